What follows belongs to an exercise in optimizing a design on an open flow for small area, a short achievable clock period and few clock cycles; a production flow would make more cautious choices.
In this exercise RTL edits were held to simulation tests only and were not proved equivalent to the original.
Runs are listed by start time; runs that overlapped did not see each other's results, and the first one shown may already differ from the original design.
The series may have gaps, and a smaller design here may also do less where the tests do not look.
Power and IR drop assume default switching activity.

===== design/flow/run.sh =====
#!/bin/bash
# synth_recipe.tcl (not shown) runs the flow's synth.tcl, then flattens the netlist and writes it again
# the make line also repeats each setting of config.mk as NAME=value (left out here)
make -C /OpenROAD-flow-scripts/flow DESIGN_CONFIG=/design/flow/config.mk WORK_HOME=/design/flow/orfs CLKGATE_MAP_FILE= SYNTH_SCRIPT=/design/flow/synth_recipe.tcl finish

===== design/flow/design.v =====
module mont_mul (
    input  logic        clk,
    input  logic [12:0] X,
    input  logic [12:0] Y,
    input  logic        sub,
    input  logic [12:0] B,
    output logic [12:0] res
);
  localparam logic [14:0] Q = 15'd7681;
  logic [13:0] a_c, a_r;
  logic [12:0] b_r;
  logic [26:0] p_r;
  assign a_c = sub ? ({1'b0, X} + 14'd7681 - {1'b0, Y}) : ({1'b0, X} + {1'b0, Y});
  always_ff @(posedge clk) begin
    a_r <= a_c;
    b_r <= B;
    p_r <= a_r * b_r;
  end
  logic [13:0] h;
  logic [12:0] l, n;
  logic [4:0]  s4;
  logic [14:0] t, t1, t2;
  assign h  = p_r[26:13];
  assign l  = p_r[12:0];
  assign s4 = {1'b0, l[12:9]} + {1'b0, l[3:0]};
  assign n  = {s4[3:0], l[8:0]};
  assign t  = {1'b0, h} + Q - {2'b0, n} + {6'b0, n[12:4]} + {14'b0, s4[4]};
  assign t1 = t - Q;
  assign t2 = t - 15'd15362;
  assign res = !t2[14] ? t2[12:0] : (!t1[14] ? t1[12:0] : t[12:0]);
endmodule
module top_top_module #(parameter W = 32, radix = 16, NUM_stages = $clog2(radix) - 1)
(
    input  logic clk,
    input  logic rst,
    input  logic start,
    input  logic [W-1:0] incoming_data,
    input  logic [NUM_stages:0] write_en_array,
    input  logic [(NUM_stages+1)*W-1:0] write_data_array,
    input  logic [(NUM_stages+1)*$clog2(radix/2)-1:0] write_addr_array,
    output logic [W-1:0] final_result,
    output logic done,
    output logic valid,
    output logic [NUM_stages:0] full_ram
);
  localparam logic [12:0] KCONST = 13'd4470;    
  logic [12:0] tw0 [0:7];
  logic [12:0] tw1 [0:3];
  logic [12:0] tw2 [0:1];
  logic [12:0] tw3;
  logic [7:0]  wf0;
  logic [3:0]  wf1;
  logic [1:0]  wf2;
  logic        wf3;
  logic [7:0]  dec0;
  logic [3:0]  dec1;
  logic [1:0]  dec2;
  always_comb begin
    for (int i = 0; i < 8; i++) dec0[i] = write_en_array[0] && write_addr_array[2:0] == i;
    for (int i = 0; i < 4; i++) dec1[i] = write_en_array[1] && write_addr_array[4:3] == i;
    for (int i = 0; i < 2; i++) dec2[i] = write_en_array[2] && write_addr_array[6] == i;
  end
  always_ff @(posedge clk) begin
    for (int i = 0; i < 8; i++) if (dec0[i]) tw0[i] <= write_data_array[12:0];
    for (int i = 0; i < 4; i++) if (dec1[i]) tw1[i] <= write_data_array[44:32];
    for (int i = 0; i < 2; i++) if (dec2[i]) tw2[i] <= write_data_array[76:64];
    if (write_en_array[3]) tw3 <= write_data_array[108:96];
  end
  always_ff @(posedge clk) begin
    if (rst) begin
      wf0 <= '0; wf1 <= '0; wf2 <= '0; wf3 <= 1'b0;
      full_ram <= '0;
    end else begin
      wf0 <= wf0 | dec0;
      wf1 <= wf1 | dec1;
      wf2 <= wf2 | dec2;
      wf3 <= wf3 | write_en_array[3];
      full_ram <= {wf3 | write_en_array[3], &(wf2 | dec2), &(wf1 | dec1), &(wf0 | dec0)};
    end
  end
  logic [5:0] cnt;
  always_ff @(posedge clk) begin
    if (rst) cnt <= '0;
    else if (start && cnt != 6'd40) cnt <= cnt + 6'd1;
  end
  always_ff @(posedge clk) begin
    if (rst) begin
      valid <= 1'b0;
      done  <= 1'b0;
    end else begin
      valid <= cnt >= 6'd19 && cnt <= 6'd34;
      done  <= cnt >= 6'd35;
    end
  end
  function automatic logic [12:0] addq(input logic [12:0] a, input logic [12:0] b);
    logic [13:0] s, s2;
    s  = {1'b0, a} + {1'b0, b};
    s2 = s - 14'd7681;
    addq = s2[13] ? s[12:0] : s2[12:0];
  endfunction
  function automatic logic [12:0] subq(input logic [12:0] a, input logic [12:0] b);
    logic [13:0] d;
    d = {1'b0, a} - {1'b0, b};
    subq = d[13] ? (d[12:0] + 13'd7681) : d[12:0];
  endfunction
  logic [12:0] xr;              
  logic [12:0] dl [0:7];        
  always_ff @(posedge clk) begin
    xr <= incoming_data[12:0];
    dl[0] <= xr;
    for (int k = 1; k < 8; k++) dl[k] <= dl[k-1];
  end
  logic        xin_en;
  logic [12:0] xin;
  logic [3:0]  nidx;
  assign xin_en = cnt >= 6'd1 && cnt <= 6'd16;
  assign xin    = xin_en ? xr : 13'd0;
  assign nidx   = 4'(cnt - 6'd1);
  logic [12:0] eo0, eo1;
  logic [12:0] uv0, uv1;
  logic [12:0] ep [0:3];
  logic first2, first4;
  assign first2 = cnt <= 6'd2;
  assign first4 = cnt <= 6'd4;
  always_ff @(posedge clk) begin
    eo0 <= addq(first2 ? 13'd0 : eo1, xin);
    eo1 <= eo0;
    uv0 <= nidx[1] ? subq(first2 ? 13'd0 : uv1, xin) : addq(first2 ? 13'd0 : uv1, xin);
    uv1 <= uv0;
    ep[0] <= nidx[2] ? subq(first4 ? 13'd0 : ep[3], xin) : addq(first4 ? 13'd0 : ep[3], xin);
    for (int k = 1; k < 4; k++) ep[k] <= ep[k-1];
  end
  logic [12:0] x1, y1, b1, x2, y2, b2;
  logic        s1, s2;
  logic [12:0] m1, m2;          
  logic [12:0] r1, r2;          
  mont_mul mm1 (.clk(clk), .X(x1), .Y(y1), .sub(s1), .B(b1), .res(m1));
  mont_mul mm2 (.clk(clk), .X(x2), .Y(y2), .sub(s2), .B(b2), .res(m2));
  logic [12:0] dd [0:6];        
  logic [12:0] ee [0:5];        
  logic [12:0] g0, g1, g2, g3;  
  logic [12:0] p0, p1, p2, p3, p4, p5, p6, p7;  
  logic [12:0] fe0, fe1, fu0, fu1;              
  always_ff @(posedge clk) begin
    r1 <= m1;
    r2 <= m2;
    dd[0] <= r1;
    for (int k = 1; k < 7; k++) dd[k] <= dd[k-1];
    ee[0] <= r2;
    for (int k = 1; k < 6; k++) ee[k] <= ee[k-1];
  end
  logic        din_en;
  logic [12:0] din;
  logic [2:0]  jidx;
  logic        firstd;
  assign din_en = cnt >= 6'd12 && cnt <= 6'd19;
  assign din    = din_en ? r1 : 13'd0;
  assign jidx   = 3'(cnt - 6'd12);
  assign firstd = cnt <= 6'd13;
  always_ff @(posedge clk) begin
    fe0 <= addq(firstd ? 13'd0 : fe1, din);
    fe1 <= fe0;
    fu0 <= jidx[1] ? subq(firstd ? 13'd0 : fu1, din) : addq(firstd ? 13'd0 : fu1, din);
    fu1 <= fu0;
  end
  always_ff @(posedge clk) begin
    case (cnt)
      6'd3:  g0 <= m1;           
      6'd6:  g2 <= m1;           
      6'd9:  g0 <= m1;           
      6'd21: g0 <= m1;           
      6'd23: g2 <= m1;           
      default: ;
    endcase
    case (cnt)
      6'd6:  g1 <= m2;           
      6'd21: g1 <= m2;           
      6'd23: g3 <= m2;           
      default: ;
    endcase
    if (cnt == 6'd7)  p6 <= m1;   
    if (cnt == 6'd10) p2 <= m1;   
    if (cnt == 6'd7)  p7 <= m2;   
    if (cnt == 6'd9)  p3 <= m2;   
    if (cnt == 6'd10) p4 <= m2;   
    if (cnt == 6'd11) p5 <= m2;   
    if (cnt == 6'd12) p0 <= m2;   
    if (cnt == 6'd13) p1 <= m2;   
  end
  always_comb begin
    x1 = '0; y1 = '0; s1 = 1'b0; b1 = '0;
    x2 = '0; y2 = '0; s2 = 1'b0; b2 = '0;
    case (cnt)
      6'd1:  begin x1 = KCONST; b1 = tw3; end
      6'd4:  begin x1 = g0; b1 = tw0[0]; end
      6'd5:  begin x1 = g0; b1 = tw2[0]; end
      6'd7:  begin x1 = g2; b1 = tw1[0]; end
      6'd8:  begin x1 = g2; b1 = tw2[0]; end
      6'd9, 6'd10, 6'd11, 6'd12, 6'd13, 6'd14, 6'd15, 6'd16:
             begin x1 = dl[7]; y1 = xr; s1 = 1'b1; b1 = tw0[3'(cnt - 6'd9)]; end
      6'd17: begin x1 = eo1; y1 = eo0; b1 = p0; end
      6'd18: begin x1 = uv0; b1 = p0; end
      6'd19: begin x1 = dd[6]; y1 = dd[2]; s1 = 1'b1; b1 = tw1[0]; end
      6'd20: begin x1 = ee[3]; y1 = ee[1]; b1 = p2; end
      6'd21: begin x1 = dd[6]; y1 = dd[2]; s1 = 1'b1; b1 = tw1[2]; end
      6'd22: begin x1 = ee[5]; y1 = ee[3]; s1 = 1'b1; b1 = p2; end
      6'd24: begin x1 = fe1; b1 = p4; end
      6'd26: begin x1 = fu1; b1 = p4; end
      6'd28: begin x1 = g0; y1 = g2; b1 = p6; end
      6'd30: begin x1 = g0; y1 = g2; s1 = 1'b1; b1 = p6; end
      default: ;
    endcase
    case (cnt)
      6'd4:  begin x2 = g0; b2 = tw1[0]; end
      6'd5:  begin x2 = g0; b2 = tw2[1]; end
      6'd7:  begin x2 = g2; b2 = tw2[1]; end
      6'd8:  begin x2 = g1; b2 = tw2[0]; end
      6'd9:  begin x2 = g1; b2 = tw2[1]; end
      6'd10: begin x2 = g0; b2 = tw2[0]; end
      6'd11: begin x2 = g0; b2 = tw2[1]; end
      6'd13, 6'd14, 6'd15, 6'd16:
             begin x2 = ep[3]; y2 = xr; s2 = 1'b1; b2 = tw1[2'(cnt - 6'd13)]; end
      6'd17: begin x2 = eo1; y2 = eo0; s2 = 1'b1; b2 = p0; end
      6'd18: begin x2 = uv1; b2 = p1; end
      6'd19: begin x2 = dd[5]; y2 = dd[1]; s2 = 1'b1; b2 = tw1[1]; end
      6'd20: begin x2 = ee[2]; y2 = ee[0]; b2 = p2; end
      6'd21: begin x2 = dd[5]; y2 = dd[1]; s2 = 1'b1; b2 = tw1[3]; end
      6'd22: begin x2 = ee[4]; y2 = ee[2]; s2 = 1'b1; b2 = p3; end
      6'd24: begin x2 = fe0; b2 = p4; end
      6'd26: begin x2 = fu0; b2 = p5; end
      6'd28: begin x2 = g1; y2 = g3; b2 = p6; end
      6'd30: begin x2 = g1; y2 = g3; s2 = 1'b1; b2 = p7; end
      default: ;
    endcase
  end
  logic [12:0] yout, hold;
  always_ff @(posedge clk) begin
    if (cnt == 6'd19)      yout <= m1;                 
    else if (cnt == 6'd20) yout <= r2;                 
    else if (cnt[0])       yout <= addq(r1, r2);       
    else                   yout <= hold;               
    hold <= subq(r1, r2);
  end
  assign final_result = {19'd0, yout};
endmodule

===== design/flow/config.mk =====
export PLATFORM = sky130hd
export DESIGN_NAME = top_top_module
export DESIGN_NICKNAME = top_top_module
export VERILOG_FILES = /design/flow/design.v
export SDC_FILE = /design/flow/constraint.sdc
export NUM_CORES = 4
export LEC_CHECK = 0
export CAP_MARGIN = 20
export CORE_MARGIN = 2
export CORE_UTILIZATION = 40
export SLEW_MARGIN = 20

===== design/flow/constraint.sdc =====
create_clock -name core_clock -period 15.0 [get_ports {clk}]
set_input_delay 3.0000 -clock core_clock [delete_from_list [all_inputs] [get_ports {clk}]]
set_output_delay 3.0000 -clock core_clock [all_outputs]
set_load 0.01 [all_outputs]

==> flow_summary.yaml, run 1 <==
placed_design:
  pre_cts_ws_ps: 8030
  gpl.final_weighted_congestion: 0.931
  placedCellCount: 7525
  dp_hpwl_mm: 130
  io_buffer_count: 96
global_routing:
  antenna_found_initial: 13
  groute.usage.overall: 0.235
  globalRoute.totalOverflow: 0
  grt_first_pass_wirelength_mm: 262
  first_global_vias: 42399
  grt_start_max_net_pins: 67
cts:
  tritoncts.num_buffers: 99
  clock_tree.buffer_depth: 3
  cts_root_buf: "sky130_fd_sc_hd__clkbuf_16"
  clock_latency_ps: 740
  post_cts_buffers: 0
  h_tree_levels: 3
  cts_resized: 0
  tritoncts_num_sinks: 979
  tritoncts: "built"
  cts_hold_repair.buffers: 0
  clock_slew_at_reported_path_ffs_ps: 60
synth:
  synth-seq-area-share: 0.403
  postSynthAreaPerCell_sq_um: 10.1
  arithmetic_cell_share_of_the_synthesized_area_counting_full_adders_half_adders_and_majority_gates: 0.202
  synthSimpleGateAreaFrac: 0.139
  synth.area.top_cells: "sky130_fd_sc_hd__dfxtp_1, sky130_fd_sc_hd__edfxtp_1, sky130_fd_sc_hd__fa_1"
  synth-seq-cells: 979
  synth_cell_type_count: 104
  syn-cell-area_sq_um: 57400
  netlist.top_cell.by_area: "sky130_fd_sc_hd__dfxtp_1"
  synth_xor_area_frac: 0.0461
  synth.area.mux_share: 0.00641
  ys.flop_type: "sky130_fd_sc_hd__dfxtp_1"
  synth_top_area_share: 0.219
  yosys_warnings: 9
  syn-instance-count: 5698
  main_combinational_cell_family_by_area_after_synthesis: "adder cells"
  synth-edff-count: 351
  async_reset_ff_frac: 0
  synth_compound_gate_area_share: 0.145
layout:
  share_of_cells_above_drive_strength_1: 0.0616
  area_growth_syn_to_layout_pct: 11.5
  layout.cells.non_filler: 7720
  design.final.nets: 6649
  n_fill_cell: 13418
setup_path:
  reg2reg_to: "mm1.a_r[13]$_DFF_P_"
  critical-path-top-delay-family: "compound AO/OA/AOI/OAI gates"
  r2r_slack_ps: 7830
  cell_chain_of_the_critical_path: "inv_1 -> ha_1 -> buf_4 -> and3_1 -> a21oi_1 -> nand3_1 -> buf_4 -> a211oi_1 -> ha_1 -> ha_1 -> inv_1 -> fa_1 -> nor2b_1 -> o21ai_0 -> a21boi_0 -> o21ai_0 -> a21boi_0 -> o21ai_0 -> a21oi_1 -> o211ai_1 -> and4b_1 -> nor3_1"
  regToRegStartpoint: "cnt[0]$_SDFFE_PP0P_"
  worst-r2r-cell-count: 22
  crit_buf_inv: 4
  cp.required_ps: 15600
  timing.critical_path.slowest_cell_delay_ps: 770
  critical_path.startpoint_type: "flop"
  cp_max_fo: 26
  crit_path_top_delay_cell: "sky130_fd_sc_hd__a211oi_1"
  worstSetupEndpointType: "flop"
  critical_path_class: "reg -> reg"
  arrival_ps: 7770
power_and_ir_drop:
  report.power.total_w: 0.00915
  switching_share: 0.375
  static-leakage-power_nw: 27.1
  net-switching-power_w: 0.00343
  pwr-share-comb: 0.315
  worst_ir_drop_vdd_mv: 0.421
  share_seq_of_total_power: 0.394
  clock_power_share: 0.290
  power_density_nw_per_um2: 143
  cellInternalPower_w: 0.00572
hold_path:
  hold_path_class: "reg -> reg"
  min_delay_path_depth: 0
  hold_path_startpoint: "dd[4][8]$_DFF_P_"
  holdPathEnd: "dd[5][8]$_DFF_P_"
route:
  route.final.wire_length_mm: 174
  wire_per_inst_microns: 22.5
  drt_iter0_markers: 4625
  first_pass_iters: 11
  postRouteAntennaNets: 0
  total_via_count_in_the_routed_design: 43158
  post_drt_via_cell_ratio: 5.59
  drc: 0
timing:
  rsz_0062_raised_after_global_routing: "false"
  final_hold_vio_count: 0
  timing_max_transition_violations_final: 0
  pin_slew_with_the_least_headroom_to_its_limit_ps: 1250
  tns_ps: 0
  min_period_over_period: 0.478
  layout_min_cycle_time_ps: 7170
  finalSetupViolCount: 0
  final_setup_skew_ps: 51.0
  fmaxAchievable_mhz: 140
  setup_slack_ps: 7830
  slew_headroom: 0.161
floorplan:
  design.portCount: 217
  placeableCoreArea_sq_um: 143000
  die-height_microns: 383
  initial_core_util: 0.401
  row_count: 139
  die_area_sq_um: 147000
  die-width_microns: 383
status:
  status: "complete, no violations"
run:
  drv_cap: 0
[cells by family after synthesis]
kind of cell	after synthesis
other	1
and+or+nand+nor	1609
buffers and inverters	868
DFF	979
adders and majority gates	747
xor gates and xnor gates	300
muxes	34
AOI/OAI and AO/OA	1160
[power groups by stage]
stage / clock, W / combinational (W) / sequential (W)
5_1_grt: 0.00280 / 0.00302 / 0.00362
4_1_cts: 0.00270 / 0.00279 / 0.00360
3_3_place_gp: 0 / 0.00273 / 0.00365
2_1_floorplan: 0 / 0.00157 / 0.00347
3_5_place_dp: 0 / 0.00276 / 0.00365
6_report: 0.00266 / 0.00289 / 0.00361
[cells in the mapped netlist (all sizes together) (170+ instances only)]
cell and number:
inv 612, o21ai 170, fa 300, xnor2 206
nor2 244, dfxtp 628, nand2 547, ha 447
clkbuf 205, a21oi 229, edfxtp 351, and2 222
[flip-flops by register name, indices dropped and copies added, names as in the netlist, 14 cells and up]
| register | cells |
|---|---|
| mm1.a_r | 14 |
| tw0 | 104 |
| mm1.p_r | 27 |
| tw1 | 52 |
| mm2.p_r | 27 |
| tw2 | 26 |
| ee | 78 |
| dd | 91 |
| ep | 52 |
| mm2.a_r | 14 |
| dl | 104 |
[how the worst max path moves through the flow]
stage,startpoint,to,slack (ps),cells after the start
final,cnt[0]$_SDFFE_PP0P_,mm1.a_r[13]$_DFF_P_,7830,22
after floorplan,mm1.b_r[1]$_DFF_P_,mm1.p_r[26]$_DFF_P_,9210,20
after global routing,mm2.p_r[0]$_DFF_P_,g1[4]$_DFFE_PP_,7530,18
after global placement,mm2.p_r[0]$_DFF_P_,g1[4]$_DFFE_PP_,8150,18
after detailed placement,cnt[0]$_SDFFE_PP0P_,mm1.a_r[13]$_DFF_P_,8030,22
after CTS,cnt[0]$_SDFFE_PP0P_,mm1.a_r[13]$_DFF_P_,7990,22
[stage by stage]
step / hold WS, ps / area, sq um / utilization
detailed placement: 312 / 60400 / 0.422
CTS: 309 / 64000 / 0.447
global placement: 309 / 60400 / 0.422
global route: 314 / 64000 / 0.447
finish: 315 / 64000 / 0.447
floorplan: 310 / 57500 / -
[layout by cell type, fill, tap and decap left out, types with 36 or more instances in the layout]
master	n
sky130_fd_sc_hd__a22oi_1	159
sky130_fd_sc_hd__nand3_1	107
sky130_fd_sc_hd__dfxtp_1	628
sky130_fd_sc_hd__edfxtp_1	351
sky130_fd_sc_hd__nand2_1	546
sky130_fd_sc_hd__nor2b_1	60
sky130_fd_sc_hd__xnor2_1	200
sky130_fd_sc_hd__a21oi_1	224
sky130_fd_sc_hd__a21o_1	61
sky130_fd_sc_hd__a211oi_1	36
sky130_fd_sc_hd__xor2_1	90
sky130_fd_sc_hd__ha_1	446
sky130_fd_sc_hd__fa_1	300
sky130_fd_sc_hd__or3_1	44
sky130_fd_sc_hd__nand4_1	47
sky130_fd_sc_hd__a221oi_1	45
sky130_fd_sc_hd__buf_4	63
sky130_fd_sc_hd__clkbuf_16	103
sky130_fd_sc_hd__clkdlybuf4s50_1	96
sky130_fd_sc_hd__inv_1	612
sky130_fd_sc_hd__and2_1	217
sky130_fd_sc_hd__nor2_1	239
sky130_fd_sc_hd__nand2b_1	47
sky130_fd_sc_hd__a222oi_1	90
sky130_fd_sc_hd__nor3_1	101
sky130_fd_sc_hd__and3_1	55
sky130_fd_sc_hd__o21ai_0	164
[per-layer routing]
metal	wire length, microns	share of wire	track usage
met2	75900	0.44	0.359
met3	14600	0.084	0.0394
met5	57	0.00033	0
met1	76500	0.44	0.331
met4	6580	0.038	0.0900
[cell type report]
cell class | instances | area (sq um) | area share
well taps | 1903 | 2380 | 0.0372
flip-flops and latches | 979 | 23100 | 0.361
diodes | 7 | 17.5 | 0.000274
clock inverters | 50 | 623 | 0.00973
clock buffers | 138 | 2930 | 0.0458
repair buffers | 159 | 1430 | 0.0224
inverters | 615 | 2310 | 0.0361
multi-input cells | 3869 | 31200 | 0.488
[worst register-to-register path: cells and delay by family (launching register included)]
| kind | cells | cell delay (ps) |
|---|---|---|
| fa+ha+maj | 4 | 1270 |
| compound gates | 9 | 2470 |
| buf+inv | 4 | 1180 |
| flops | 1 | 640 |
| simple gates | 5 | 1470 |
Testbench counts, summed over its fixed seeds: cycles 6,912.
==> run 2: changes to the inputs <==
--- a/design/flow/config.mk
+++ b/design/flow/config.mk
@@ -7,2 +7,3 @@
 export LEC_CHECK = 0
+export ABC_CLOCK_PERIOD_IN_PS = 4000
 export CAP_MARGIN = 20
==> run 2 against run 1 <==
  * Synthesized area is the same
  * Largest cell class unchanged
  * Power is the same
  * Die area is the same
  * Combinational power is essentially flat
  * Cell area is the same
  * Hold slack is the same
  * Still clean
  * Setup slack is the same
  * Critical path depth is the same
==> flow_summary.yaml, run 2 <==
status:
  status: "complete, no violations"
global_routing:
  globalRoute.totalOverflow: 0
  antenna_found_initial: 13
  grt_first_pass_wirelength_mm: 262
  groute.usage.overall: 0.235
  first_global_vias: 42399
  grt_start_max_net_pins: 67
cts:
  post_cts_buffers: 0
  tritoncts.num_buffers: 99
  h_tree_levels: 3
  clock_latency_ps: 740
  tritoncts_num_sinks: 979
  tritoncts: "built"
  cts_resized: 0
  clock_slew_at_reported_path_ffs_ps: 60
  cts_hold_repair.buffers: 0
  clock_tree.buffer_depth: 3
  cts_root_buf: "sky130_fd_sc_hd__clkbuf_16"
timing:
  final_setup_skew_ps: 51.0
  tns_ps: 0
  setup_slack_ps: 7830
  fmaxAchievable_mhz: 140
  timing_max_transition_violations_final: 0
  pin_slew_with_the_least_headroom_to_its_limit_ps: 1250
  final_hold_vio_count: 0
  layout_min_cycle_time_ps: 7170
  min_period_over_period: 0.478
  final.hold.worst_slack_ps: 315
  rsz_0062_raised_after_global_routing: "false"
  finalSetupViolCount: 0
  slew_headroom: 0.161
synth:
  synthSimpleGateAreaFrac: 0.139
  synth-edff-count: 351
  main_combinational_cell_family_by_area_after_synthesis: "adder cells"
  synth_cell_type_count: 104
  syn-instance-count: 5698
  synth-seq-cells: 979
  synth_compound_gate_area_share: 0.145
  synth_top_area_share: 0.219
  ys.flop_type: "sky130_fd_sc_hd__dfxtp_1"
  synthMostInstantiatedCell: "sky130_fd_sc_hd__dfxtp_1"
  arithmetic_cell_share_of_the_synthesized_area_counting_full_adders_half_adders_and_majority_gates: 0.202
  yosys_warnings: 9
  synth_xor_area_frac: 0.0461
  netlist.top_cell.by_area: "sky130_fd_sc_hd__dfxtp_1"
  postSynthAreaPerCell_sq_um: 10.1
  synth-seq-area-share: 0.403
  syn-cell-area_sq_um: 57400
  synth.area.top_cells: "sky130_fd_sc_hd__dfxtp_1, sky130_fd_sc_hd__edfxtp_1, sky130_fd_sc_hd__fa_1"
  synth.area.mux_share: 0.00641
  async_reset_ff_frac: 0
  synth_common_cells: "sky130_fd_sc_hd__dfxtp_1, sky130_fd_sc_hd__inv_1, sky130_fd_sc_hd__nand2_1, sky130_fd_sc_hd__ha_1, sky130_fd_sc_hd__edfxtp_1"
route:
  drt_iter0_markers: 4625
  drc: 0
  route.final.wire_length_mm: 174
  first_pass_iters: 11
  wire_per_inst_microns: 22.5
  postRouteAntennaNets: 0
  post_drt_via_cell_ratio: 5.59
  total_via_count_in_the_routed_design: 43158
layout:
  share_of_cells_above_drive_strength_1: 0.0616
  design.final.nets: 6649
  area_growth_syn_to_layout_pct: 11.5
  mostFrequentLayoutCell: "sky130_fd_sc_hd__dfxtp_1"
  finish.utilization: 0.447
  layout_common_cells: "sky130_fd_sc_hd__dfxtp_1, sky130_fd_sc_hd__inv_1, sky130_fd_sc_hd__nand2_1"
  layout.cells.non_filler: 7720
  largest_registers: "dl (104), tw0 (104), dd (91)"
power_and_ir_drop:
  worst_ir_drop_vdd_mv: 0.421
  power_density_nw_per_um2: 143
  static-leakage-power_nw: 27.1
floorplan:
  die_area_sq_um: 147000
  placeableCoreArea_sq_um: 143000
  die-height_microns: 383
  die-width_microns: 383
  design.portCount: 217
  row_count: 139
  initial_core_util: 0.401
run:
  drv_cap: 0
setup_path:
  r2r_slack_ps: 7830
  critical_path_class: "reg -> reg"
  arrival_ps: 7770
  worstSetupEndpointType: "flop"
  critical_path.startpoint_type: "flop"
  crit_path_top_delay_cell: "sky130_fd_sc_hd__a211oi_1"
  crit_buf_inv: 4
  cp_max_fo: 26
  cell_chain_of_the_critical_path: "inv_1 -> ha_1 -> buf_4 -> and3_1 -> a21oi_1 -> nand3_1 -> buf_4 -> a211oi_1 -> ha_1 -> ha_1 -> inv_1 -> fa_1 -> nor2b_1 -> o21ai_0 -> a21boi_0 -> o21ai_0 -> a21boi_0 -> o21ai_0 -> a21oi_1 -> o211ai_1 -> and4b_1 -> nor3_1"
  critical-path-top-delay-family: "compound AO/OA/AOI/OAI gates"
  cp.required_ps: 15600
  timing.critical_path.slowest_cell_delay_ps: 770
placed_design:
  dp_hpwl_mm: 130
  gpl.final_weighted_congestion: 0.931
  io_buffer_count: 96
  pre_cts_ws_ps: 8030
  placedCellCount: 7525
hold_path:
  hold_path_class: "reg -> reg"
==> run 2: cell counts after synthesis <==
No cell type changed its count.
==> run 2: layout make-up <==
cell class                 instances  area, sq um
clock inverter                    50          623
sequential                       979        23100
timing repair buffer             159         1430
multi-input combinational       3869        31200
antenna                            7         17.5
clock buffer                     138         2930
fill                           13418        79100
inverter                         615         2310
tap                             1903         2380
==> run 2: final timing paths <==
check                            from             endpoint  depth (start not counted)
hold reg to reg      dd[4][8]$_DFF_P_     dd[5][8]$_DFF_P_                          0
setup / recovery  cnt[0]$_SDFFE_PP0P_  mm1.a_r[13]$_DFF_P_                         22
hold / removal       dd[4][8]$_DFF_P_     dd[5][8]$_DFF_P_                          0
setup reg to reg  cnt[0]$_SDFFE_PP0P_  mm1.a_r[13]$_DFF_P_                         22
==> run 2: power by group <==
part,internal (W),switching (W)
clock network,0.00154,0.00112
logic,0.000873,0.00201
registers,0.00331,0.000300
total,0.00572,0.00343
==> run 2: stage by stage <==
step / power, W / cell area [sq um]
floorplan: 0.00503 / 57500
global placement: 0.00638 / 60400
detailed placement: 0.00641 / 60400
CTS: 0.00908 / 64000
global route: 0.00944 / 64000
finish: 0.00915 / 64000
==> run 2: logic make-up after synthesis <==
family                   after synthesis
buffers and inverters                868
XOR/XNOR                             300
other                                  1
adder cells (fa/ha/maj)              747
AO/OA/AOI/OAI                       1160
flip-flops                           979
multiplexers                          34
AND/OR/NAND/NOR                     1609
==> run 2: routing by layer <==
metal / track usage / routed length [microns] / vias up
met4: 0.0900 / 6580 / 8
met2: 0.359 / 75900 / 1781
li1: - / - / 19972
met5: 0 / 57 / -
met3: 0.0394 / 14600 / 337
met1: 0.331 / 76500 / 21060
==> run 3: changes to the inputs <==
==> design/flow/design.v (replaced) <==
module fadd15 (
    input  logic [14:0] a,
    input  logic [14:0] b,
    input  logic        ci,
    output logic [14:0] s
);
  logic [15:0] g, p;
  logic [15:0] gg [0:4];
  logic [15:0] pp [0:4];
  assign g = {a & b, ci};
  assign p = {a ^ b, 1'b0};
  always_comb begin
    gg[0] = g;
    pp[0] = p;
    for (int l = 0; l < 4; l++) begin
      gg[l+1] = gg[l];
      pp[l+1] = pp[l];
      for (int i = 0; i < 16; i++) begin
        if ((i >> l) & 1) begin
          gg[l+1][i] = gg[l][i] | (pp[l][i] & gg[l][((i >> l) << l) - 1]);
          pp[l+1][i] = pp[l][i] & pp[l][((i >> l) << l) - 1];
        end
      end
    end
  end
  assign s = p[15:1] ^ gg[4][14:0];
endmodule
module mont_mul (
    input  logic        clk,
    input  logic [12:0] X,
    input  logic [12:0] Y,
    input  logic        sub,
    input  logic [12:0] B,
    output logic [12:0] res
);
  logic [14:0] sum_c, dif_c, dcs, dcc;
  logic [13:0] a_r;
  logic [12:0] b_r;
  logic [26:0] ps_c, pc_c, ps_r, pc_r;
  assign dcs = {2'b0, X} ^ {2'b0, ~Y} ^ 15'd15874;
  assign dcc = {(({2'b0, X} & {2'b0, ~Y}) | ({2'b0, X} & 15'd15874) | ({2'b0, ~Y} & 15'd15874)), 1'b0};
  fadd15 u_sum (.a({2'b0, X}), .b({2'b0, Y}), .ci(1'b0), .s(sum_c));
  fadd15 u_dif (.a(dcs), .b(dcc), .ci(1'b0), .s(dif_c));
  mul_cs u_mul (.a(a_r), .b(b_r), .ps(ps_c), .pc(pc_c));
  always_ff @(posedge clk) begin
    a_r  <= sub ? dif_c[13:0] : sum_c[13:0];
    b_r  <= B;
    ps_r <= ps_c;
    pc_r <= pc_c;
  end
  logic [14:0] lo;
  logic [12:0] l, n;
  logic [4:0]  s4;
  logic        c13, cp;
  fadd15 u_lo (.a({2'b0, ps_r[12:0]}), .b({2'b0, pc_r[12:0]}), .ci(1'b0), .s(lo));
  assign l   = lo[12:0];
  assign c13 = lo[13];
  assign s4  = {1'b0, l[12:9]} + {1'b0, l[3:0]};
  assign n   = {s4[3:0], l[8:0]};
  assign cp  = s4[4];
  logic [14:0] o1, o2, o3, o4, s1, k1, s2, k2, s2_r, k2_r;
  logic        c13_r;
  assign o1 = {1'b0, ps_r[26:13]};
  assign o2 = {1'b0, pc_r[26:13]};
  assign o3 = ~{2'b0, n};
  assign o4 = {6'b0, n[12:4]};
  assign s1 = o1 ^ o2 ^ o3;
  assign k1 = {((o1 & o2) | (o1 & o3) | (o2 & o3)), 1'b0};
  assign s2 = s1 ^ k1 ^ o4;
  assign k2 = {((s1 & k1) | (s1 & o4) | (k1 & o4)), cp};
  always_ff @(posedge clk) begin
    s2_r  <= s2;
    k2_r  <= k2;
    c13_r <= c13;
  end
  logic [14:0] t0, t1, t2;
  logic [14:0] u0, v0, u1, v1, u2, v2;
  assign u0 = s2_r ^ k2_r ^ 15'd7682;
  assign v0 = {((s2_r & k2_r) | (s2_r & 15'd7682) | (k2_r & 15'd7682)), 1'b0};
  assign u1 = s2_r ^ k2_r ^ 15'd1;
  assign v1 = {((s2_r & k2_r) | (s2_r & 15'd1) | (k2_r & 15'd1)), 1'b0};
  assign u2 = s2_r ^ k2_r ^ 15'd25088;
  assign v2 = {((s2_r & k2_r) | (s2_r & 15'd25088) | (k2_r & 15'd25088)), 1'b0};
  fadd15 u_t0 (.a(u0), .b(v0), .ci(c13_r), .s(t0));
  fadd15 u_t1 (.a(u1), .b(v1), .ci(c13_r), .s(t1));
  fadd15 u_t2 (.a(u2), .b(v2), .ci(c13_r), .s(t2));
  assign res = !t2[14] ? t2[12:0] : (!t1[14] ? t1[12:0] : t0[12:0]);
endmodule
module mul_cs (input logic [13:0] a, input logic [12:0] b,
    output logic [26:0] ps, output logic [26:0] pc);
  wire w1 = (a[0] & b[9]) ^ (a[1] & b[8]);
  wire w2 = (a[0] & b[9]) & (a[1] & b[8]);
  wire w3 = (a[0] & b[10]) ^ (a[1] & b[9]) ^ (a[2] & b[8]);
  wire w4 = ((a[0] & b[10]) & (a[1] & b[9])) | ((a[0] & b[10]) & (a[2] & b[8])) | ((a[1] & b[9]) & (a[2] & b[8]));
  wire w5 = (a[3] & b[7]) ^ (a[4] & b[6]);
  wire w6 = (a[3] & b[7]) & (a[4] & b[6]);
  wire w7 = (a[0] & b[11]) ^ (a[1] & b[10]) ^ (a[2] & b[9]);
  wire w8 = ((a[0] & b[11]) & (a[1] & b[10])) | ((a[0] & b[11]) & (a[2] & b[9])) | ((a[1] & b[10]) & (a[2] & b[9]));
  wire w9 = (a[3] & b[8]) ^ (a[4] & b[7]) ^ (a[5] & b[6]);
  wire w10 = ((a[3] & b[8]) & (a[4] & b[7])) | ((a[3] & b[8]) & (a[5] & b[6])) | ((a[4] & b[7]) & (a[5] & b[6]));
  wire w11 = (a[6] & b[5]) ^ (a[7] & b[4]);
  wire w12 = (a[6] & b[5]) & (a[7] & b[4]);
  wire w13 = (a[0] & b[12]) ^ (a[1] & b[11]) ^ (a[2] & b[10]);
  wire w14 = ((a[0] & b[12]) & (a[1] & b[11])) | ((a[0] & b[12]) & (a[2] & b[10])) | ((a[1] & b[11]) & (a[2] & b[10]));
  wire w15 = (a[3] & b[9]) ^ (a[4] & b[8]) ^ (a[5] & b[7]);
  wire w16 = ((a[3] & b[9]) & (a[4] & b[8])) | ((a[3] & b[9]) & (a[5] & b[7])) | ((a[4] & b[8]) & (a[5] & b[7]));
  wire w17 = (a[6] & b[6]) ^ (a[7] & b[5]) ^ (a[8] & b[4]);
  wire w18 = ((a[6] & b[6]) & (a[7] & b[5])) | ((a[6] & b[6]) & (a[8] & b[4])) | ((a[7] & b[5]) & (a[8] & b[4]));
  wire w19 = (a[9] & b[3]) ^ (a[10] & b[2]);
  wire w20 = (a[9] & b[3]) & (a[10] & b[2]);
  wire w21 = (a[1] & b[12]) ^ (a[2] & b[11]) ^ (a[3] & b[10]);
  wire w22 = ((a[1] & b[12]) & (a[2] & b[11])) | ((a[1] & b[12]) & (a[3] & b[10])) | ((a[2] & b[11]) & (a[3] & b[10]));
  wire w23 = (a[4] & b[9]) ^ (a[5] & b[8]) ^ (a[6] & b[7]);
  wire w24 = ((a[4] & b[9]) & (a[5] & b[8])) | ((a[4] & b[9]) & (a[6] & b[7])) | ((a[5] & b[8]) & (a[6] & b[7]));
  wire w25 = (a[7] & b[6]) ^ (a[8] & b[5]) ^ (a[9] & b[4]);
  wire w26 = ((a[7] & b[6]) & (a[8] & b[5])) | ((a[7] & b[6]) & (a[9] & b[4])) | ((a[8] & b[5]) & (a[9] & b[4]));
  wire w27 = (a[10] & b[3]) ^ (a[11] & b[2]) ^ (a[12] & b[1]);
  wire w28 = ((a[10] & b[3]) & (a[11] & b[2])) | ((a[10] & b[3]) & (a[12] & b[1])) | ((a[11] & b[2]) & (a[12] & b[1]));
  wire w29 = (a[2] & b[12]) ^ (a[3] & b[11]) ^ (a[4] & b[10]);
  wire w30 = ((a[2] & b[12]) & (a[3] & b[11])) | ((a[2] & b[12]) & (a[4] & b[10])) | ((a[3] & b[11]) & (a[4] & b[10]));
  wire w31 = (a[5] & b[9]) ^ (a[6] & b[8]) ^ (a[7] & b[7]);
  wire w32 = ((a[5] & b[9]) & (a[6] & b[8])) | ((a[5] & b[9]) & (a[7] & b[7])) | ((a[6] & b[8]) & (a[7] & b[7]));
  wire w33 = (a[8] & b[6]) ^ (a[9] & b[5]) ^ (a[10] & b[4]);
  wire w34 = ((a[8] & b[6]) & (a[9] & b[5])) | ((a[8] & b[6]) & (a[10] & b[4])) | ((a[9] & b[5]) & (a[10] & b[4]));
  wire w35 = (a[11] & b[3]) ^ (a[12] & b[2]);
  wire w36 = (a[11] & b[3]) & (a[12] & b[2]);
  wire w37 = (a[3] & b[12]) ^ (a[4] & b[11]) ^ (a[5] & b[10]);
  wire w38 = ((a[3] & b[12]) & (a[4] & b[11])) | ((a[3] & b[12]) & (a[5] & b[10])) | ((a[4] & b[11]) & (a[5] & b[10]));
  wire w39 = (a[6] & b[9]) ^ (a[7] & b[8]) ^ (a[8] & b[7]);
  wire w40 = ((a[6] & b[9]) & (a[7] & b[8])) | ((a[6] & b[9]) & (a[8] & b[7])) | ((a[7] & b[8]) & (a[8] & b[7]));
  wire w41 = (a[9] & b[6]) ^ (a[10] & b[5]) ^ (a[11] & b[4]);
  wire w42 = ((a[9] & b[6]) & (a[10] & b[5])) | ((a[9] & b[6]) & (a[11] & b[4])) | ((a[10] & b[5]) & (a[11] & b[4]));
  wire w43 = (a[4] & b[12]) ^ (a[5] & b[11]) ^ (a[6] & b[10]);
  wire w44 = ((a[4] & b[12]) & (a[5] & b[11])) | ((a[4] & b[12]) & (a[6] & b[10])) | ((a[5] & b[11]) & (a[6] & b[10]));
  wire w45 = (a[7] & b[9]) ^ (a[8] & b[8]) ^ (a[9] & b[7]);
  wire w46 = ((a[7] & b[9]) & (a[8] & b[8])) | ((a[7] & b[9]) & (a[9] & b[7])) | ((a[8] & b[8]) & (a[9] & b[7]));
  wire w47 = (a[5] & b[12]) ^ (a[6] & b[11]) ^ (a[7] & b[10]);
  wire w48 = ((a[5] & b[12]) & (a[6] & b[11])) | ((a[5] & b[12]) & (a[7] & b[10])) | ((a[6] & b[11]) & (a[7] & b[10]));
  wire w49 = (a[0] & b[6]) ^ (a[1] & b[5]);
  wire w50 = (a[0] & b[6]) & (a[1] & b[5]);
  wire w51 = (a[0] & b[7]) ^ (a[1] & b[6]) ^ (a[2] & b[5]);
  wire w52 = ((a[0] & b[7]) & (a[1] & b[6])) | ((a[0] & b[7]) & (a[2] & b[5])) | ((a[1] & b[6]) & (a[2] & b[5]));
  wire w53 = (a[3] & b[4]) ^ (a[4] & b[3]);
  wire w54 = (a[3] & b[4]) & (a[4] & b[3]);
  wire w55 = (a[0] & b[8]) ^ (a[1] & b[7]) ^ (a[2] & b[6]);
  wire w56 = ((a[0] & b[8]) & (a[1] & b[7])) | ((a[0] & b[8]) & (a[2] & b[6])) | ((a[1] & b[7]) & (a[2] & b[6]));
  wire w57 = (a[3] & b[5]) ^ (a[4] & b[4]) ^ (a[5] & b[3]);
  wire w58 = ((a[3] & b[5]) & (a[4] & b[4])) | ((a[3] & b[5]) & (a[5] & b[3])) | ((a[4] & b[4]) & (a[5] & b[3]));
  wire w59 = (a[6] & b[2]) ^ (a[7] & b[1]);
  wire w60 = (a[6] & b[2]) & (a[7] & b[1]);
  wire w61 = (w1) ^ (a[2] & b[7]) ^ (a[3] & b[6]);
  wire w62 = ((w1) & (a[2] & b[7])) | ((w1) & (a[3] & b[6])) | ((a[2] & b[7]) & (a[3] & b[6]));
  wire w63 = (a[4] & b[5]) ^ (a[5] & b[4]) ^ (a[6] & b[3]);
  wire w64 = ((a[4] & b[5]) & (a[5] & b[4])) | ((a[4] & b[5]) & (a[6] & b[3])) | ((a[5] & b[4]) & (a[6] & b[3]));
  wire w65 = (a[7] & b[2]) ^ (a[8] & b[1]) ^ (a[9] & b[0]);
  wire w66 = ((a[7] & b[2]) & (a[8] & b[1])) | ((a[7] & b[2]) & (a[9] & b[0])) | ((a[8] & b[1]) & (a[9] & b[0]));
  wire w67 = (w3) ^ (w5) ^ (a[5] & b[5]);
  wire w68 = ((w3) & (w5)) | ((w3) & (a[5] & b[5])) | ((w5) & (a[5] & b[5]));
  wire w69 = (a[6] & b[4]) ^ (a[7] & b[3]) ^ (a[8] & b[2]);
  wire w70 = ((a[6] & b[4]) & (a[7] & b[3])) | ((a[6] & b[4]) & (a[8] & b[2])) | ((a[7] & b[3]) & (a[8] & b[2]));
  wire w71 = (a[9] & b[1]) ^ (a[10] & b[0]) ^ (w2);
  wire w72 = ((a[9] & b[1]) & (a[10] & b[0])) | ((a[9] & b[1]) & (w2)) | ((a[10] & b[0]) & (w2));
  wire w73 = (w7) ^ (w9) ^ (w11);
  wire w74 = ((w7) & (w9)) | ((w7) & (w11)) | ((w9) & (w11));
  wire w75 = (a[8] & b[3]) ^ (a[9] & b[2]) ^ (a[10] & b[1]);
  wire w76 = ((a[8] & b[3]) & (a[9] & b[2])) | ((a[8] & b[3]) & (a[10] & b[1])) | ((a[9] & b[2]) & (a[10] & b[1]));
  wire w77 = (a[11] & b[0]) ^ (w4) ^ (w6);
  wire w78 = ((a[11] & b[0]) & (w4)) | ((a[11] & b[0]) & (w6)) | ((w4) & (w6));
  wire w79 = (w13) ^ (w15) ^ (w17);
  wire w80 = ((w13) & (w15)) | ((w13) & (w17)) | ((w15) & (w17));
  wire w81 = (w19) ^ (a[11] & b[1]) ^ (a[12] & b[0]);
  wire w82 = ((w19) & (a[11] & b[1])) | ((w19) & (a[12] & b[0])) | ((a[11] & b[1]) & (a[12] & b[0]));
  wire w83 = (w8) ^ (w10) ^ (w12);
  wire w84 = ((w8) & (w10)) | ((w8) & (w12)) | ((w10) & (w12));
  wire w85 = (w21) ^ (w23) ^ (w25);
  wire w86 = ((w21) & (w23)) | ((w21) & (w25)) | ((w23) & (w25));
  wire w87 = (w27) ^ (a[13] & b[0]) ^ (w14);
  wire w88 = ((w27) & (a[13] & b[0])) | ((w27) & (w14)) | ((a[13] & b[0]) & (w14));
  wire w89 = (w16) ^ (w18) ^ (w20);
  wire w90 = ((w16) & (w18)) | ((w16) & (w20)) | ((w18) & (w20));
  wire w91 = (w29) ^ (w31) ^ (w33);
  wire w92 = ((w29) & (w31)) | ((w29) & (w33)) | ((w31) & (w33));
  wire w93 = (w35) ^ (a[13] & b[1]) ^ (w22);
  wire w94 = ((w35) & (a[13] & b[1])) | ((w35) & (w22)) | ((a[13] & b[1]) & (w22));
  wire w95 = (w24) ^ (w26) ^ (w28);
  wire w96 = ((w24) & (w26)) | ((w24) & (w28)) | ((w26) & (w28));
  wire w97 = (w37) ^ (w39) ^ (w41);
  wire w98 = ((w37) & (w39)) | ((w37) & (w41)) | ((w39) & (w41));
  wire w99 = (a[12] & b[3]) ^ (a[13] & b[2]) ^ (w30);
  wire w100 = ((a[12] & b[3]) & (a[13] & b[2])) | ((a[12] & b[3]) & (w30)) | ((a[13] & b[2]) & (w30));
  wire w101 = (w32) ^ (w34) ^ (w36);
  wire w102 = ((w32) & (w34)) | ((w32) & (w36)) | ((w34) & (w36));
  wire w103 = (w43) ^ (w45) ^ (a[10] & b[6]);
  wire w104 = ((w43) & (w45)) | ((w43) & (a[10] & b[6])) | ((w45) & (a[10] & b[6]));
  wire w105 = (a[11] & b[5]) ^ (a[12] & b[4]) ^ (a[13] & b[3]);
  wire w106 = ((a[11] & b[5]) & (a[12] & b[4])) | ((a[11] & b[5]) & (a[13] & b[3])) | ((a[12] & b[4]) & (a[13] & b[3]));
  wire w107 = (w38) ^ (w40) ^ (w42);
  wire w108 = ((w38) & (w40)) | ((w38) & (w42)) | ((w40) & (w42));
  wire w109 = (w47) ^ (a[8] & b[9]) ^ (a[9] & b[8]);
  wire w110 = ((w47) & (a[8] & b[9])) | ((w47) & (a[9] & b[8])) | ((a[8] & b[9]) & (a[9] & b[8]));
  wire w111 = (a[10] & b[7]) ^ (a[11] & b[6]) ^ (a[12] & b[5]);
  wire w112 = ((a[10] & b[7]) & (a[11] & b[6])) | ((a[10] & b[7]) & (a[12] & b[5])) | ((a[11] & b[6]) & (a[12] & b[5]));
  wire w113 = (a[13] & b[4]) ^ (w44) ^ (w46);
  wire w114 = ((a[13] & b[4]) & (w44)) | ((a[13] & b[4]) & (w46)) | ((w44) & (w46));
  wire w115 = (a[6] & b[12]) ^ (a[7] & b[11]) ^ (a[8] & b[10]);
  wire w116 = ((a[6] & b[12]) & (a[7] & b[11])) | ((a[6] & b[12]) & (a[8] & b[10])) | ((a[7] & b[11]) & (a[8] & b[10]));
  wire w117 = (a[9] & b[9]) ^ (a[10] & b[8]) ^ (a[11] & b[7]);
  wire w118 = ((a[9] & b[9]) & (a[10] & b[8])) | ((a[9] & b[9]) & (a[11] & b[7])) | ((a[10] & b[8]) & (a[11] & b[7]));
  wire w119 = (a[12] & b[6]) ^ (a[13] & b[5]) ^ (w48);
  wire w120 = ((a[12] & b[6]) & (a[13] & b[5])) | ((a[12] & b[6]) & (w48)) | ((a[13] & b[5]) & (w48));
  wire w121 = (a[7] & b[12]) ^ (a[8] & b[11]) ^ (a[9] & b[10]);
  wire w122 = ((a[7] & b[12]) & (a[8] & b[11])) | ((a[7] & b[12]) & (a[9] & b[10])) | ((a[8] & b[11]) & (a[9] & b[10]));
  wire w123 = (a[10] & b[9]) ^ (a[11] & b[8]) ^ (a[12] & b[7]);
  wire w124 = ((a[10] & b[9]) & (a[11] & b[8])) | ((a[10] & b[9]) & (a[12] & b[7])) | ((a[11] & b[8]) & (a[12] & b[7]));
  wire w125 = (a[8] & b[12]) ^ (a[9] & b[11]) ^ (a[10] & b[10]);
  wire w126 = ((a[8] & b[12]) & (a[9] & b[11])) | ((a[8] & b[12]) & (a[10] & b[10])) | ((a[9] & b[11]) & (a[10] & b[10]));
  wire w127 = (a[0] & b[4]) ^ (a[1] & b[3]);
  wire w128 = (a[0] & b[4]) & (a[1] & b[3]);
  wire w129 = (a[0] & b[5]) ^ (a[1] & b[4]) ^ (a[2] & b[3]);
  wire w130 = ((a[0] & b[5]) & (a[1] & b[4])) | ((a[0] & b[5]) & (a[2] & b[3])) | ((a[1] & b[4]) & (a[2] & b[3]));
  wire w131 = (a[3] & b[2]) ^ (a[4] & b[1]);
  wire w132 = (a[3] & b[2]) & (a[4] & b[1]);
  wire w133 = (w49) ^ (a[2] & b[4]) ^ (a[3] & b[3]);
  wire w134 = ((w49) & (a[2] & b[4])) | ((w49) & (a[3] & b[3])) | ((a[2] & b[4]) & (a[3] & b[3]));
  wire w135 = (a[4] & b[2]) ^ (a[5] & b[1]) ^ (a[6] & b[0]);
  wire w136 = ((a[4] & b[2]) & (a[5] & b[1])) | ((a[4] & b[2]) & (a[6] & b[0])) | ((a[5] & b[1]) & (a[6] & b[0]));
  wire w137 = (w51) ^ (w53) ^ (a[5] & b[2]);
  wire w138 = ((w51) & (w53)) | ((w51) & (a[5] & b[2])) | ((w53) & (a[5] & b[2]));
  wire w139 = (a[6] & b[1]) ^ (a[7] & b[0]) ^ (w50);
  wire w140 = ((a[6] & b[1]) & (a[7] & b[0])) | ((a[6] & b[1]) & (w50)) | ((a[7] & b[0]) & (w50));
  wire w141 = (w55) ^ (w57) ^ (w59);
  wire w142 = ((w55) & (w57)) | ((w55) & (w59)) | ((w57) & (w59));
  wire w143 = (a[8] & b[0]) ^ (w52) ^ (w54);
  wire w144 = ((a[8] & b[0]) & (w52)) | ((a[8] & b[0]) & (w54)) | ((w52) & (w54));
  wire w145 = (w61) ^ (w63) ^ (w65);
  wire w146 = ((w61) & (w63)) | ((w61) & (w65)) | ((w63) & (w65));
  wire w147 = (w56) ^ (w58) ^ (w60);
  wire w148 = ((w56) & (w58)) | ((w56) & (w60)) | ((w58) & (w60));
  wire w149 = (w67) ^ (w69) ^ (w71);
  wire w150 = ((w67) & (w69)) | ((w67) & (w71)) | ((w69) & (w71));
  wire w151 = (w62) ^ (w64) ^ (w66);
  wire w152 = ((w62) & (w64)) | ((w62) & (w66)) | ((w64) & (w66));
  wire w153 = (w73) ^ (w75) ^ (w77);
  wire w154 = ((w73) & (w75)) | ((w73) & (w77)) | ((w75) & (w77));
  wire w155 = (w68) ^ (w70) ^ (w72);
  wire w156 = ((w68) & (w70)) | ((w68) & (w72)) | ((w70) & (w72));
  wire w157 = (w79) ^ (w81) ^ (w83);
  wire w158 = ((w79) & (w81)) | ((w79) & (w83)) | ((w81) & (w83));
  wire w159 = (w74) ^ (w76) ^ (w78);
  wire w160 = ((w74) & (w76)) | ((w74) & (w78)) | ((w76) & (w78));
  wire w161 = (w85) ^ (w87) ^ (w89);
  wire w162 = ((w85) & (w87)) | ((w85) & (w89)) | ((w87) & (w89));
  wire w163 = (w80) ^ (w82) ^ (w84);
  wire w164 = ((w80) & (w82)) | ((w80) & (w84)) | ((w82) & (w84));
  wire w165 = (w91) ^ (w93) ^ (w95);
  wire w166 = ((w91) & (w93)) | ((w91) & (w95)) | ((w93) & (w95));
  wire w167 = (w86) ^ (w88) ^ (w90);
  wire w168 = ((w86) & (w88)) | ((w86) & (w90)) | ((w88) & (w90));
  wire w169 = (w97) ^ (w99) ^ (w101);
  wire w170 = ((w97) & (w99)) | ((w97) & (w101)) | ((w99) & (w101));
  wire w171 = (w92) ^ (w94) ^ (w96);
  wire w172 = ((w92) & (w94)) | ((w92) & (w96)) | ((w94) & (w96));
  wire w173 = (w103) ^ (w105) ^ (w107);
  wire w174 = ((w103) & (w105)) | ((w103) & (w107)) | ((w105) & (w107));
  wire w175 = (w98) ^ (w100) ^ (w102);
  wire w176 = ((w98) & (w100)) | ((w98) & (w102)) | ((w100) & (w102));
  wire w177 = (w109) ^ (w111) ^ (w113);
  wire w178 = ((w109) & (w111)) | ((w109) & (w113)) | ((w111) & (w113));
  wire w179 = (w104) ^ (w106) ^ (w108);
  wire w180 = ((w104) & (w106)) | ((w104) & (w108)) | ((w106) & (w108));
  wire w181 = (w115) ^ (w117) ^ (w119);
  wire w182 = ((w115) & (w117)) | ((w115) & (w119)) | ((w117) & (w119));
  wire w183 = (w110) ^ (w112) ^ (w114);
  wire w184 = ((w110) & (w112)) | ((w110) & (w114)) | ((w112) & (w114));
  wire w185 = (w121) ^ (w123) ^ (a[13] & b[6]);
  wire w186 = ((w121) & (w123)) | ((w121) & (a[13] & b[6])) | ((w123) & (a[13] & b[6]));
  wire w187 = (w116) ^ (w118) ^ (w120);
  wire w188 = ((w116) & (w118)) | ((w116) & (w120)) | ((w118) & (w120));
  wire w189 = (w125) ^ (a[11] & b[9]) ^ (a[12] & b[8]);
  wire w190 = ((w125) & (a[11] & b[9])) | ((w125) & (a[12] & b[8])) | ((a[11] & b[9]) & (a[12] & b[8]));
  wire w191 = (a[13] & b[7]) ^ (w122) ^ (w124);
  wire w192 = ((a[13] & b[7]) & (w122)) | ((a[13] & b[7]) & (w124)) | ((w122) & (w124));
  wire w193 = (a[9] & b[12]) ^ (a[10] & b[11]) ^ (a[11] & b[10]);
  wire w194 = ((a[9] & b[12]) & (a[10] & b[11])) | ((a[9] & b[12]) & (a[11] & b[10])) | ((a[10] & b[11]) & (a[11] & b[10]));
  wire w195 = (a[12] & b[9]) ^ (a[13] & b[8]) ^ (w126);
  wire w196 = ((a[12] & b[9]) & (a[13] & b[8])) | ((a[12] & b[9]) & (w126)) | ((a[13] & b[8]) & (w126));
  wire w197 = (a[10] & b[12]) ^ (a[11] & b[11]) ^ (a[12] & b[10]);
  wire w198 = ((a[10] & b[12]) & (a[11] & b[11])) | ((a[10] & b[12]) & (a[12] & b[10])) | ((a[11] & b[11]) & (a[12] & b[10]));
  wire w199 = (a[0] & b[3]) ^ (a[1] & b[2]);
  wire w200 = (a[0] & b[3]) & (a[1] & b[2]);
  wire w201 = (w127) ^ (a[2] & b[2]) ^ (a[3] & b[1]);
  wire w202 = ((w127) & (a[2] & b[2])) | ((w127) & (a[3] & b[1])) | ((a[2] & b[2]) & (a[3] & b[1]));
  wire w203 = (w129) ^ (w131) ^ (a[5] & b[0]);
  wire w204 = ((w129) & (w131)) | ((w129) & (a[5] & b[0])) | ((w131) & (a[5] & b[0]));
  wire w205 = (w133) ^ (w135) ^ (w130);
  wire w206 = ((w133) & (w135)) | ((w133) & (w130)) | ((w135) & (w130));
  wire w207 = (w137) ^ (w139) ^ (w134);
  wire w208 = ((w137) & (w139)) | ((w137) & (w134)) | ((w139) & (w134));
  wire w209 = (w141) ^ (w143) ^ (w138);
  wire w210 = ((w141) & (w143)) | ((w141) & (w138)) | ((w143) & (w138));
  wire w211 = (w145) ^ (w147) ^ (w142);
  wire w212 = ((w145) & (w147)) | ((w145) & (w142)) | ((w147) & (w142));
  wire w213 = (w149) ^ (w151) ^ (w146);
  wire w214 = ((w149) & (w151)) | ((w149) & (w146)) | ((w151) & (w146));
  wire w215 = (w153) ^ (w155) ^ (w150);
  wire w216 = ((w153) & (w155)) | ((w153) & (w150)) | ((w155) & (w150));
  wire w217 = (w157) ^ (w159) ^ (w154);
  wire w218 = ((w157) & (w159)) | ((w157) & (w154)) | ((w159) & (w154));
  wire w219 = (w161) ^ (w163) ^ (w158);
  wire w220 = ((w161) & (w163)) | ((w161) & (w158)) | ((w163) & (w158));
  wire w221 = (w165) ^ (w167) ^ (w162);
  wire w222 = ((w165) & (w167)) | ((w165) & (w162)) | ((w167) & (w162));
  wire w223 = (w169) ^ (w171) ^ (w166);
  wire w224 = ((w169) & (w171)) | ((w169) & (w166)) | ((w171) & (w166));
  wire w225 = (w173) ^ (w175) ^ (w170);
  wire w226 = ((w173) & (w175)) | ((w173) & (w170)) | ((w175) & (w170));
  wire w227 = (w177) ^ (w179) ^ (w174);
  wire w228 = ((w177) & (w179)) | ((w177) & (w174)) | ((w179) & (w174));
  wire w229 = (w181) ^ (w183) ^ (w178);
  wire w230 = ((w181) & (w183)) | ((w181) & (w178)) | ((w183) & (w178));
  wire w231 = (w185) ^ (w187) ^ (w182);
  wire w232 = ((w185) & (w187)) | ((w185) & (w182)) | ((w187) & (w182));
  wire w233 = (w189) ^ (w191) ^ (w186);
  wire w234 = ((w189) & (w191)) | ((w189) & (w186)) | ((w191) & (w186));
  wire w235 = (w193) ^ (w195) ^ (w190);
  wire w236 = ((w193) & (w195)) | ((w193) & (w190)) | ((w195) & (w190));
  wire w237 = (w197) ^ (a[13] & b[9]) ^ (w194);
  wire w238 = ((w197) & (a[13] & b[9])) | ((w197) & (w194)) | ((a[13] & b[9]) & (w194));
  wire w239 = (a[11] & b[12]) ^ (a[12] & b[11]) ^ (a[13] & b[10]);
  wire w240 = ((a[11] & b[12]) & (a[12] & b[11])) | ((a[11] & b[12]) & (a[13] & b[10])) | ((a[12] & b[11]) & (a[13] & b[10]));
  wire w241 = (a[0] & b[2]) ^ (a[1] & b[1]);
  wire w242 = (a[0] & b[2]) & (a[1] & b[1]);
  wire w243 = (w199) ^ (a[2] & b[1]) ^ (a[3] & b[0]);
  wire w244 = ((w199) & (a[2] & b[1])) | ((w199) & (a[3] & b[0])) | ((a[2] & b[1]) & (a[3] & b[0]));
  wire w245 = (w201) ^ (a[4] & b[0]) ^ (w200);
  wire w246 = ((w201) & (a[4] & b[0])) | ((w201) & (w200)) | ((a[4] & b[0]) & (w200));
  wire w247 = (w203) ^ (w128) ^ (w202);
  wire w248 = ((w203) & (w128)) | ((w203) & (w202)) | ((w128) & (w202));
  wire w249 = (w205) ^ (w132) ^ (w204);
  wire w250 = ((w205) & (w132)) | ((w205) & (w204)) | ((w132) & (w204));
  wire w251 = (w207) ^ (w136) ^ (w206);
  wire w252 = ((w207) & (w136)) | ((w207) & (w206)) | ((w136) & (w206));
  wire w253 = (w209) ^ (w140) ^ (w208);
  wire w254 = ((w209) & (w140)) | ((w209) & (w208)) | ((w140) & (w208));
  wire w255 = (w211) ^ (w144) ^ (w210);
  wire w256 = ((w211) & (w144)) | ((w211) & (w210)) | ((w144) & (w210));
  wire w257 = (w213) ^ (w148) ^ (w212);
  wire w258 = ((w213) & (w148)) | ((w213) & (w212)) | ((w148) & (w212));
  wire w259 = (w215) ^ (w152) ^ (w214);
  wire w260 = ((w215) & (w152)) | ((w215) & (w214)) | ((w152) & (w214));
  wire w261 = (w217) ^ (w156) ^ (w216);
  wire w262 = ((w217) & (w156)) | ((w217) & (w216)) | ((w156) & (w216));
  wire w263 = (w219) ^ (w160) ^ (w218);
  wire w264 = ((w219) & (w160)) | ((w219) & (w218)) | ((w160) & (w218));
  wire w265 = (w221) ^ (w164) ^ (w220);
  wire w266 = ((w221) & (w164)) | ((w221) & (w220)) | ((w164) & (w220));
  wire w267 = (w223) ^ (w168) ^ (w222);
  wire w268 = ((w223) & (w168)) | ((w223) & (w222)) | ((w168) & (w222));
  wire w269 = (w225) ^ (w172) ^ (w224);
  wire w270 = ((w225) & (w172)) | ((w225) & (w224)) | ((w172) & (w224));
  wire w271 = (w227) ^ (w176) ^ (w226);
  wire w272 = ((w227) & (w176)) | ((w227) & (w226)) | ((w176) & (w226));
  wire w273 = (w229) ^ (w180) ^ (w228);
  wire w274 = ((w229) & (w180)) | ((w229) & (w228)) | ((w180) & (w228));
  wire w275 = (w231) ^ (w184) ^ (w230);
  wire w276 = ((w231) & (w184)) | ((w231) & (w230)) | ((w184) & (w230));
  wire w277 = (w233) ^ (w188) ^ (w232);
  wire w278 = ((w233) & (w188)) | ((w233) & (w232)) | ((w188) & (w232));
  wire w279 = (w235) ^ (w192) ^ (w234);
  wire w280 = ((w235) & (w192)) | ((w235) & (w234)) | ((w192) & (w234));
  wire w281 = (w237) ^ (w196) ^ (w236);
  wire w282 = ((w237) & (w196)) | ((w237) & (w236)) | ((w196) & (w236));
  wire w283 = (w239) ^ (w198) ^ (w238);
  wire w284 = ((w239) & (w198)) | ((w239) & (w238)) | ((w198) & (w238));
  wire w285 = (a[12] & b[12]) ^ (a[13] & b[11]) ^ (w240);
  wire w286 = ((a[12] & b[12]) & (a[13] & b[11])) | ((a[12] & b[12]) & (w240)) | ((a[13] & b[11]) & (w240));
  assign ps = {1'b0, a[13] & b[12], w285, w283, w281, w279, w277, w275, w273, w271, w269, w267, w265, w263, w261, w259, w257, w255, w253, w251, w249, w247, w245, w243, w241, a[0] & b[1], a[0] & b[0]};
  assign pc = {1'b0, w286, w284, w282, w280, w278, w276, w274, w272, w270, w268, w266, w264, w262, w260, w258, w256, w254, w252, w250, w248, w246, w244, w242, a[2] & b[0], a[1] & b[0], 1'b0};
endmodule
module modas (
    input  logic [12:0] a,
    input  logic [12:0] b,
    input  logic        sub,
    output logic [12:0] r
);
  logic [14:0] aa, bb, k, cs, cc, r1, r2;
  assign aa = {2'b0, a};
  assign bb = {2'b0, b} ^ {15{sub}};
  assign k  = sub ? 15'd7681 : 15'd25087;       
  assign cs = aa ^ bb ^ k;
  assign cc = {((aa & bb) | (aa & k) | (bb & k)), sub};
  fadd15 u_r1 (.a(aa), .b(bb), .ci(sub), .s(r1));
  fadd15 u_r2 (.a(cs), .b({cc[14:1], 1'b0}), .ci(cc[0]), .s(r2));
  assign r = sub ? (r1[14] ? r2[12:0] : r1[12:0]) : (r2[14] ? r1[12:0] : r2[12:0]);
endmodule
module top_top_module #(parameter W = 32, radix = 16, NUM_stages = $clog2(radix) - 1)
(
    input  logic clk,
    input  logic rst,
    input  logic start,
    input  logic [W-1:0] incoming_data,
    input  logic [NUM_stages:0] write_en_array,
    input  logic [(NUM_stages+1)*W-1:0] write_data_array,
    input  logic [(NUM_stages+1)*$clog2(radix/2)-1:0] write_addr_array,
    output logic [W-1:0] final_result,
    output logic done,
    output logic valid,
    output logic [NUM_stages:0] full_ram
);
  localparam logic [12:0] KCONST = 13'd4470;    
  logic [12:0] tw0 [0:7];
  logic [12:0] tw1 [0:3];
  logic [12:0] tw2 [0:1];
  logic [12:0] tw3;
  logic [7:0]  wf0;
  logic [3:0]  wf1;
  logic [1:0]  wf2;
  logic        wf3;
  logic [7:0]  dec0;
  logic [3:0]  dec1;
  logic [1:0]  dec2;
  always_comb begin
    for (int i = 0; i < 8; i++) dec0[i] = write_en_array[0] && write_addr_array[2:0] == i;
    for (int i = 0; i < 4; i++) dec1[i] = write_en_array[1] && write_addr_array[4:3] == i;
    for (int i = 0; i < 2; i++) dec2[i] = write_en_array[2] && write_addr_array[6] == i;
  end
  always_ff @(posedge clk) begin
    for (int i = 0; i < 8; i++) if (dec0[i]) tw0[i] <= write_data_array[12:0];
    for (int i = 0; i < 4; i++) if (dec1[i]) tw1[i] <= write_data_array[44:32];
    for (int i = 0; i < 2; i++) if (dec2[i]) tw2[i] <= write_data_array[76:64];
    if (write_en_array[3]) tw3 <= write_data_array[108:96];
  end
  always_ff @(posedge clk) begin
    if (rst) begin
      wf0 <= '0; wf1 <= '0; wf2 <= '0; wf3 <= 1'b0;
      full_ram <= '0;
    end else begin
      wf0 <= wf0 | dec0;
      wf1 <= wf1 | dec1;
      wf2 <= wf2 | dec2;
      wf3 <= wf3 | write_en_array[3];
      full_ram <= {wf3 | write_en_array[3], &(wf2 | dec2), &(wf1 | dec1), &(wf0 | dec0)};
    end
  end
  logic [5:0] cnt, cn;
  always_ff @(posedge clk) begin
    if (rst) cnt <= '0;
    else if (start && cnt != 6'd40) cnt <= cnt + 6'd1;
  end
  assign cn = cnt + 6'd1;       
  always_ff @(posedge clk) begin
    if (rst) begin
      valid <= 1'b0;
      done  <= 1'b0;
    end else begin
      valid <= cnt >= 6'd20 && cnt <= 6'd35;
      done  <= cnt >= 6'd36;
    end
  end
  logic [12:0] xr;              
  logic [12:0] dl [0:8];        
  always_ff @(posedge clk) begin
    xr <= incoming_data[12:0];
    dl[0] <= xr;
    for (int k = 1; k < 9; k++) dl[k] <= dl[k-1];
  end
  logic        xin_en, first2, first4, uvsub, epsub;
  logic        din_en, firstd, fusub;
  logic [5:0]  nn, jj;
  assign nn = cnt;              
  assign jj = cnt - 6'd12;      
  always_ff @(posedge clk) begin
    xin_en <= cn <= 6'd16;
    first2 <= cn <= 6'd2;
    first4 <= cn <= 6'd4;
    uvsub  <= nn[1];            
    epsub  <= nn[2];            
    din_en <= cn >= 6'd13 && cn <= 6'd20;
    firstd <= cn <= 6'd14;
    fusub  <= jj[1];            
  end
  logic [12:0] xin;
  assign xin = xin_en ? xr : 13'd0;
  logic [12:0] eo0, eo1, uv0, uv1;
  logic [12:0] ep [0:3];
  logic [12:0] eo_n, uv_n, ep_n;
  modas u_eo   (.a(first2 ? 13'd0 : eo1), .b(xin), .sub(1'b0), .r(eo_n));
  modas u_uv   (.a(first2 ? 13'd0 : uv1), .b(xin), .sub(uvsub), .r(uv_n));
  modas u_ep   (.a(first4 ? 13'd0 : ep[3]), .b(xin), .sub(epsub), .r(ep_n));
  always_ff @(posedge clk) begin
    eo0 <= eo_n;
    eo1 <= eo0;
    uv0 <= uv_n;
    uv1 <= uv0;
    ep[0] <= ep_n;
    for (int k = 1; k < 4; k++) ep[k] <= ep[k-1];
  end
  logic [12:0] x1, y1, b1, x2, y2, b2;
  logic        s1, s2;
  logic [12:0] m1, m2;          
  logic [12:0] r1, r2;          
  mont_mul mm1 (.clk(clk), .X(x1), .Y(y1), .sub(s1), .B(b1), .res(m1));
  mont_mul mm2 (.clk(clk), .X(x2), .Y(y2), .sub(s2), .B(b2), .res(m2));
  logic [12:0] dd [0:5];        
  logic [12:0] ee [0:4];        
  logic [12:0] g0, g1, g2, g3;  
  logic [12:0] p0, p1, p2, p3, p4, p5, p6, p7;  
  logic [12:0] fe0, fe1, fu0, fu1;              
  always_ff @(posedge clk) begin
    r1 <= m1;
    r2 <= m2;
    dd[0] <= r1;
    for (int k = 1; k < 6; k++) dd[k] <= dd[k-1];
    ee[0] <= r2;
    for (int k = 1; k < 5; k++) ee[k] <= ee[k-1];
  end
  logic [12:0] din, fe_n, fu_n;
  assign din = din_en ? r1 : 13'd0;
  modas u_fe (.a(firstd ? 13'd0 : fe1), .b(din), .sub(1'b0), .r(fe_n));
  modas u_fu (.a(firstd ? 13'd0 : fu1), .b(din), .sub(fusub), .r(fu_n));
  always_ff @(posedge clk) begin
    fe0 <= fe_n;
    fe1 <= fe0;
    fu0 <= fu_n;
    fu1 <= fu0;
  end
  always_ff @(posedge clk) begin
    case (cnt)
      6'd3:  g0 <= m1;           
      6'd7:  g2 <= m1;           
      6'd8:  g3 <= m1;           
      6'd22: g0 <= m1;           
      6'd24: g2 <= m1;           
      default: ;
    endcase
    case (cnt)
      6'd7:  g1 <= m2;           
      6'd22: g1 <= m2;           
      6'd24: g3 <= m2;           
      default: ;
    endcase
    if (cnt == 6'd9)  p7 <= m1;                   
    if (cnt == 6'd11) p2 <= m1;                   
    if (cnt == 6'd8)  p6 <= m2;                   
    if (cnt == 6'd11) p0 <= m2;                   
    if (cnt == 6'd12) p1 <= m2;                   
    if (cnt == 6'd13) p3 <= m2;                   
    if (cnt == 6'd14) p4 <= m2;                   
    if (cnt == 6'd3 || cnt == 6'd15) p5 <= m2;    
  end
  logic [10:0] x1_sel;
  always_ff @(posedge clk) begin
    x1_sel[0] <= cn == 6'd1;    
    x1_sel[1] <= cn == 6'd4 || cn == 6'd5 || cn == 6'd6 || cn == 6'd28 || cn == 6'd30;    
    x1_sel[2] <= cn == 6'd8;    
    x1_sel[3] <= cn == 6'd9 || cn == 6'd10 || cn == 6'd11 || cn == 6'd12 || cn == 6'd13 || cn == 6'd14 || cn == 6'd15 || cn == 6'd16;    
    x1_sel[4] <= cn == 6'd17;    
    x1_sel[5] <= cn == 6'd18;    
    x1_sel[6] <= cn == 6'd19 || cn == 6'd21;    
    x1_sel[7] <= cn == 6'd20;    
    x1_sel[8] <= cn == 6'd22;    
    x1_sel[9] <= cn == 6'd24;    
    x1_sel[10] <= cn == 6'd26;    
  end
  assign x1 = ({13{x1_sel[0]}} & KCONST) | ({13{x1_sel[1]}} & g0) | ({13{x1_sel[2]}} & g2) | ({13{x1_sel[3]}} & dl[7]) | ({13{x1_sel[4]}} & eo1) | ({13{x1_sel[5]}} & uv0) | ({13{x1_sel[6]}} & dd[5]) | ({13{x1_sel[7]}} & ee[2]) | ({13{x1_sel[8]}} & ee[4]) | ({13{x1_sel[9]}} & fe0) | ({13{x1_sel[10]}} & fu0);
  logic [5:0] y1_sel;
  always_ff @(posedge clk) begin
    y1_sel[0] <= cn == 6'd9 || cn == 6'd10 || cn == 6'd11 || cn == 6'd12 || cn == 6'd13 || cn == 6'd14 || cn == 6'd15 || cn == 6'd16;    
    y1_sel[1] <= cn == 6'd17;    
    y1_sel[2] <= cn == 6'd19 || cn == 6'd21;    
    y1_sel[3] <= cn == 6'd20;    
    y1_sel[4] <= cn == 6'd22;    
    y1_sel[5] <= cn == 6'd28 || cn == 6'd30;    
  end
  assign y1 = ({13{y1_sel[0]}} & xr) | ({13{y1_sel[1]}} & eo0) | ({13{y1_sel[2]}} & dd[1]) | ({13{y1_sel[3]}} & ee[0]) | ({13{y1_sel[4]}} & ee[2]) | ({13{y1_sel[5]}} & g2);
  logic [16:0] b1_sel;
  always_ff @(posedge clk) begin
    b1_sel[0] <= cn == 6'd1;    
    b1_sel[1] <= cn == 6'd4 || cn == 6'd9;    
    b1_sel[2] <= cn == 6'd5 || cn == 6'd19;    
    b1_sel[3] <= cn == 6'd6;    
    b1_sel[4] <= cn == 6'd8;    
    b1_sel[5] <= cn == 6'd10;    
    b1_sel[6] <= cn == 6'd11;    
    b1_sel[7] <= cn == 6'd12;    
    b1_sel[8] <= cn == 6'd13;    
    b1_sel[9] <= cn == 6'd14;    
    b1_sel[10] <= cn == 6'd15;    
    b1_sel[11] <= cn == 6'd16;    
    b1_sel[12] <= cn == 6'd17 || cn == 6'd18;    
    b1_sel[13] <= cn == 6'd20 || cn == 6'd22;    
    b1_sel[14] <= cn == 6'd21;    
    b1_sel[15] <= cn == 6'd24 || cn == 6'd26;    
    b1_sel[16] <= cn == 6'd28 || cn == 6'd30;    
  end
  assign b1 = ({13{b1_sel[0]}} & tw3) | ({13{b1_sel[1]}} & tw0[0]) | ({13{b1_sel[2]}} & tw1[0]) | ({13{b1_sel[3]}} & tw2[1]) | ({13{b1_sel[4]}} & tw2[0]) | ({13{b1_sel[5]}} & tw0[1]) | ({13{b1_sel[6]}} & tw0[2]) | ({13{b1_sel[7]}} & tw0[3]) | ({13{b1_sel[8]}} & tw0[4]) | ({13{b1_sel[9]}} & tw0[5]) | ({13{b1_sel[10]}} & tw0[6]) | ({13{b1_sel[11]}} & tw0[7]) | ({13{b1_sel[12]}} & p0) | ({13{b1_sel[13]}} & p2) | ({13{b1_sel[14]}} & tw1[2]) | ({13{b1_sel[15]}} & p4) | ({13{b1_sel[16]}} & p6);
  always_ff @(posedge clk) s1 <= cn == 6'd9 || cn == 6'd10 || cn == 6'd11 || cn == 6'd12 || cn == 6'd13 || cn == 6'd14 || cn == 6'd15 || cn == 6'd16 || cn == 6'd19 || cn == 6'd21 || cn == 6'd22 || cn == 6'd30;
  logic [12:0] x2_sel;
  always_ff @(posedge clk) begin
    x2_sel[0] <= cn == 6'd1;    
    x2_sel[1] <= cn == 6'd4 || cn == 6'd5;    
    x2_sel[2] <= cn == 6'd8 || cn == 6'd9 || cn == 6'd28 || cn == 6'd30;    
    x2_sel[3] <= cn == 6'd10;    
    x2_sel[4] <= cn == 6'd11 || cn == 6'd12;    
    x2_sel[5] <= cn == 6'd13 || cn == 6'd14 || cn == 6'd15 || cn == 6'd16;    
    x2_sel[6] <= cn == 6'd17;    
    x2_sel[7] <= cn == 6'd18;    
    x2_sel[8] <= cn == 6'd19 || cn == 6'd21;    
    x2_sel[9] <= cn == 6'd20;    
    x2_sel[10] <= cn == 6'd22;    
    x2_sel[11] <= cn == 6'd24;    
    x2_sel[12] <= cn == 6'd26;    
  end
  assign x2 = ({13{x2_sel[0]}} & tw0[0]) | ({13{x2_sel[1]}} & g0) | ({13{x2_sel[2]}} & g1) | ({13{x2_sel[3]}} & g2) | ({13{x2_sel[4]}} & g3) | ({13{x2_sel[5]}} & ep[3]) | ({13{x2_sel[6]}} & eo1) | ({13{x2_sel[7]}} & uv1) | ({13{x2_sel[8]}} & dd[4]) | ({13{x2_sel[9]}} & ee[1]) | ({13{x2_sel[10]}} & ee[3]) | ({13{x2_sel[11]}} & fe1) | ({13{x2_sel[12]}} & fu1);
  logic [5:0] y2_sel;
  always_ff @(posedge clk) begin
    y2_sel[0] <= cn == 6'd13 || cn == 6'd14 || cn == 6'd15 || cn == 6'd16;    
    y2_sel[1] <= cn == 6'd17;    
    y2_sel[2] <= cn == 6'd19 || cn == 6'd21;    
    y2_sel[3] <= cn == 6'd20;    
    y2_sel[4] <= cn == 6'd22;    
    y2_sel[5] <= cn == 6'd28 || cn == 6'd30;    
  end
  assign y2 = ({13{y2_sel[0]}} & xr) | ({13{y2_sel[1]}} & eo0) | ({13{y2_sel[2]}} & dd[0]) | ({13{y2_sel[3]}} & r2) | ({13{y2_sel[4]}} & ee[1]) | ({13{y2_sel[5]}} & g3);
  logic [13:0] b2_sel;
  always_ff @(posedge clk) begin
    b2_sel[0] <= cn == 6'd1 || cn == 6'd13;    
    b2_sel[1] <= cn == 6'd4 || cn == 6'd26;    
    b2_sel[2] <= cn == 6'd5 || cn == 6'd8 || cn == 6'd11;    
    b2_sel[3] <= cn == 6'd9 || cn == 6'd10 || cn == 6'd12;    
    b2_sel[4] <= cn == 6'd14 || cn == 6'd19;    
    b2_sel[5] <= cn == 6'd15;    
    b2_sel[6] <= cn == 6'd16 || cn == 6'd21;    
    b2_sel[7] <= cn == 6'd17;    
    b2_sel[8] <= cn == 6'd18;    
    b2_sel[9] <= cn == 6'd20;    
    b2_sel[10] <= cn == 6'd22;    
    b2_sel[11] <= cn == 6'd24;    
    b2_sel[12] <= cn == 6'd28;    
    b2_sel[13] <= cn == 6'd30;    
  end
  assign b2 = ({13{b2_sel[0]}} & tw1[0]) | ({13{b2_sel[1]}} & p5) | ({13{b2_sel[2]}} & tw2[0]) | ({13{b2_sel[3]}} & tw2[1]) | ({13{b2_sel[4]}} & tw1[1]) | ({13{b2_sel[5]}} & tw1[2]) | ({13{b2_sel[6]}} & tw1[3]) | ({13{b2_sel[7]}} & p0) | ({13{b2_sel[8]}} & p1) | ({13{b2_sel[9]}} & p2) | ({13{b2_sel[10]}} & p3) | ({13{b2_sel[11]}} & p4) | ({13{b2_sel[12]}} & p6) | ({13{b2_sel[13]}} & p7);
  always_ff @(posedge clk) s2 <= cn == 6'd13 || cn == 6'd14 || cn == 6'd15 || cn == 6'd16 || cn == 6'd17 || cn == 6'd19 || cn == 6'd21 || cn == 6'd22 || cn == 6'd30;
  logic [12:0] yout, hold, ysum, ydif;
  modas u_ysum (.a(r1), .b(r2), .sub(1'b0), .r(ysum));
  modas u_ydif (.a(r1), .b(r2), .sub(1'b1), .r(ydif));
  always_ff @(posedge clk) begin
    if (cnt == 6'd20)      yout <= m1;       
    else if (!cnt[0])      yout <= ysum;     
    else                   yout <= hold;     
    hold <= (cnt == 6'd20) ? m2 : ydif;
  end
  assign final_result = {19'd0, yout};
endmodule
--- a/design/flow/config.mk
+++ b/design/flow/config.mk
@@ -7,3 +7,2 @@
 export LEC_CHECK = 0
-export ABC_CLOCK_PERIOD_IN_PS = 4000
 export CAP_MARGIN = 20
==> run 3 against run 2 <==
  * Still clean on timing, DRC and antenna
  * Wire length increased by 0.14%
  * Power increased by 60%
  * Critical path depth decreased by 4
  * Cell area increased by 2.5%
  * Maximum frequency increased by 35%
==> flow_summary.yaml, run 3 <==
status:
  status: "complete, no violations"
power_and_ir_drop:
  clock_power_share: 0.212
  pwr-share-comb: 0.462
  report.power.total_w: 0.0146
  share_seq_of_total_power: 0.326
  net-switching-power_w: 0.00626
  switching_share: 0.428
  static-leakage-power_nw: 28.3
  worst_ir_drop_vdd_mv: 0.213
  power_density_nw_per_um2: 223
  cellInternalPower_w: 0.00836
timing:
  min_period_over_period: 0.354
  final_setup_skew_ps: 39.2
  final_hold_vio_count: 0
  timing_max_transition_violations_final: 0
  tns_ps: 0
  slew_headroom: 0.203
  rsz_0062_raised_after_global_routing: "false"
  pin_slew_with_the_least_headroom_to_its_limit_ps: 1190
  fmaxAchievable_mhz: 188
  layout_min_cycle_time_ps: 5310
  finalSetupViolCount: 0
synth:
  netlist.top_cell.by_area: "sky130_fd_sc_hd__dfxtp_1"
  ys.flop_type: "sky130_fd_sc_hd__dfxtp_1"
  synth.area.top_cells: "sky130_fd_sc_hd__dfxtp_1, sky130_fd_sc_hd__edfxtp_1, sky130_fd_sc_hd__fa_1"
  synth_top_area_share: 0.260
  syn-cell-area_sq_um: 58300
  synth-seq-cells: 1108
  synth_common_cells: "sky130_fd_sc_hd__dfxtp_1, sky130_fd_sc_hd__inv_1, sky130_fd_sc_hd__ha_1, sky130_fd_sc_hd__fa_1, sky130_fd_sc_hd__edfxtp_1"
  yosys_warnings: 12
  synth_cell_type_count: 81
  synthMostInstantiatedCell: "sky130_fd_sc_hd__dfxtp_1"
  synth-seq-area-share: 0.441
  async_reset_ff_frac: 0
  synth-edff-count: 351
  syn-instance-count: 5300
  postSynthAreaPerCell_sq_um: 11.0
route:
  post_drt_via_cell_ratio: 5.40
  postRouteAntennaNets: 0
  route.final.wire_length_mm: 174
  first_pass_iters: 6
  drt_iter0_markers: 4038
  wire_per_inst_microns: 23.5
  total_via_count_in_the_routed_design: 39930
  drc: 0
hold_path:
  hold_path_startpoint: "dd[2][4]$_DFF_P_"
  holdPathEnd: "dd[3][4]$_DFF_P_"
  min_delay_path_depth: 0
  hold_path_class: "reg -> reg"
setup_path:
  reg2reg_to: "mm1.a_r[13]$_DFF_P_"
  crit_path_top_delay_cell: "sky130_fd_sc_hd__dfxtp_1"
  r2r_slack_ps: 9690
  critical_path.startpoint_type: "flop"
  worst-r2r-cell-count: 18
  crit_buf_inv: 2
  cp_max_fo: 14
  regToRegStartpoint: "x1_sel[2]$_DFF_P_"
  critical_path_class: "reg -> reg"
  cp.required_ps: 15590
  cell_chain_of_the_critical_path: "buf_4 -> a22oi_1 -> and4_1 -> nand4_1 -> ha_1 -> ha_1 -> inv_1 -> fa_1 -> nor2b_1 -> o21ai_0 -> a21oi_1 -> o21ai_0 -> a21boi_0 -> o21a_1 -> o31a_1 -> o41ai_1 -> xor2_1 -> a211oi_1"
  cp_num_cells: 18
  critical-path-top-delay-family: "compound AO/OA/AOI/OAI gates"
  arrival_ps: 5910
  timing.critical_path.slowest_cell_delay_ps: 980
  worstSetupEndpointType: "flop"
cts:
  cts_hold_repair.buffers: 0
  tritoncts: "built"
  post_cts_buffers: 0
  clock_tree.buffer_depth: 3
  clock_latency_ps: 760
  cts_resized: 0
  h_tree_levels: 3
  tritoncts_num_sinks: 1108
  cts_root_buf: "sky130_fd_sc_hd__clkbuf_16"
  tritoncts.num_buffers: 117
  clock_slew_at_reported_path_ffs_ps: 70
floorplan:
  die_area_sq_um: 149000
  die-width_microns: 386
  design.portCount: 217
  initial_core_util: 0.402
  die-height_microns: 386
  row_count: 140
  placeableCoreArea_sq_um: 145000
global_routing:
  grt_start_max_net_pins: 53
  globalRoute.totalOverflow: 0
  groute.usage.overall: 0.234
  grt_first_pass_wirelength_mm: 257
  antenna_found_initial: 14
  first_global_vias: 39682
placed_design:
  placedCellCount: 7170
  dp_hpwl_mm: 126
  gpl.final_weighted_congestion: 0.895
  io_buffer_count: 96
  dpl-instance-area_sq_um: 61400
layout:
  finish.utilization: 0.452
  post-route-cell-area_sq_um: 65600
  share_of_cells_above_drive_strength_1: 0.0615
  layout.cells.non_filler: 7397
  area_growth_syn_to_layout_pct: 12.5
  layout_common_cells: "sky130_fd_sc_hd__dfxtp_1, sky130_fd_sc_hd__inv_1, sky130_fd_sc_hd__ha_1"
  mostFrequentLayoutCell: "sky130_fd_sc_hd__dfxtp_1"
  design.final.nets: 6379
  largest_registers: "dl (104), tw0 (104), dd (78)"
run:
  drv_cap: 0
[run 3: changes by cell type after synthesis, sizes merged, moves of 68 or more]
cell / previous run / this run
a21oi: 229 / 155
a22oi: 159 / 261
fa: 300 / 391
and2: 222 / 320
dfxtp: 628 / 757
nor3: 108 / 40
nand2: 547 / 338
[run 3: layer usage]
| layer | GRT usage | wire length [microns] |
|---|---|---|
| met5 | 0 | 54 |
| met1 | 0.308 | 71300 |
| met3 | 0.0405 | 14200 |
| met2 | 0.372 | 79400 |
| met4 | 0.115 | 9010 |
[run 3: cell type report]
type	count	area, sq um
flip-flops and latches	1108	25700
fillers	13283	79600
multi-input cells	3335	29400
inverters	651	2440
clock inverters	66	867
repair buffers	163	1490
diodes	2	5.00
clock buffers	155	3260
well taps	1917	2400
[run 3: how the worst max path moves through the flow]
| stage | startpoint | end | slack [ps] |
|---|---|---|---|
| 6_report | x1_sel[2]$_DFF_P_ | mm1.a_r[13]$_DFF_P_ | 9690 |
| 5_1_grt | x1_sel[2]$_DFF_P_ | mm1.a_r[13]$_DFF_P_ | 9450 |
| 4_1_cts | fusub$_DFF_P_ | uv0[0]$_DFF_P_ | 9800 |
| 3_5_place_dp | write_addr_array[2] | full_ram[0]$_SDFF_PP0_ | 9540 |
| 3_3_place_gp | write_addr_array[2] | full_ram[0]$_SDFF_PP0_ | 9560 |
| 2_1_floorplan | write_addr_array[1] | full_ram[0]$_SDFF_PP0_ | 10140 |
[run 3: kinds of logic after synthesis]
logic type	share of synthesized area
simple gates	0.106
flops	0.441
xor+xnor	0.0407
mux	0.0156
other cells	0.0000643
buf+inv	0.0580
fa+ha+maj	0.227
compound gates	0.112
[run 3: power by group through the flow]
stage	Sequential, W	Clock, W	Combinational, W
2_1_floorplan	0.00450	0	0.00410
3_3_place_gp	0.00481	0	0.00657
3_5_place_dp	0.00482	0	0.00666
4_1_cts	0.00476	0.00313	0.00673
5_1_grt	0.00482	0.00326	0.00743
6_report	0.00477	0.00309	0.00676
[run 3: worst register-to-register path, cell delays in order, from the launching register on]
cell	delay, ps
sky130_fd_sc_hd__dfxtp_1	980
sky130_fd_sc_hd__buf_4	460
sky130_fd_sc_hd__a22oi_1	160
sky130_fd_sc_hd__and4_1	210
sky130_fd_sc_hd__nand4_1	170
sky130_fd_sc_hd__ha_1	280
sky130_fd_sc_hd__ha_1	200
sky130_fd_sc_hd__inv_1	60
sky130_fd_sc_hd__fa_1	220
sky130_fd_sc_hd__nor2b_1	60
sky130_fd_sc_hd__o21ai_0	250
sky130_fd_sc_hd__a21oi_1	140
sky130_fd_sc_hd__o21ai_0	300
sky130_fd_sc_hd__a21boi_0	150
sky130_fd_sc_hd__o21a_1	220
sky130_fd_sc_hd__o31a_1	310
sky130_fd_sc_hd__o41ai_1	370
sky130_fd_sc_hd__xor2_1	120
sky130_fd_sc_hd__a211oi_1	470
[run 3: stage by stage]
stage / hold WS [ps] / worst slack, ps
floorplan: 310 / 10140
detailed placement: 312 / 9540
CTS: 311 / 9800
finish: 311 / 9690
global placement: 310 / 9560
global route: 316 / 9450
Testbench counts for the RTL of run 3, summed over its fixed seeds: cycles 7,104.
==> run 4: changes to the inputs <==
--- a/design/flow/config.mk
+++ b/design/flow/config.mk
@@ -7,5 +7,5 @@
 export LEC_CHECK = 0
-export CAP_MARGIN = 20
+export CAP_MARGIN = 50
 export CORE_MARGIN = 2
-export CORE_UTILIZATION = 40
-export SLEW_MARGIN = 20
+export CORE_UTILIZATION = 50
+export SLEW_MARGIN = 80
==> run 4 against run 3 <==
  * Still clean
  * Register-to-register slack improved by 30 ps
  * Synthesized cell count stayed put
  * Combinational power grew 13%
  * Sequential cell count is the same
  * Non-clock buffer count increased by 158
  * Core utilization up 14 points
  * First-iteration DRC count increased by 4.1%
  * Cell count down 3.3%
  * Clock skew increased by 26 ps
  * Global-route usage rose by 5.7 points
  * Synthesized area unchanged
  * Critical path type unchanged
  * Critical endpoint is now uv0[1]$_DFF_P_
==> flow_summary.yaml, run 4 <==
synth:
  synth_xor_area_frac: 0.0407
  synthMostInstantiatedCell: "sky130_fd_sc_hd__dfxtp_1"
  syn-instance-count: 5300
  synth_top_area_share: 0.260
  async_reset_ff_frac: 0
  synth_compound_gate_area_share: 0.112
  synth_common_cells: "sky130_fd_sc_hd__dfxtp_1, sky130_fd_sc_hd__inv_1, sky130_fd_sc_hd__ha_1, sky130_fd_sc_hd__fa_1, sky130_fd_sc_hd__edfxtp_1"
  netlist.top_cell.by_area: "sky130_fd_sc_hd__dfxtp_1"
  synth.area.mux_share: 0.0156
  arithmetic_cell_share_of_the_synthesized_area_counting_full_adders_half_adders_and_majority_gates: 0.227
  synth.area.top_cells: "sky130_fd_sc_hd__dfxtp_1, sky130_fd_sc_hd__edfxtp_1, sky130_fd_sc_hd__fa_1"
  ys.flop_type: "sky130_fd_sc_hd__dfxtp_1"
  synth-seq-cells: 1108
  synthSimpleGateAreaFrac: 0.106
  main_combinational_cell_family_by_area_after_synthesis: "adder cells"
  synth-edff-count: 351
  synth_cell_type_count: 81
  synth-seq-area-share: 0.441
  yosys_warnings: 12
  postSynthAreaPerCell_sq_um: 11.0
  syn-cell-area_sq_um: 58300
setup_path:
  cell_chain_of_the_critical_path: "buf_6 -> buf_6 -> buf_8 -> buf_12 -> xnor2_1 -> ha_1 -> xnor2_1 -> ha_1 -> a21o_1 -> a21o_1 -> a2111o_1 -> a31o_2 -> a31oi_2 -> o21bai_2 -> and3_1 -> o21ai_1 -> a22oi_2 -> buf_2 -> buf_2 -> buf_2 -> buf_1 -> buf_2 -> mux2i_1"
  crit_path_top_delay_cell: "sky130_fd_sc_hd__a2111o_1"
  cp_max_fo: 25
  worstSetupEndpointType: "flop"
  critical_path.startpoint_type: "flop"
  critical_path_class: "reg -> reg"
  arrival_ps: 5850
  cp.required_ps: 15560
  r2r_slack_ps: 9710
  path_common_cell: "sky130_fd_sc_hd__buf_2"
  timing.critical_path.slowest_cell_delay_ps: 460
floorplan:
  die_area_sq_um: 119000
  placeableCoreArea_sq_um: 116000
  design.portCount: 217
  die-width_microns: 346
  row_count: 125
  initial_core_util: 0.503
  die-height_microns: 346
cts:
  cts_hold_repair.buffers: 0
  tritoncts: "built"
  clock_latency_ps: 740
  post_cts_buffers: 0
  cts_root_buf: "sky130_fd_sc_hd__clkbuf_16"
  clock_tree.buffer_depth: 3
  h_tree_levels: 3
  cts_resized: 0
  clock_slew_at_reported_path_ffs_ps: 60
  tritoncts.num_buffers: 112
  tritoncts_num_sinks: 1108
timing:
  finalSetupViolCount: 0
  tns_ps: 0
  rsz_0062_raised_after_global_routing: "false"
  min_period_over_period: 0.352
  final_hold_vio_count: 0
  fmaxAchievable_mhz: 189
  timing_max_transition_violations_final: 0
  final_setup_skew_ps: 64.8
  layout_min_cycle_time_ps: 5290
power_and_ir_drop:
  power_density_nw_per_um2: 223
  pwr-share-comb: 0.504
  clock_power_share: 0.184
  cellInternalPower_w: 0.00865
  static-leakage-power_nw: 29.4
  switching_share: 0.430
  net-switching-power_w: 0.00652
  worst_ir_drop_vdd_mv: 0.215
  share_seq_of_total_power: 0.313
layout:
  design.final.nets: 6532
  finish.utilization: 0.588
  mostFrequentLayoutCell: "sky130_fd_sc_hd__dfxtp_1"
  share_of_cells_above_drive_strength_1: 0.141
  layout_common_cells: "sky130_fd_sc_hd__dfxtp_1, sky130_fd_sc_hd__inv_1, sky130_fd_sc_hd__ha_1"
  largest_registers: "dl (104), tw0 (104), dd (78)"
  area_growth_syn_to_layout_pct: 16.8
route:
  wire_per_inst_microns: 24.3
  total_via_count_in_the_routed_design: 40709
  drt_iter0_markers: 4203
  first_pass_iters: 6
  postRouteAntennaNets: 0
  route.final.wire_length_mm: 174
  post_drt_via_cell_ratio: 5.69
  drc: 0
hold_path:
  hold_path_class: "reg -> reg"
global_routing:
  grt_start_max_net_pins: 30
  antenna_found_initial: 10
  first_global_vias: 40966
  groute.usage.overall: 0.291
  grt_first_pass_wirelength_mm: 260
  globalRoute.totalOverflow: 0
placed_design:
  dp_hpwl_mm: 129
  io_buffer_count: 96
  gpl.final_weighted_congestion: 0.959
status:
  status: "complete, no violations"
run:
  drv_cap: 0
## run 4: cell counts after synthesis
No cell type changed its count.
## run 4: cells by family (layout without fill, tap and decap cells)
family                     count (synthesis)  count (layout)
and+or+nand+nor                         1209            1209
DFF                                     1108            1108
AOI/OAI and AO/OA                        922             922
buffers and inverters                    875            1184
adders and majority gates                826             826
xor gates and xnor gates                 271             271
muxes                                     88              88
other                                      1              21
## run 4: layout make-up
type	instances	area (sq um)
Fill cell	9654	47800
Clock buffer	157	3060
Clock inverter	55	597
Sequential cell	1108	26100
Inverter	651	2440
Multi-Input combinational cell	3335	31100
Antenna cell	2	5.00
Timing Repair Buffer	321	2940
Tap cell	1524	1910
## run 4: final timing paths
path / from / endpoint / cells past startpoint
max: fusub$_DFF_P_ / uv0[1]$_DFF_P_ / 23
min: ep[0][0]$_DFF_P_ / ep[1][0]$_DFF_P_ / 0
max reg2reg: fusub$_DFF_P_ / uv0[1]$_DFF_P_ / 23
min reg2reg: ep[0][0]$_DFF_P_ / ep[1][0]$_DFF_P_ / 0
## run 4: critical path, delay by kind of cell, from the launching register on
kind,cells,cell delay [ps]
AND/OR/NAND/NOR,1,220
XOR/XNOR,2,370
multiplexers,1,120
adder cells (fa/ha/maj),2,550
flip-flops,1,420
AO/OA/AOI/OAI,8,1840
buffers and inverters,9,1590
## run 4: through the flow
step	cells	setup WS [ps]	hold WS (ps)	total power, W	instance area, sq um
after global placement	6780	9600	309	0.0112	60900
after CTS	7126	9650	278	0.0150	67500
after global routing	7151	9520	296	0.0161	68100
after floorplan	5318	10140	310	0.00860	58400
final	7153	9710	287	0.0152	68100
after detailed placement	6914	9710	312	0.0121	63800
## run 4: power by group through the flow
stage               combinational, W  sequential (W)  clock [W]
floorplan                    0.00410         0.00450          0
global placement             0.00638         0.00479          0
detailed placement           0.00736         0.00479          0
CTS                          0.00745         0.00474    0.00282
global route                 0.00839         0.00479    0.00295
finish                       0.00764         0.00474    0.00279
## run 4: routing by layer
metal | routed length [microns] | part of all wire | vias to the layer above | global-route usage
met1 | 73100 | 0.42 | 20062 | 0.402
met2 | 76700 | 0.44 | 1830 | 0.446
met3 | 15200 | 0.088 | 401 | 0.0522
met4 | 8710 | 0.050 | 2 | 0.132
li1 | - | - | 18414 | -
met5 | 12 | 0.000069 | - | 0
==> run 5: changes to the inputs <==
--- a/design/flow/config.mk
+++ b/design/flow/config.mk
@@ -7,5 +7,5 @@
 export LEC_CHECK = 0
-export CAP_MARGIN = 50
+export CAP_MARGIN = 20
 export CORE_MARGIN = 2
-export CORE_UTILIZATION = 50
-export SLEW_MARGIN = 80
+export CORE_UTILIZATION = 70
+export SLEW_MARGIN = 20
==> run 5 against run 4 <==
  * Power is 6.1% lower
  * Clock power hardly changed
  * Register-to-register slack better by 190 ps
  * Largest power group unchanged
==> flow_summary.yaml, run 5 <==
cts:
  h_tree_levels: 3
  clock_slew_at_reported_path_ffs_ps: 70
  cts_resized: 0
  cts_root_buf: "sky130_fd_sc_hd__clkbuf_16"
  cts_hold_repair.buffers: 0
  tritoncts_num_sinks: 1108
  clock_latency_ps: 700
  tritoncts.num_buffers: 109
  clock_tree.buffer_depth: 3
  tritoncts: "built"
  post_cts_buffers: 0
placed_design:
  io_buffer_count: 96
  gpl.final_weighted_congestion: 0.990
  placedCellCount: 6316
  dp_hpwl_mm: 119
  pre_cts_ws_ps: 9620
floorplan:
  design.portCount: 217
  initial_core_util: 0.709
  die-height_microns: 293
  row_count: 105
  placeableCoreArea_sq_um: 82200
  die-width_microns: 293
  die_area_sq_um: 85700
global_routing:
  grt_first_pass_wirelength_mm: 246
  first_global_vias: 40775
  grt_start_max_net_pins: 54
  globalRoute.totalOverflow: 0
  groute.usage.overall: 0.386
  antenna_found_initial: 11
timing:
  layout_min_cycle_time_ps: 5100
  slew_headroom: 0.155
  rsz_0062_raised_after_global_routing: "false"
  timing_max_transition_violations_final: 0
  finalSetupViolCount: 0
  min_period_over_period: 0.340
  final.hold.worst_slack_ps: 321
  setup_slack_ps: 9900
  final_setup_skew_ps: 51.9
  pin_slew_with_the_least_headroom_to_its_limit_ps: 1260
  final_hold_vio_count: 0
  fmaxAchievable_mhz: 196
  tns_ps: 0
run:
  drv_cap: 0
setup_path:
  path_common_cell: "sky130_fd_sc_hd__a21o_1"
  worstSetupEndpointType: "flop"
  cp_max_fo: 13
  critical_path_class: "reg -> reg"
  reg2reg_to: "fu0[12]$_DFF_P_"
  crit_path_top_delay_cell: "sky130_fd_sc_hd__dfxtp_1"
  critical-path-top-delay-family: "compound AO/OA/AOI/OAI gates"
  cp.required_ps: 15600
  arrival_ps: 5690
  critical_path.startpoint_type: "flop"
  r2r_slack_ps: 9900
  timing.critical_path.slowest_cell_delay_ps: 780
  startpoint: "din_en$_DFF_P_"
  cell_chain_of_the_critical_path: "nand2_1 -> xnor2_1 -> ha_1 -> xnor2_1 -> ha_1 -> a21o_1 -> a21o_1 -> a21o_1 -> a31oi_1 -> o21ai_0 -> o21a_1 -> and3_1 -> o21a_1 -> mux2_2"
  regToRegStartpoint: "din_en$_DFF_P_"
  endpoint: "fu0[12]$_DFF_P_"
  cp_num_cells: 14
  worst-r2r-cell-count: 14
  crit_buf_inv: 0
layout:
  area_growth_syn_to_layout_pct: 9.84
  share_of_cells_above_drive_strength_1: 0.0574
  layout_common_cells: "sky130_fd_sc_hd__dfxtp_1, sky130_fd_sc_hd__inv_1, sky130_fd_sc_hd__ha_1"
  mostFrequentLayoutCell: "sky130_fd_sc_hd__dfxtp_1"
  finish.utilization: 0.779
  layout.cells.non_filler: 6525
  largest_registers: "dl (104), tw0 (104), dd (78)"
  design.final.nets: 6362
route:
  postRouteAntennaNets: 0
  first_pass_iters: 9
  drt_iter0_markers: 4443
  wire_per_inst_microns: 25.3
  drc: 0
  total_via_count_in_the_routed_design: 40904
  route.final.wire_length_mm: 165
  post_drt_via_cell_ratio: 6.27
power_and_ir_drop:
  power_density_nw_per_um2: 222
  static-leakage-power_nw: 28.1
  worst_ir_drop_vdd_mv: 0.306
hold_path:
  hold_path_class: "reg -> reg"
synth:
  synth-seq-cells: 1108
  yosys_warnings: 12
  synth-seq-area-share: 0.441
  netlist.top_cell.by_area: "sky130_fd_sc_hd__dfxtp_1"
  synth_cell_type_count: 81
  async_reset_ff_frac: 0
  synth.area.top_cells: "sky130_fd_sc_hd__dfxtp_1, sky130_fd_sc_hd__edfxtp_1, sky130_fd_sc_hd__fa_1"
  syn-cell-area_sq_um: 58300
  ys.flop_type: "sky130_fd_sc_hd__dfxtp_1"
  synth_top_area_share: 0.260
  postSynthAreaPerCell_sq_um: 11.0
  synthMostInstantiatedCell: "sky130_fd_sc_hd__dfxtp_1"
  syn-instance-count: 5300
  synth-edff-count: 351
  synth_common_cells: "sky130_fd_sc_hd__dfxtp_1, sky130_fd_sc_hd__inv_1, sky130_fd_sc_hd__ha_1, sky130_fd_sc_hd__fa_1, sky130_fd_sc_hd__edfxtp_1"
status:
  status: "complete, no violations"
-- run 5: how the worst min path moves through the flow --
stage                          start               end  slack [ps]  cells past startpoint
floorplan           dd[2][0]$_DFF_P_  dd[3][0]$_DFF_P_         310                      0
global placement    dl[0][1]$_DFF_P_  dl[1][1]$_DFF_P_         310                      0
detailed placement  dl[0][8]$_DFF_P_  dl[1][8]$_DFF_P_         310                      0
CTS                 ep[2][1]$_DFF_P_  ep[3][1]$_DFF_P_         320                      0
global route        dd[0][3]$_DFF_P_  dd[1][3]$_DFF_P_         330                      0
finish              ep[2][1]$_DFF_P_  ep[3][1]$_DFF_P_         320                      0
-- run 5: worst reg2reg max path, cell delays in order (launching register included) --
cell and delay (ps):
sky130_fd_sc_hd__dfxtp_1 780, sky130_fd_sc_hd__nand2_1 400, sky130_fd_sc_hd__xnor2_1 320, sky130_fd_sc_hd__ha_1 300, sky130_fd_sc_hd__xnor2_1 160, sky130_fd_sc_hd__ha_1 310
sky130_fd_sc_hd__a21o_1 110, sky130_fd_sc_hd__a21o_1 180, sky130_fd_sc_hd__a21o_1 170, sky130_fd_sc_hd__a31oi_1 170, sky130_fd_sc_hd__o21ai_0 520, sky130_fd_sc_hd__o21a_1 260
sky130_fd_sc_hd__and3_1 190, sky130_fd_sc_hd__o21a_1 720, sky130_fd_sc_hd__mux2_2 410
-- run 5: per-stage QoR --
| step | instance area [sq um] | total power, W |
|---|---|---|
| global placement | 60300 | 0.0111 |
| floorplan | 58400 | 0.00860 |
| CTS | 64000 | 0.0141 |
| detailed placement | 60300 | 0.0113 |
| global route | 64100 | 0.0151 |
| finish | 64100 | 0.0143 |
-- run 5: per-layer routing --
layer / up-vias / part of all wire / routed length (microns) / GRT usage
li1: 18065 / - / - / -
met1: 19819 / 0.37 / 61500 / 0.495
met2: 2391 / 0.44 / 73300 / 0.596
met3: 617 / 0.12 / 19000 / 0.103
met4: 12 / 0.067 / 11000 / 0.217
met5: - / 0.00045 / 75 / 0
-- run 5: kinds of logic after synthesis --
family / Yosys count / share of synthesized area
other: 1 / 0.0000643
adder cells (fa/ha/maj): 826 / 0.227
buffers and inverters: 875 / 0.0580
AND/OR/NAND/NOR: 1209 / 0.106
flip-flops: 1108 / 0.441
AO/OA/AOI/OAI: 922 / 0.112
XOR/XNOR: 271 / 0.0407
multiplexers: 88 / 0.0156
-- run 5: power breakdown --
group          switching [W]  internal [W]
sequential          0.000520       0.00422
combinational        0.00436       0.00233
clock                0.00122       0.00160
-- run 5: final cells by class --
class | count | area, sq um
multi-input combinational | 3335 | 29400
sequential | 1108 | 25700
fill | 5346 | 18200
clock buffer | 147 | 3130
inverter | 651 | 2440
timing repair buffer | 154 | 1410
tap | 1070 | 1340
clock inverter | 56 | 608
antenna | 4 | 10.0
==> run 6: changes to the inputs <==
--- a/design/flow/design.v
+++ b/design/flow/design.v
@@ -29,5 +29,4 @@
     input  logic        clk,
-    input  logic [12:0] X,
+    input  logic [13:0] XH,
     input  logic [12:0] Y,
-    input  logic        sub,
     input  logic [12:0] B,
@@ -35,3 +34,3 @@
 );
-  logic [14:0] sum_c, dif_c, dcs, dcc;
+  logic [14:0] a_c;
   logic [13:0] a_r;
@@ -39,9 +38,6 @@
   logic [26:0] ps_c, pc_c, ps_r, pc_r;
-  assign dcs = {2'b0, X} ^ {2'b0, ~Y} ^ 15'd15874;
-  assign dcc = {(({2'b0, X} & {2'b0, ~Y}) | ({2'b0, X} & 15'd15874) | ({2'b0, ~Y} & 15'd15874)), 1'b0};
-  fadd15 u_sum (.a({2'b0, X}), .b({2'b0, Y}), .ci(1'b0), .s(sum_c));
-  fadd15 u_dif (.a(dcs), .b(dcc), .ci(1'b0), .s(dif_c));
+  fadd15 u_pre (.a({1'b0, XH}), .b({2'b0, Y}), .ci(1'b0), .s(a_c));
   mul_cs u_mul (.a(a_r), .b(b_r), .ps(ps_c), .pc(pc_c));
   always_ff @(posedge clk) begin
-    a_r  <= sub ? dif_c[13:0] : sum_c[13:0];
+    a_r  <= a_c[13:0];
     b_r  <= B;
@@ -51,11 +47,13 @@
   logic [14:0] lo;
-  logic [12:0] l, n;
-  logic [4:0]  s4;
-  logic        c13, cp;
-  fadd15 u_lo (.a({2'b0, ps_r[12:0]}), .b({2'b0, pc_r[12:0]}), .ci(1'b0), .s(lo));
-  assign l   = lo[12:0];
-  assign c13 = lo[13];
-  assign s4  = {1'b0, l[12:9]} + {1'b0, l[3:0]};
-  assign n   = {s4[3:0], l[8:0]};
-  assign cp  = s4[4];
+  logic [8:0]  l9;
+  logic        c9;
+  logic [5:0]  z;
+  logic [12:0] n;
+  logic [1:0]  cc;
+  fadd15 u_lo (.a({6'b0, ps_r[8:0]}), .b({6'b0, pc_r[8:0]}), .ci(1'b0), .s(lo));
+  assign l9 = lo[8:0];
+  assign c9 = lo[9];
+  assign z  = {2'b0, ps_r[12:9]} + {2'b0, pc_r[12:9]} + {2'b0, l9[3:0]} + {5'b0, c9};
+  assign n  = {z[3:0], l9};
+  assign cc = z[5:4];
   logic [14:0] o1, o2, o3, o4, s1, k1, s2, k2, s2_r, k2_r;
@@ -67,5 +65,5 @@
   assign s1 = o1 ^ o2 ^ o3;
-  assign k1 = {((o1 & o2) | (o1 & o3) | (o2 & o3)), 1'b0};
+  assign k1 = {((o1 & o2) | (o1 & o3) | (o2 & o3)), cc[0]};
   assign s2 = s1 ^ k1 ^ o4;
-  assign k2 = {((s1 & k1) | (s1 & o4) | (k1 & o4)), cp};
+  assign k2 = {((s1 & k1) | (s1 & o4) | (k1 & o4)), cc[1]};
   always_ff @(posedge clk) begin
@@ -73,3 +71,3 @@
     k2_r  <= k2;
-    c13_r <= c13;
+    c13_r <= cc[1];          
   end
@@ -379,2 +377,16 @@
 endmodule
+module addq (
+    input  logic [12:0] a,
+    input  logic [12:0] b,
+    output logic [12:0] r
+);
+  logic [14:0] aa, bb, cs, cc, r1, r2;
+  assign aa = {2'b0, a};
+  assign bb = {2'b0, b};
+  assign cs = aa ^ bb ^ 15'd25087;                         
+  assign cc = {((aa & bb) | (aa & 15'd25087) | (bb & 15'd25087)), 1'b0};
+  fadd15 u_r1 (.a(aa), .b(bb), .ci(1'b0), .s(r1));
+  fadd15 u_r2 (.a(cs), .b(cc), .ci(1'b0), .s(r2));
+  assign r = r2[14] ? r1[12:0] : r2[12:0];
+endmodule
 module modas (
@@ -421,2 +433,5 @@
   logic [1:0]  dec2;
+  logic        ld_p0, ld_p5, ld_p2;    
+  logic        fe_act, fu_act, feclr, fuclr;
+  logic [12:0] fe_n, fu_n;
   always_comb begin
@@ -427,6 +442,23 @@
   always_ff @(posedge clk) begin
-    for (int i = 0; i < 8; i++) if (dec0[i]) tw0[i] <= write_data_array[12:0];
+    for (int i = 6; i < 8; i++) if (dec0[i]) tw0[i] <= write_data_array[12:0];
+    if (dec0[4]) tw0[4] <= write_data_array[12:0];
+    else if (cnt == 6'd13) tw0[4] <= m2;           
+    if (dec0[5]) tw0[5] <= write_data_array[12:0];
+    else if (cnt == 6'd14) tw0[5] <= m2;           
+    if (dec0[0]) tw0[0] <= write_data_array[12:0];
+    else if (fu_act) tw0[0] <= fuclr ? 13'd0 : fu_n;
+    if (dec0[1]) tw0[1] <= write_data_array[12:0];
+    else if (fu_act) tw0[1] <= fuclr ? 13'd0 : tw0[0];
+    if (dec0[2]) tw0[2] <= write_data_array[12:0];
+    else if (fe_act) tw0[2] <= feclr ? 13'd0 : fe_n;
+    if (dec0[3]) tw0[3] <= write_data_array[12:0];
+    else if (fe_act) tw0[3] <= feclr ? 13'd0 : tw0[2];
     for (int i = 0; i < 4; i++) if (dec1[i]) tw1[i] <= write_data_array[44:32];
-    for (int i = 0; i < 2; i++) if (dec2[i]) tw2[i] <= write_data_array[76:64];
+    if (dec2[0]) tw2[0] <= write_data_array[76:64];
+    else if (ld_p0) tw2[0] <= r2;
+    if (dec2[1]) tw2[1] <= write_data_array[76:64];
+    else if (ld_p5) tw2[1] <= r2;
     if (write_en_array[3]) tw3 <= write_data_array[108:96];
+    else if (cnt == 6'd7) tw3 <= m2;               
+    else if (ld_p2) tw3 <= r1;
   end
@@ -459,26 +491,39 @@
   end
-  logic [12:0] xr;              
-  logic [12:0] dl [0:8];        
+  logic [12:0] xr;
+  logic [12:0] ln [0:6];
+  logic        ln_r1;
   always_ff @(posedge clk) begin
     xr <= incoming_data[12:0];
-    dl[0] <= xr;
-    for (int k = 1; k < 9; k++) dl[k] <= dl[k-1];
-  end
-  logic        xin_en, first2, first4, uvsub, epsub;
-  logic        din_en, firstd, fusub;
-  logic [5:0]  nn, jj;
-  assign nn = cnt;              
-  assign jj = cnt - 6'd12;      
-  always_ff @(posedge clk) begin
-    xin_en <= cn <= 6'd16;
-    first2 <= cn <= 6'd2;
-    first4 <= cn <= 6'd4;
-    uvsub  <= nn[1];            
-    epsub  <= nn[2];            
-    din_en <= cn >= 6'd13 && cn <= 6'd20;
-    firstd <= cn <= 6'd14;
-    fusub  <= jj[1];            
+    ln_r1 <= cn >= 6'd13;
+    ln[0] <= ln_r1 ? r1 : xr;
+    for (int k = 1; k < 7; k++) ln[k] <= ln[k-1];
+  end
+  logic [5:0]  jj;
+  assign jj = cnt - 6'd12;
+  logic        xin_en, xd_en, uvneg, epneg, din_en, dfu_en, funeg;
+  logic        eoclr, uvclr, epclr, ep_r2;
+  always_ff @(posedge clk) begin
+    xin_en   <= cn <= 6'd16;
+    xd_en    <= cn <= 6'd16;           
+    uvneg    <= cnt[1];                
+    epneg    <= cnt[2];                
+    din_en   <= cn >= 6'd13 && cn <= 6'd20;
+    dfu_en   <= cn >= 6'd13 && cn <= 6'd20;
+    funeg    <= jj[1];                 
+    eoclr    <= cnt == 6'd0 && !start;    
+    uvclr    <= cnt == 6'd0 && start;     
+    epclr    <= cnt == 6'd0 && start;     
+    feclr    <= cn == 6'd12;
+    fuclr    <= cn == 6'd13;
+    fe_act   <= cn >= 6'd12 && cn <= 6'd26;
+    fu_act   <= cn >= 6'd13 && cn <= 6'd26;
+    ep_r2    <= cn >= 6'd17;
+  end
+  logic [12:0] xin, xneg, xu, xe;
+  assign xin  = xin_en ? xr : 13'd0;
+  assign xneg = 13'd7681 - xr;         
+  always_ff @(posedge clk) begin
+    xu <= xd_en ? (uvneg ? xneg : xr) : 13'd0;
+    xe <= xd_en ? (epneg ? xneg : xr) : 13'd0;
   end
-  logic [12:0] xin;
-  assign xin = xin_en ? xr : 13'd0;
   logic [12:0] eo0, eo1, uv0, uv1;
@@ -486,24 +531,20 @@
   logic [12:0] eo_n, uv_n, ep_n;
-  modas u_eo   (.a(first2 ? 13'd0 : eo1), .b(xin), .sub(1'b0), .r(eo_n));
-  modas u_uv   (.a(first2 ? 13'd0 : uv1), .b(xin), .sub(uvsub), .r(uv_n));
-  modas u_ep   (.a(first4 ? 13'd0 : ep[3]), .b(xin), .sub(epsub), .r(ep_n));
-  always_ff @(posedge clk) begin
-    eo0 <= eo_n;
-    eo1 <= eo0;
-    uv0 <= uv_n;
-    uv1 <= uv0;
-    ep[0] <= ep_n;
-    for (int k = 1; k < 4; k++) ep[k] <= ep[k-1];
+  addq u_eo (.a(eo1), .b(xin), .r(eo_n));
+  addq u_uv (.a(uv1), .b(xu), .r(uv_n));
+  addq u_ep (.a(ep[3]), .b(xe), .r(ep_n));
+  always_ff @(posedge clk) begin
+    eo0 <= eoclr ? 13'd0 : eo_n;
+    eo1 <= eoclr ? 13'd0 : eo0;
+    uv0 <= uvclr ? 13'd0 : uv_n;
+    uv1 <= uvclr ? 13'd0 : uv0;
+    ep[0] <= epclr ? 13'd0 : (ep_r2 ? r2 : ep_n);
+    for (int k = 1; k < 4; k++) ep[k] <= epclr ? 13'd0 : ep[k-1];
   end
-  logic [12:0] x1, y1, b1, x2, y2, b2;
-  logic        s1, s2;
+  logic [12:0] xm1, y1, b1, xm2, y2, b2;
+  logic [13:0] xh1, xh2;        
   logic [12:0] m1, m2;          
   logic [12:0] r1, r2;          
-  mont_mul mm1 (.clk(clk), .X(x1), .Y(y1), .sub(s1), .B(b1), .res(m1));
-  mont_mul mm2 (.clk(clk), .X(x2), .Y(y2), .sub(s2), .B(b2), .res(m2));
-  logic [12:0] dd [0:5];        
-  logic [12:0] ee [0:4];        
-  logic [12:0] g0, g1, g2, g3;  
-  logic [12:0] p0, p1, p2, p3, p4, p5, p6, p7;  
-  logic [12:0] fe0, fe1, fu0, fu1;              
+  mont_mul mm1 (.clk(clk), .XH(xh1), .Y(y1), .B(b1), .res(m1));
+  mont_mul mm2 (.clk(clk), .XH(xh2), .Y(y2), .B(b2), .res(m2));
+  logic [12:0] p3, p6, p7;   
   always_ff @(posedge clk) begin
@@ -511,134 +552,118 @@
     r2 <= m2;
-    dd[0] <= r1;
-    for (int k = 1; k < 6; k++) dd[k] <= dd[k-1];
-    ee[0] <= r2;
-    for (int k = 1; k < 5; k++) ee[k] <= ee[k-1];
-  end
-  logic [12:0] din, fe_n, fu_n;
-  assign din = din_en ? r1 : 13'd0;
-  modas u_fe (.a(firstd ? 13'd0 : fe1), .b(din), .sub(1'b0), .r(fe_n));
-  modas u_fu (.a(firstd ? 13'd0 : fu1), .b(din), .sub(fusub), .r(fu_n));
-  always_ff @(posedge clk) begin
-    fe0 <= fe_n;
-    fe1 <= fe0;
-    fu0 <= fu_n;
-    fu1 <= fu0;
-  end
-  always_ff @(posedge clk) begin
-    case (cnt)
-      6'd3:  g0 <= m1;           
-      6'd7:  g2 <= m1;           
-      6'd8:  g3 <= m1;           
-      6'd22: g0 <= m1;           
-      6'd24: g2 <= m1;           
-      default: ;
-    endcase
-    case (cnt)
-      6'd7:  g1 <= m2;           
-      6'd22: g1 <= m2;           
-      6'd24: g3 <= m2;           
-      default: ;
-    endcase
-    if (cnt == 6'd9)  p7 <= m1;                   
-    if (cnt == 6'd11) p2 <= m1;                   
-    if (cnt == 6'd8)  p6 <= m2;                   
-    if (cnt == 6'd11) p0 <= m2;                   
-    if (cnt == 6'd12) p1 <= m2;                   
-    if (cnt == 6'd13) p3 <= m2;                   
-    if (cnt == 6'd14) p4 <= m2;                   
-    if (cnt == 6'd3 || cnt == 6'd15) p5 <= m2;    
-  end
-  logic [10:0] x1_sel;
-  always_ff @(posedge clk) begin
-    x1_sel[0] <= cn == 6'd1;    
-    x1_sel[1] <= cn == 6'd4 || cn == 6'd5 || cn == 6'd6 || cn == 6'd28 || cn == 6'd30;    
-    x1_sel[2] <= cn == 6'd8;    
-    x1_sel[3] <= cn == 6'd9 || cn == 6'd10 || cn == 6'd11 || cn == 6'd12 || cn == 6'd13 || cn == 6'd14 || cn == 6'd15 || cn == 6'd16;    
-    x1_sel[4] <= cn == 6'd17;    
-    x1_sel[5] <= cn == 6'd18;    
-    x1_sel[6] <= cn == 6'd19 || cn == 6'd21;    
-    x1_sel[7] <= cn == 6'd20;    
-    x1_sel[8] <= cn == 6'd22;    
-    x1_sel[9] <= cn == 6'd24;    
-    x1_sel[10] <= cn == 6'd26;    
-  end
-  assign x1 = ({13{x1_sel[0]}} & KCONST) | ({13{x1_sel[1]}} & g0) | ({13{x1_sel[2]}} & g2) | ({13{x1_sel[3]}} & dl[7]) | ({13{x1_sel[4]}} & eo1) | ({13{x1_sel[5]}} & uv0) | ({13{x1_sel[6]}} & dd[5]) | ({13{x1_sel[7]}} & ee[2]) | ({13{x1_sel[8]}} & ee[4]) | ({13{x1_sel[9]}} & fe0) | ({13{x1_sel[10]}} & fu0);
-  logic [5:0] y1_sel;
-  always_ff @(posedge clk) begin
-    y1_sel[0] <= cn == 6'd9 || cn == 6'd10 || cn == 6'd11 || cn == 6'd12 || cn == 6'd13 || cn == 6'd14 || cn == 6'd15 || cn == 6'd16;    
-    y1_sel[1] <= cn == 6'd17;    
-    y1_sel[2] <= cn == 6'd19 || cn == 6'd21;    
-    y1_sel[3] <= cn == 6'd20;    
-    y1_sel[4] <= cn == 6'd22;    
-    y1_sel[5] <= cn == 6'd28 || cn == 6'd30;    
-  end
-  assign y1 = ({13{y1_sel[0]}} & xr) | ({13{y1_sel[1]}} & eo0) | ({13{y1_sel[2]}} & dd[1]) | ({13{y1_sel[3]}} & ee[0]) | ({13{y1_sel[4]}} & ee[2]) | ({13{y1_sel[5]}} & g2);
-  logic [16:0] b1_sel;
-  always_ff @(posedge clk) begin
-    b1_sel[0] <= cn == 6'd1;    
-    b1_sel[1] <= cn == 6'd4 || cn == 6'd9;    
-    b1_sel[2] <= cn == 6'd5 || cn == 6'd19;    
-    b1_sel[3] <= cn == 6'd6;    
-    b1_sel[4] <= cn == 6'd8;    
-    b1_sel[5] <= cn == 6'd10;    
-    b1_sel[6] <= cn == 6'd11;    
-    b1_sel[7] <= cn == 6'd12;    
-    b1_sel[8] <= cn == 6'd13;    
-    b1_sel[9] <= cn == 6'd14;    
-    b1_sel[10] <= cn == 6'd15;    
-    b1_sel[11] <= cn == 6'd16;    
-    b1_sel[12] <= cn == 6'd17 || cn == 6'd18;    
-    b1_sel[13] <= cn == 6'd20 || cn == 6'd22;    
-    b1_sel[14] <= cn == 6'd21;    
-    b1_sel[15] <= cn == 6'd24 || cn == 6'd26;    
-    b1_sel[16] <= cn == 6'd28 || cn == 6'd30;    
-  end
-  assign b1 = ({13{b1_sel[0]}} & tw3) | ({13{b1_sel[1]}} & tw0[0]) | ({13{b1_sel[2]}} & tw1[0]) | ({13{b1_sel[3]}} & tw2[1]) | ({13{b1_sel[4]}} & tw2[0]) | ({13{b1_sel[5]}} & tw0[1]) | ({13{b1_sel[6]}} & tw0[2]) | ({13{b1_sel[7]}} & tw0[3]) | ({13{b1_sel[8]}} & tw0[4]) | ({13{b1_sel[9]}} & tw0[5]) | ({13{b1_sel[10]}} & tw0[6]) | ({13{b1_sel[11]}} & tw0[7]) | ({13{b1_sel[12]}} & p0) | ({13{b1_sel[13]}} & p2) | ({13{b1_sel[14]}} & tw1[2]) | ({13{b1_sel[15]}} & p4) | ({13{b1_sel[16]}} & p6);
-  always_ff @(posedge clk) s1 <= cn == 6'd9 || cn == 6'd10 || cn == 6'd11 || cn == 6'd12 || cn == 6'd13 || cn == 6'd14 || cn == 6'd15 || cn == 6'd16 || cn == 6'd19 || cn == 6'd21 || cn == 6'd22 || cn == 6'd30;
-  logic [12:0] x2_sel;
-  always_ff @(posedge clk) begin
-    x2_sel[0] <= cn == 6'd1;    
-    x2_sel[1] <= cn == 6'd4 || cn == 6'd5;    
-    x2_sel[2] <= cn == 6'd8 || cn == 6'd9 || cn == 6'd28 || cn == 6'd30;    
-    x2_sel[3] <= cn == 6'd10;    
-    x2_sel[4] <= cn == 6'd11 || cn == 6'd12;    
-    x2_sel[5] <= cn == 6'd13 || cn == 6'd14 || cn == 6'd15 || cn == 6'd16;    
-    x2_sel[6] <= cn == 6'd17;    
-    x2_sel[7] <= cn == 6'd18;    
-    x2_sel[8] <= cn == 6'd19 || cn == 6'd21;    
-    x2_sel[9] <= cn == 6'd20;    
-    x2_sel[10] <= cn == 6'd22;    
-    x2_sel[11] <= cn == 6'd24;    
-    x2_sel[12] <= cn == 6'd26;    
-  end
-  assign x2 = ({13{x2_sel[0]}} & tw0[0]) | ({13{x2_sel[1]}} & g0) | ({13{x2_sel[2]}} & g1) | ({13{x2_sel[3]}} & g2) | ({13{x2_sel[4]}} & g3) | ({13{x2_sel[5]}} & ep[3]) | ({13{x2_sel[6]}} & eo1) | ({13{x2_sel[7]}} & uv1) | ({13{x2_sel[8]}} & dd[4]) | ({13{x2_sel[9]}} & ee[1]) | ({13{x2_sel[10]}} & ee[3]) | ({13{x2_sel[11]}} & fe1) | ({13{x2_sel[12]}} & fu1);
-  logic [5:0] y2_sel;
-  always_ff @(posedge clk) begin
-    y2_sel[0] <= cn == 6'd13 || cn == 6'd14 || cn == 6'd15 || cn == 6'd16;    
-    y2_sel[1] <= cn == 6'd17;    
-    y2_sel[2] <= cn == 6'd19 || cn == 6'd21;    
-    y2_sel[3] <= cn == 6'd20;    
-    y2_sel[4] <= cn == 6'd22;    
-    y2_sel[5] <= cn == 6'd28 || cn == 6'd30;    
-  end
-  assign y2 = ({13{y2_sel[0]}} & xr) | ({13{y2_sel[1]}} & eo0) | ({13{y2_sel[2]}} & dd[0]) | ({13{y2_sel[3]}} & r2) | ({13{y2_sel[4]}} & ee[1]) | ({13{y2_sel[5]}} & g3);
-  logic [13:0] b2_sel;
-  always_ff @(posedge clk) begin
-    b2_sel[0] <= cn == 6'd1 || cn == 6'd13;    
-    b2_sel[1] <= cn == 6'd4 || cn == 6'd26;    
-    b2_sel[2] <= cn == 6'd5 || cn == 6'd8 || cn == 6'd11;    
-    b2_sel[3] <= cn == 6'd9 || cn == 6'd10 || cn == 6'd12;    
-    b2_sel[4] <= cn == 6'd14 || cn == 6'd19;    
-    b2_sel[5] <= cn == 6'd15;    
-    b2_sel[6] <= cn == 6'd16 || cn == 6'd21;    
-    b2_sel[7] <= cn == 6'd17;    
-    b2_sel[8] <= cn == 6'd18;    
-    b2_sel[9] <= cn == 6'd20;    
-    b2_sel[10] <= cn == 6'd22;    
-    b2_sel[11] <= cn == 6'd24;    
-    b2_sel[12] <= cn == 6'd28;    
-    b2_sel[13] <= cn == 6'd30;    
   end
-  assign b2 = ({13{b2_sel[0]}} & tw1[0]) | ({13{b2_sel[1]}} & p5) | ({13{b2_sel[2]}} & tw2[0]) | ({13{b2_sel[3]}} & tw2[1]) | ({13{b2_sel[4]}} & tw1[1]) | ({13{b2_sel[5]}} & tw1[2]) | ({13{b2_sel[6]}} & tw1[3]) | ({13{b2_sel[7]}} & p0) | ({13{b2_sel[8]}} & p1) | ({13{b2_sel[9]}} & p2) | ({13{b2_sel[10]}} & p3) | ({13{b2_sel[11]}} & p4) | ({13{b2_sel[12]}} & p6) | ({13{b2_sel[13]}} & p7);
-  always_ff @(posedge clk) s2 <= cn == 6'd13 || cn == 6'd14 || cn == 6'd15 || cn == 6'd16 || cn == 6'd17 || cn == 6'd19 || cn == 6'd21 || cn == 6'd22 || cn == 6'd30;
+  logic [12:0] din, dneg, dfu;
+  assign din  = din_en ? r1 : 13'd0;
+  assign dneg = 13'd7681 - r1;
+  always_ff @(posedge clk) dfu <= dfu_en ? (funeg ? dneg : r1) : 13'd0;
+  addq u_fe (.a(tw0[3]), .b(din), .r(fe_n));
+  addq u_fu (.a(tw0[1]), .b(dfu), .r(fu_n));
+  assign ld_p2 = cnt == 6'd12;                    
+  assign ld_p0 = cnt == 6'd13;                    
+  assign ld_p5 = cnt == 6'd16;                    
+  always_ff @(posedge clk) begin
+    if (cnt == 6'd3 || cnt == 6'd8)  p6 <= m1;    
+    if (cnt == 6'd7 || cnt == 6'd9)  p7 <= m1;    
+    if (cnt == 6'd3 || cnt == 6'd8) p3 <= m2;     
+    else if (cnt == 6'd12) p3 <= r2;              
+  end
+  logic [11:0] xm1_sel;
+  always_ff @(posedge clk) begin
+    xm1_sel[0] <= cnt == 6'd0;    
+    xm1_sel[1] <= cnt == 6'd2 || cnt == 6'd24;    
+    xm1_sel[2] <= cnt == 6'd3 || cnt == 6'd6;    
+    xm1_sel[3] <= cnt == 6'd4;    
+    xm1_sel[4] <= cnt == 6'd7 || cnt == 6'd8 || cnt == 6'd9 || cnt == 6'd10 || cnt == 6'd11 || cnt == 6'd12 || cnt == 6'd13 || cnt == 6'd14 || cnt == 6'd21;    
+    xm1_sel[5] <= cnt == 6'd15;    
+    xm1_sel[6] <= cnt == 6'd17;    
+    xm1_sel[7] <= cnt == 6'd18;    
+    xm1_sel[8] <= cnt == 6'd19 || cnt == 6'd28;    
+    xm1_sel[9] <= cnt == 6'd20;    
+    xm1_sel[10] <= cnt == 6'd22;    
+    xm1_sel[11] <= cnt == 6'd26;    
+  end
+  assign xm1 = ({13{xm1_sel[0]}} & KCONST) | ({13{xm1_sel[1]}} & tw0[0]) | ({13{xm1_sel[2]}} & tw2[0]) | ({13{xm1_sel[3]}} & tw2[1]) | ({13{xm1_sel[4]}} & ln[6]) | ({13{xm1_sel[5]}} & eo0) | ({13{xm1_sel[6]}} & ln[4]) | ({13{xm1_sel[7]}} & ep[1]) | ({13{xm1_sel[8]}} & ln[5]) | ({13{xm1_sel[9]}} & ep[3]) | ({13{xm1_sel[10]}} & tw0[3]) | ({13{xm1_sel[11]}} & ln[3]);
+  logic [8:0] y1_sel;
+  always_ff @(posedge clk) begin
+    y1_sel[0] <= cnt == 6'd8 || cnt == 6'd9 || cnt == 6'd10 || cnt == 6'd11 || cnt == 6'd12 || cnt == 6'd13 || cnt == 6'd14 || cnt == 6'd15;    
+    y1_sel[1] <= cnt == 6'd16;    
+    y1_sel[2] <= cnt == 6'd17;    
+    y1_sel[3] <= cnt == 6'd18;    
+    y1_sel[4] <= cnt == 6'd19;    
+    y1_sel[5] <= cnt == 6'd20 || cnt == 6'd29;    
+    y1_sel[6] <= cnt == 6'd21;    
+    y1_sel[7] <= cnt == 6'd22;    
+    y1_sel[8] <= cnt == 6'd27;    
+  end
+  assign y1 = ({13{y1_sel[0]}} & ~xr) | ({13{y1_sel[1]}} & eo0) | ({13{y1_sel[2]}} & uv1) | ({13{y1_sel[3]}} & ~ln[1]) | ({13{y1_sel[4]}} & ep[0]) | ({13{y1_sel[5]}} & ~ln[2]) | ({13{y1_sel[6]}} & ~ep[2]) | ({13{y1_sel[7]}} & ~ln[3]) | ({13{y1_sel[8]}} & ln[0]);
+  logic [14:0] b1_sel;
+  always_ff @(posedge clk) begin
+    b1_sel[0] <= cnt == 6'd0 || cnt == 6'd19 || cnt == 6'd21;    
+    b1_sel[1] <= cnt == 6'd3 || cnt == 6'd4 || cnt == 6'd5 || cnt == 6'd27 || cnt == 6'd29;    
+    b1_sel[2] <= cnt == 6'd7;    
+    b1_sel[3] <= cnt == 6'd8;    
+    b1_sel[4] <= cnt == 6'd9;    
+    b1_sel[5] <= cnt == 6'd10;    
+    b1_sel[6] <= cnt == 6'd11;    
+    b1_sel[7] <= cnt == 6'd12;    
+    b1_sel[8] <= cnt == 6'd13 || cnt == 6'd23 || cnt == 6'd25;    
+    b1_sel[9] <= cnt == 6'd14;    
+    b1_sel[10] <= cnt == 6'd15;    
+    b1_sel[11] <= cnt == 6'd16 || cnt == 6'd17;    
+    b1_sel[12] <= cnt == 6'd18;    
+    b1_sel[13] <= cnt == 6'd20;    
+    b1_sel[14] <= cnt == 6'd22;    
+  end
+  assign b1 = ({13{b1_sel[0]}} & tw3) | ({13{b1_sel[1]}} & p6) | ({13{b1_sel[2]}} & p7) | ({13{b1_sel[3]}} & tw0[0]) | ({13{b1_sel[4]}} & tw0[1]) | ({13{b1_sel[5]}} & tw0[2]) | ({13{b1_sel[6]}} & tw0[3]) | ({13{b1_sel[7]}} & tw0[4]) | ({13{b1_sel[8]}} & tw0[5]) | ({13{b1_sel[9]}} & tw0[6]) | ({13{b1_sel[10]}} & tw0[7]) | ({13{b1_sel[11]}} & tw2[0]) | ({13{b1_sel[12]}} & tw1[0]) | ({13{b1_sel[13]}} & tw1[1]) | ({13{b1_sel[14]}} & tw1[2]);
+  logic xsub1;
+  always_ff @(posedge clk) xsub1 <= cnt == 6'd7 || cnt == 6'd8 || cnt == 6'd9 || cnt == 6'd10 || cnt == 6'd11 || cnt == 6'd12 || cnt == 6'd13 || cnt == 6'd14 || cnt == 6'd17 || cnt == 6'd19 || cnt == 6'd20 || cnt == 6'd21 || cnt == 6'd28;
+  always_ff @(posedge clk) xh1 <= {1'b0, xm1} + (xsub1 ? 14'd15874 : 14'd0);
+  logic [13:0] xm2_sel;
+  always_ff @(posedge clk) begin
+    xm2_sel[0] <= cnt == 6'd0;    
+    xm2_sel[1] <= cnt == 6'd2;    
+    xm2_sel[2] <= cnt == 6'd3;    
+    xm2_sel[3] <= cnt == 6'd6 || cnt == 6'd8 || cnt == 6'd10;    
+    xm2_sel[4] <= cnt == 6'd7 || cnt == 6'd9;    
+    xm2_sel[5] <= cnt == 6'd11 || cnt == 6'd12 || cnt == 6'd13 || cnt == 6'd14;    
+    xm2_sel[6] <= cnt == 6'd15;    
+    xm2_sel[7] <= cnt == 6'd18;    
+    xm2_sel[8] <= cnt == 6'd20;    
+    xm2_sel[9] <= cnt == 6'd21;    
+    xm2_sel[10] <= cnt == 6'd22;    
+    xm2_sel[11] <= cnt == 6'd24;    
+    xm2_sel[12] <= cnt == 6'd26;    
+    xm2_sel[13] <= cnt == 6'd28;    
+  end
+  assign xm2 = ({13{xm2_sel[0]}} & tw0[0]) | ({13{xm2_sel[1]}} & tw1[0]) | ({13{xm2_sel[2]}} & p6) | ({13{xm2_sel[3]}} & tw2[1]) | ({13{xm2_sel[4]}} & tw2[0]) | ({13{xm2_sel[5]}} & ep[1]) | ({13{xm2_sel[6]}} & eo0) | ({13{xm2_sel[7]}} & ep[0]) | ({13{xm2_sel[8]}} & ep[2]) | ({13{xm2_sel[9]}} & ln[5]) | ({13{xm2_sel[10]}} & tw0[2]) | ({13{xm2_sel[11]}} & tw0[1]) | ({13{xm2_sel[12]}} & ln[1]) | ({13{xm2_sel[13]}} & ln[3]);
+  logic [7:0] y2_sel;
+  always_ff @(posedge clk) begin
+    y2_sel[0] <= cnt == 6'd12 || cnt == 6'd13 || cnt == 6'd14 || cnt == 6'd15;    
+    y2_sel[1] <= cnt == 6'd16;    
+    y2_sel[2] <= cnt == 6'd17;    
+    y2_sel[3] <= cnt == 6'd19;    
+    y2_sel[4] <= cnt == 6'd21;    
+    y2_sel[5] <= cnt == 6'd22;    
+    y2_sel[6] <= cnt == 6'd27;    
+    y2_sel[7] <= cnt == 6'd29;    
+  end
+  assign y2 = ({13{y2_sel[0]}} & ~xr) | ({13{y2_sel[1]}} & ~eo0) | ({13{y2_sel[2]}} & uv0) | ({13{y2_sel[3]}} & r2) | ({13{y2_sel[4]}} & ~ep[1]) | ({13{y2_sel[5]}} & ~ln[2]) | ({13{y2_sel[6]}} & ep[0]) | ({13{y2_sel[7]}} & ~ep[2]);
+  logic [11:0] b2_sel;
+  always_ff @(posedge clk) begin
+    b2_sel[0] <= cnt == 6'd0 || cnt == 6'd12;    
+    b2_sel[1] <= cnt == 6'd3 || cnt == 6'd27;    
+    b2_sel[2] <= cnt == 6'd4 || cnt == 6'd8 || cnt == 6'd9 || cnt == 6'd21;    
+    b2_sel[3] <= cnt == 6'd7 || cnt == 6'd29;    
+    b2_sel[4] <= cnt == 6'd10 || cnt == 6'd11 || cnt == 6'd19;    
+    b2_sel[5] <= cnt == 6'd13;    
+    b2_sel[6] <= cnt == 6'd14;    
+    b2_sel[7] <= cnt == 6'd15 || cnt == 6'd22;    
+    b2_sel[8] <= cnt == 6'd16;    
+    b2_sel[9] <= cnt == 6'd17;    
+    b2_sel[10] <= cnt == 6'd23;    
+    b2_sel[11] <= cnt == 6'd25;    
+  end
+  assign b2 = ({13{b2_sel[0]}} & tw1[0]) | ({13{b2_sel[1]}} & p6) | ({13{b2_sel[2]}} & p3) | ({13{b2_sel[3]}} & p7) | ({13{b2_sel[4]}} & tw3) | ({13{b2_sel[5]}} & tw1[1]) | ({13{b2_sel[6]}} & tw1[2]) | ({13{b2_sel[7]}} & tw1[3]) | ({13{b2_sel[8]}} & tw2[0]) | ({13{b2_sel[9]}} & tw0[4]) | ({13{b2_sel[10]}} & tw0[5]) | ({13{b2_sel[11]}} & tw2[1]);
+  logic xsub2;
+  always_ff @(posedge clk) xsub2 <= cnt == 6'd11 || cnt == 6'd12 || cnt == 6'd13 || cnt == 6'd14 || cnt == 6'd15 || cnt == 6'd20 || cnt == 6'd21 || cnt == 6'd28;
+  always_ff @(posedge clk) xh2 <= {1'b0, xm2} + (xsub2 ? 14'd15874 : 14'd0);
   logic [12:0] yout, hold, ysum, ydif;
@@ -648,5 +673,6 @@
     if (cnt == 6'd20)      yout <= m1;       
+    else if (cnt == 6'd21) yout <= r2;       
     else if (!cnt[0])      yout <= ysum;     
     else                   yout <= hold;     
-    hold <= (cnt == 6'd20) ? m2 : ydif;
+    hold <= ydif;
   end
==> design/flow/flow/run.sh (new file) <==
#!/bin/bash
# Standard synthesis, then the standard layout with:
# - the delay cells (clkdlybuf4s*, dlygate4sd*, dlymetal6s*) kept out of
#   buffering, and port buffers made of buf_4 instead of a delay buffer;
set -e
bash standard.sh synth > synth.log 2>&1
export DONT_USE_CELLS="sky130_fd_sc_hd__clkdlybuf4s15_1 sky130_fd_sc_hd__clkdlybuf4s15_2 \
sky130_fd_sc_hd__clkdlybuf4s18_1 sky130_fd_sc_hd__clkdlybuf4s18_2 \
sky130_fd_sc_hd__clkdlybuf4s25_1 sky130_fd_sc_hd__clkdlybuf4s25_2 \
sky130_fd_sc_hd__clkdlybuf4s50_1 sky130_fd_sc_hd__clkdlybuf4s50_2 \
sky130_fd_sc_hd__dlygate4sd1_1 sky130_fd_sc_hd__dlygate4sd2_1 sky130_fd_sc_hd__dlygate4sd3_1 \
sky130_fd_sc_hd__dlymetal6s2s_1 sky130_fd_sc_hd__dlymetal6s4s_1 sky130_fd_sc_hd__dlymetal6s6s_1"
export BUFFER_PORTS_ARGS="-buffer_cell sky130_fd_sc_hd__buf_4"
export SETUP_SLACK_MARGIN=11
bash standard.sh > layout.log 2>&1
==> design/flow/standard.sh (new file) <==
#!/bin/bash
# synth_recipe.tcl (not shown) runs the flow's synth.tcl, then flattens the netlist and writes it again
# the make line also repeats each setting of config.mk as NAME=value (left out here)
make -C /OpenROAD-flow-scripts/flow DESIGN_CONFIG=/design/flow/config.mk WORK_HOME=/design/flow/orfs CLKGATE_MAP_FILE= SYNTH_SCRIPT=/design/flow/synth_recipe.tcl "${@:-finish}"
--- a/design/flow/config.mk
+++ b/design/flow/config.mk
@@ -9,3 +9,5 @@
 export CORE_MARGIN = 2
-export CORE_UTILIZATION = 70
+export CORE_UTILIZATION = 80
+export CTS_CLUSTER_DIAMETER = 100
+export CTS_CLUSTER_SIZE = 24
 export SLEW_MARGIN = 20
removed: design/flow/run.sh
==> run 6 against run 5 <==
  * The run now fails in global routing
  * Synthesized area down 7.4%
  * Synthesized cell count up 2.8%
==> flow_summary.yaml, run 6 <==
status:
  status: "stopped before the end"
  failed_stage: "global routing"
  first-error: "[ERROR GRT-0232] Routing congestion too high. Check the congestion heatmap in the GUI."
synth:
  synth-seq-area-share: 0.362
  synthMostInstantiatedCell: "sky130_fd_sc_hd__inv_1"
  syn-cell-area_sq_um: 54000
  synth.area.top_cells: "sky130_fd_sc_hd__dfxtp_1, sky130_fd_sc_hd__fa_1, sky130_fd_sc_hd__edfxtp_1"
  synth-seq-cells: 861
  synth_common_cells: "sky130_fd_sc_hd__inv_1, sky130_fd_sc_hd__dfxtp_1, sky130_fd_sc_hd__ha_1, sky130_fd_sc_hd__fa_1, sky130_fd_sc_hd__nand2_1"
  syn-instance-count: 5449
  postSynthAreaPerCell_sq_um: 9.92
  ys.flop_type: "sky130_fd_sc_hd__dfxtp_1"
  synth_cell_type_count: 93
  yosys_warnings: 15
  netlist.top_cell.by_area: "sky130_fd_sc_hd__dfxtp_1"
  synth-edff-count: 234
  synth_top_area_share: 0.232
  async_reset_ff_frac: 0
global_routing:
  groute.usage.overall: 0.765
  globalRoute.totalOverflow: 48
  grt_start_max_net_pins: 68
placed_design:
  pre_cts_ws_ps: 9950
  io_buffer_count: 96
  dp_hpwl_mm: 144
  gpl.final_weighted_congestion: 1.12
cts:
  h_tree_levels: 2
  tritoncts_num_sinks: 861
  tritoncts.num_buffers: 42
  clock_tree.buffer_depth: 3
  cts_root_buf: "sky130_fd_sc_hd__clkbuf_16"
timing:
  timing.grt.repair.worst_endpoint: "mm1.s2_r[0]$_DFF_P_/D"
  worst_path_end_type: "register input"
floorplan:
  design.portCount: 217
  die-width_microns: 264
  die-height_microns: 264
  initial_core_util: 0.806
  row_count: 95
## run 6: cell count changes after synthesis, sizes merged, moves of 51 or more
cell	delta
dfxtp	-130
inv	+101
o21ai	+52
clkbuf	+58
edfxtp	-117
nor2	+51
a221oi	+56
a22oi	-92
a22o	+63
## run 6: how the worst max path moves through the flow
stage                                    from                      to  slack [ps]  cells after the start
after floorplan           write_addr_array[1]     tw0[4][0]$_DFFE_PP_       10750                      5
after detailed placement  write_addr_array[2]  full_ram[0]$_SDFF_PP0_        9950                      6
after global placement    write_addr_array[2]  full_ram[0]$_SDFF_PP0_       10150                      6
after CTS                     yout[2]$_DFF_P_         final_result[2]       10900                      1
## run 6: per-layer routing
layer / overflow / global-route usage
met1: 1 / 0.771
met2: 27 / 0.912
met3: 4 / 0.637
met4: 16 / 0.719
met5: 0 / 0.425
## run 6: logic make-up after synthesis
| family | synth area share |
|---|---|
| simple gates | 0.128 |
| compound gates | 0.147 |
| buf+inv | 0.0722 |
| flops | 0.362 |
| fa+ha+maj | 0.242 |
| xor+xnor | 0.0366 |
| mux | 0.0121 |
| other cells | 0.0000694 |
## run 6: stage by stage
step | power, W | area, sq um | cells
global placement | 0.00955 | 55400 | 6224
floorplan | 0.00748 | 54300 | 5467
CTS | 0.0118 | 57400 | 6330
detailed placement | 0.0100 | 55400 | 6225
## run 6: power groups by stage
stage          combinational (W)  clock [W]  sequential, W
2_1_floorplan            0.00413          0        0.00335
3_3_place_gp             0.00590          0        0.00366
3_5_place_dp             0.00634          0        0.00368
4_1_cts                  0.00681    0.00131        0.00364
## run 6: timing repair
action | in CTS
resized for setup | 124
cloned | 1
setup endpoints to repair | 242
buffers inserted | 39
hold buffers | 0
pin swaps | 35
Testbench counts for the RTL of run 6, summed over its fixed seeds: cycles 7,104.

==> re-timing with driven ports <==
The results above use ideal ports. As a check the final layouts listed here were re-extracted and re-timed, cells and wires unchanged.
Step 1 sets driving cells, clkbuf_16 on the clock port and buf_2 on the other inputs (assumed; they add their load-dependent delay and slew).
Step 2 moves the port delays by t, midway between the first and last clock arrival at a register: inputs arrive t later, outputs are due t later. That takes back most of the time a late clock gives input paths.
Three values: ideal, step 1, step 2; two values: the first two.
run	shift t [ns]	setup slack, ns	hold slack, ns	clock arrival spread, ns
run 1	0.780	7.835 / 7.835 / 7.835	0.315 / 0.315 / 0.315	0.052 / 0.052
run 2	0.780	7.835 / 7.835 / 7.835	0.315 / 0.315 / 0.315	0.052 / 0.052
run 3	0.829	9.686 / 9.686 / 9.686	0.311 / 0.311 / 0.311	0.042 / 0.043
run 4	0.790	9.713 / 9.713 / 9.713	0.287 / 0.287 / 0.287	0.076 / 0.075
run 5	0.749	9.905 / 9.905 / 9.567	0.321 / 0.321 / 0.321	0.057 / 0.058
After both steps every run listed still meets setup and hold. For run 5, which loses most, drivers alone change the setup slack by 0.000 ns; drivers and shift together by -0.338 ns.
